From an optimization exercise on the open Yosys and OpenROAD flow, aimed at small area and a short achievable clock period; shortcuts taken in it are not production practice.
Function was checked by simulation only, so behaviour that the tests miss may differ from the original.
Runs are listed by start time; runs that overlapped did not see each other's results, and the first one shown may already differ from the original design.
The series may have gaps, and a smaller design here may also do less where the tests do not look.

<file path="flow/run.sh">
#!/bin/bash
# synth_recipe.tcl (not shown) runs the flow's synth.tcl, then flattens the netlist and writes it again
# the make line also repeats each setting of config.mk as NAME=value (left out here)
make -C /OpenROAD-flow-scripts/flow DESIGN_CONFIG=/design/flow/config.mk WORK_HOME=/design/flow/orfs CLKGATE_MAP_FILE= SYNTH_SCRIPT=/design/flow/synth_recipe.tcl finish
</file>
<file path="flow/config.mk">
export PLATFORM = sky130hd
export DESIGN_NAME = KSK
export DESIGN_NICKNAME = KSK
export VERILOG_FILES = /design/flow/design.v
export SDC_FILE = /design/flow/constraint.sdc
export NUM_CORES = 4
export LEC_CHECK = 0
export CAP_MARGIN = 20
export CORE_MARGIN = 2
export CORE_UTILIZATION = 40
export PLACE_DENSITY = 0.6
export SLEW_MARGIN = 20
</file>
<file path="flow/constraint.sdc">
create_clock -name core_clock -period 150.0 [get_ports {clock}]
set_input_delay 30.0000 -clock core_clock [delete_from_list [all_inputs] [get_ports {clock}]]
set_output_delay 30.0000 -clock core_clock [all_outputs]
set_load 0.01 [all_outputs]
</file>
<file path="flow/design.v">
module ALU (flag_ALUOp, data_1, data_2, ALU_Result, shamt, zero, error_of, error_uf, error_div);
	input [5:0] flag_ALUOp;
	input [31:0] data_1, data_2;
	input [4:0] shamt;
	output zero;
	output reg error_of, error_uf, error_div;
	output reg [31:0] ALU_Result;
	parameter S0 = 6'b000000,	 
				 S1 = 6'b000001,	 
				 S2 = 6'b000010,	 
				 S3 = 6'b000011,	 
				 S4 = 6'b000100,	 
				 S5 = 6'b000101,	 
				 S6 = 6'b000110,	 
				 S7 = 6'b000111,	 
				 S8 = 6'b001000,	 
				 S9 = 6'b001001,	 
				 S10 = 6'b001010,	 
				 S11 = 6'b001011,	 
				 S12 = 6'b001100,	 
				 S13 = 6'b001101,	 
				 S14 = 6'b001110,	 
				 S15 = 6'b001111,	 
				 S16 = 6'b010000,	 
				 S17 = 6'b010001,	 
				 S18 = 6'b010010,	 
				 S19 = 6'b010011,	 
				 S20 = 6'b010100;	 
	always@(*)
	begin
		error_of = 0;
		error_uf = 0;
		error_div = 0;
		case(flag_ALUOp[5:0])
			S0: 
			begin
				ALU_Result = data_1 + data_2;
				if (data_1[31] == data_2[31] && data_1[31] != ALU_Result[31])
					error_of = 1;
			end
			S1: 
			begin
				ALU_Result = data_1 - data_2;
				if (data_1[31] != data_2[31] && data_1[31] != ALU_Result[31])
					error_uf = 1;
			end
			S2: ALU_Result = data_1[15:0] * data_2[15:0];
			S3: 
			begin
				ALU_Result = (data_2 == 32'd0) ? 32'd0 : data_1 / data_2;
				error_div = data_2 == 32'd0 ? 1 : 0;
			end
			S4: 
			begin
				ALU_Result = (data_2 == 32'd0) ? 32'd0 : data_1 % data_2;
				error_div = data_2 == 32'd0 ? 1 : 0;
			end
			S5: ALU_Result = data_1 & data_2;
			S6: ALU_Result = data_1 | data_2;
			S7: ALU_Result = data_1 ^ data_2;
			S8: ALU_Result = ~data_1;
			S9: ALU_Result = ($signed(data_1) < $signed(data_2)) ? 1 : 0;
			S10: ALU_Result = ($signed(data_1) <= $signed(data_2)) ? 1 : 0;
			S11: ALU_Result = ($signed(data_1) > $signed(data_2)) ? 1 : 0;
			S12: ALU_Result = ($signed(data_1) >= $signed(data_2)) ? 1 : 0;
			S13: ALU_Result = data_1 == data_2 ? 1 : 0;
			S14: ALU_Result = data_1 != data_2 ? 1 : 0;
			S15: ALU_Result = ($signed(data_1) < 0) ? 1 : 0;
			S16: ALU_Result = ($signed(data_1) <= 0) ? 1 : 0;
			S17: ALU_Result = ($signed(data_1) > 0) ? 1 : 0;
			S18: ALU_Result = ($signed(data_1) >= 0) ? 1 : 0;
			S19: ALU_Result = data_1 >> shamt;
			S20: ALU_Result = data_1 << shamt;
			default: ALU_Result = 0;
		endcase	
	end
	assign zero = (ALU_Result == 1);
endmodule
module BinaryToBCD_Converter (binary, negative, first, second, third, fourth, fifth, sixth, seventh);
	input [31:0] binary;
	reg [31:0] binary_out;
	output reg [3:0] first, second, third, fourth, fifth, sixth, seventh;
	reg [3:0] eighth;
	output reg negative;
	integer i;
	always@(binary)
	begin
		if(binary[31])
		begin
			binary_out = ~binary + 1;
			negative = 0;
		end
		else
		begin
			binary_out = binary;
			negative = 1;
		end
		first = 4'd0;
		second = 4'd0;
		third = 4'd0;
		fourth = 4'd0;
		fifth = 4'd0;
		sixth = 4'd0;
		seventh = 4'd0;
		eighth = 4'd0;
		for(i=31; i>=0; i=i-1)
		begin
			if(eighth >= 5)
				eighth = eighth + 4'd3;
			if(seventh >= 5)
				seventh = seventh + 4'd3;
			if(sixth >= 5)
				sixth = sixth + 4'd3;
			if(fifth >= 5)
				fifth = fifth + 4'd3;
			if(fourth >= 5)
				fourth = fourth + 4'd3;
			if(third >= 5)
				third = third + 4'd3;
			if(second >= 5)
				second = second + 4'd3;
			if(first >= 5)
				first = first + 4'd3;
			eighth = eighth << 1;
			eighth[0] = seventh[3];	
			seventh = seventh << 1;
			seventh[0] = sixth[3];	
			sixth = sixth << 1;
			sixth[0] = fifth[3];	
			fifth = fifth << 1;
			fifth[0] = fourth[3];
			fourth = fourth << 1;
			fourth[0] = third[3];
			third = third << 1;
			third[0] = second[3];
			second = second << 1;
			second[0] = first[3];
			first = first << 1;
			first[0] = binary_out[i];
		end
	end
endmodule 
module ControlUnit (OPCode, flag_Halt, PC_Halt, RB_Jal, RB_RegWrite, ALU_ALUOp, DM_MemWrite, DM_MemRead, MuxB_OrigPC, MuxIM_RegDst, MuxDM_MemtoReg, MuxRB_ALUSrc, MuxJ_Jump, MuxJr_Jr, MuxIn_SelectIn, Out);
	input [5:0] OPCode;
	input flag_Halt;
	output reg [5:0] ALU_ALUOp;
	output reg 	PC_Halt,
					MuxIM_RegDst,
					RB_Jal,
					RB_RegWrite,
					MuxRB_ALUSrc,
					DM_MemWrite,
					DM_MemRead,
					MuxDM_MemtoReg,
					MuxB_OrigPC,
					MuxJ_Jump,
					MuxJr_Jr,
					MuxIn_SelectIn,
					Out;
	parameter S0 = 6'b000000,	 
				 S1 = 6'b000001,	 
				 S2 = 6'b000010,	 
				 S3 = 6'b000011,	 
				 S4 = 6'b000100,	 
				 S5 = 6'b000101,	 
				 S6 = 6'b000110,	 
				 S7 = 6'b000111,	 
				 S8 = 6'b001000,	 
				 S9 = 6'b001001,	 
				 S10 = 6'b001010,	 
				 S11 = 6'b001011,	 
				 S12 = 6'b001100,	 
				 S13 = 6'b001101,	 
				 S14 = 6'b001110,	 
				 S15 = 6'b001111,	 
				 S16 = 6'b010000,	 
				 S17 = 6'b010001,	 
				 S18 = 6'b010010,	 
				 S19 = 6'b010011,	 
				 S20 = 6'b010100,	 
				 S21 = 6'b010101,	 
				 S22 = 6'b010110,	 
				 S23 = 6'b010111,	 
				 S24 = 6'b011000,	 
				 S25 = 6'b011001,	 
				 S26 = 6'b011010,	 
				 S27 = 6'b011011,	 
				 S28 = 6'b011100,	 
				 S29 = 6'b011101,	 
				 S30 = 6'b011110,	 
				 S31 = 6'b011111,	 
				 S32 = 6'b100000,	 
				 S33 = 6'b100001,	 
				 S34 = 6'b100010,	 
				 S35 = 6'b100011,	 
				 S36 = 6'b100101,	 
				 S37 = 6'b100110,	 
				 S38 = 6'b100111;  
	always@(*)
	begin
		case (OPCode)
			S0:	 
			begin
				PC_Halt = 0;
				MuxIM_RegDst = 0;
				RB_Jal = 0;
				RB_RegWrite = 1;
				MuxRB_ALUSrc = 0;
				ALU_ALUOp = 6'b000000;
				DM_MemWrite = 0;
				DM_MemRead = 0;
				MuxDM_MemtoReg = 0;
				MuxB_OrigPC = 0;
				MuxJ_Jump = 0;
				MuxJr_Jr = 0;
				MuxIn_SelectIn = 0;
				Out = 0;
			end
			S1:	 
			begin
				PC_Halt = 0;
				MuxIM_RegDst = 1;
				RB_Jal = 0;
				RB_RegWrite = 1;
				MuxRB_ALUSrc = 1;
				ALU_ALUOp = 6'b000000;
				DM_MemWrite = 0;
				DM_MemRead = 0;
				MuxDM_MemtoReg = 0;
				MuxB_OrigPC = 0;
				MuxJ_Jump = 0;
				MuxJr_Jr = 0;
				MuxIn_SelectIn = 0;
				Out = 0;
			end
			S2:	 
			begin
				PC_Halt = 0;
				MuxIM_RegDst = 0;
				RB_Jal = 0;
				RB_RegWrite = 1;
				MuxRB_ALUSrc = 0;
				ALU_ALUOp = 6'b000001;
				DM_MemWrite = 0;
				DM_MemRead = 0;
				MuxDM_MemtoReg = 0;
				MuxB_OrigPC = 0;
				MuxJ_Jump = 0;
				MuxJr_Jr = 0;
				MuxIn_SelectIn = 0;
				Out = 0;
			end
			S3:	 
			begin
				PC_Halt = 0;
				MuxIM_RegDst = 1;
				RB_Jal = 0;
				RB_RegWrite = 1;
				MuxRB_ALUSrc = 1;
				ALU_ALUOp = 6'b000001;
				DM_MemWrite = 0;
				DM_MemRead = 0;
				MuxDM_MemtoReg = 0;
				MuxB_OrigPC = 0;
				MuxJ_Jump = 0;
				MuxJr_Jr = 0;
				MuxIn_SelectIn = 0;
				Out = 0;
			end
			S4:	 
			begin
				PC_Halt = 0;
				MuxIM_RegDst = 0;
				RB_Jal = 0;
				RB_RegWrite = 1;
				MuxRB_ALUSrc = 0;
				ALU_ALUOp = 6'b000010;
				DM_MemWrite = 0;
				DM_MemRead = 0;
				MuxDM_MemtoReg = 0;
				MuxB_OrigPC = 0;
				MuxJ_Jump = 0;
				MuxJr_Jr = 0;
				MuxIn_SelectIn = 0;
				Out = 0;
			end
			S5:	 
			begin
				PC_Halt = 0;
				MuxIM_RegDst = 0;
				RB_Jal = 0;
				RB_RegWrite = 1;
				MuxRB_ALUSrc = 0;
				ALU_ALUOp = 6'b000011;
				DM_MemWrite = 0;
				DM_MemRead = 0;
				MuxDM_MemtoReg = 0;
				MuxB_OrigPC = 0;
				MuxJ_Jump = 0;
				MuxJr_Jr = 0;
				MuxIn_SelectIn = 0;
				Out = 0;
			end
			S6:	 
			begin
				PC_Halt = 0;
				MuxIM_RegDst = 0;
				RB_Jal = 0;
				RB_RegWrite = 1;
				MuxRB_ALUSrc = 0;
				ALU_ALUOp = 6'b000101;
				DM_MemWrite = 0;
				DM_MemRead = 0;
				MuxDM_MemtoReg = 0;
				MuxB_OrigPC = 0;
				MuxJ_Jump = 0;
				MuxJr_Jr = 0;
				MuxIn_SelectIn = 0;
				Out = 0;
			end
			S7:	 
			begin
				PC_Halt = 0;
				MuxIM_RegDst = 1;
				RB_Jal = 0;
				RB_RegWrite = 1;
				MuxRB_ALUSrc = 1;
				ALU_ALUOp = 6'b000101;
				DM_MemWrite = 0;
				DM_MemRead = 0;
				MuxDM_MemtoReg = 0;
				MuxB_OrigPC = 0;
				MuxJ_Jump = 0;
				MuxJr_Jr = 0;
				MuxIn_SelectIn = 0;
				Out = 0;
			end
			S8:	 
			begin
				PC_Halt = 0;
				MuxIM_RegDst = 0;
				RB_Jal = 0;
				RB_RegWrite = 1;
				MuxRB_ALUSrc = 0;
				ALU_ALUOp = 6'b000110;
				DM_MemWrite = 0;
				DM_MemRead = 0;
				MuxDM_MemtoReg = 0;
				MuxB_OrigPC = 0;
				MuxJ_Jump = 0;
				MuxJr_Jr = 0;
				MuxIn_SelectIn = 0;
				Out = 0;
			end
			S9:	 
			begin
				PC_Halt = 0;
				MuxIM_RegDst = 1;
				RB_Jal = 0;
				RB_RegWrite = 1;
				MuxRB_ALUSrc = 1;
				ALU_ALUOp = 6'b000110;
				DM_MemWrite = 0;
				DM_MemRead = 0;
				MuxDM_MemtoReg = 0;
				MuxB_OrigPC = 0;
				MuxJ_Jump = 0;
				MuxJr_Jr = 0;
				MuxIn_SelectIn = 0;
				Out = 0;
			end
			S10:	 
			begin
				PC_Halt = 0;
				MuxIM_RegDst = 0;
				RB_Jal = 0;
				RB_RegWrite = 1;
				MuxRB_ALUSrc = 0;
				ALU_ALUOp = 6'b000111;
				DM_MemWrite = 0;
				DM_MemRead = 0;
				MuxDM_MemtoReg = 0;
				MuxB_OrigPC = 0;
				MuxJ_Jump = 0;
				MuxJr_Jr = 0;
				MuxIn_SelectIn = 0;
				Out = 0;
			end
			S11:	 
			begin
				PC_Halt = 0;
				MuxIM_RegDst = 1;
				RB_Jal = 0;
				RB_RegWrite = 1;
				MuxRB_ALUSrc = 1;
				ALU_ALUOp = 6'b000111;
				DM_MemWrite = 0;
				DM_MemRead = 0;
				MuxDM_MemtoReg = 0;
				MuxB_OrigPC = 0;
				MuxJ_Jump = 0;
				MuxJr_Jr = 0;
				MuxIn_SelectIn = 0;
				Out = 0;
			end
			S12:	 
			begin
				PC_Halt = 0;
				MuxIM_RegDst = 0;
				RB_Jal = 0;
				RB_RegWrite = 1;
				MuxRB_ALUSrc = 0;
				ALU_ALUOp = 6'b001001;
				DM_MemWrite = 0;
				DM_MemRead = 0;
				MuxDM_MemtoReg = 0;
				MuxB_OrigPC = 0;
				MuxJ_Jump = 0;
				MuxJr_Jr = 0;
				MuxIn_SelectIn = 0;
				Out = 0;
			end
			S13:	 
			begin
				PC_Halt = 0;
				MuxIM_RegDst = 0;
				RB_Jal = 0;
				RB_RegWrite = 1;
				MuxRB_ALUSrc = 0;
				ALU_ALUOp = 6'b001010;
				DM_MemWrite = 0;
				DM_MemRead = 0;
				MuxDM_MemtoReg = 0;
				MuxB_OrigPC = 0;
				MuxJ_Jump = 0;
				MuxJr_Jr = 0;
				MuxIn_SelectIn = 0;
				Out = 0;
			end
			S14:	 
			begin
				PC_Halt = 0;
				MuxIM_RegDst = 0;
				RB_Jal = 0;
				RB_RegWrite = 1;
				MuxRB_ALUSrc = 0;
				ALU_ALUOp = 6'b001011;
				DM_MemWrite = 0;
				DM_MemRead = 0;
				MuxDM_MemtoReg = 0;
				MuxB_OrigPC = 0;
				MuxJ_Jump = 0;
				MuxJr_Jr = 0;
				MuxIn_SelectIn = 0;
				Out = 0;
			end
			S15:	 
			begin
				PC_Halt = 0;
				MuxIM_RegDst = 0;
				RB_Jal = 0;
				RB_RegWrite = 1;
				MuxRB_ALUSrc = 0;
				ALU_ALUOp = 6'b001100;
				DM_MemWrite = 0;
				DM_MemRead = 0;
				MuxDM_MemtoReg = 0;
				MuxB_OrigPC = 0;
				MuxJ_Jump = 0;
				MuxJr_Jr = 0;
				MuxIn_SelectIn = 0;
				Out = 0;
			end
			S16:	 
			begin
				PC_Halt = 0;
				MuxIM_RegDst = 0;
				RB_Jal = 0;
				RB_RegWrite = 0;
				MuxRB_ALUSrc = 0;
				ALU_ALUOp = 6'b001101;
				DM_MemWrite = 0;
				DM_MemRead = 0;
				MuxDM_MemtoReg = 0;
				MuxB_OrigPC = 1;
				MuxJ_Jump = 0;
				MuxJr_Jr = 0;
				MuxIn_SelectIn = 0;
				Out = 0;
			end
			S17:	 
			begin
				PC_Halt = 0;
				MuxIM_RegDst = 0;
				RB_Jal = 0;
				RB_RegWrite = 0;
				MuxRB_ALUSrc = 0;
				ALU_ALUOp = 6'b001110;
				DM_MemWrite = 0;
				DM_MemRead = 0;
				MuxDM_MemtoReg = 0;
				MuxB_OrigPC = 1;
				MuxJ_Jump = 0;
				MuxJr_Jr = 0;
				MuxIn_SelectIn = 0;
				Out = 0;
			end
			S18:	 
			begin
				PC_Halt = 0;
				MuxIM_RegDst = 0;
				RB_Jal = 0;
				RB_RegWrite = 0;
				MuxRB_ALUSrc = 0;
				ALU_ALUOp = 6'b001001;
				DM_MemWrite = 0;
				DM_MemRead = 0;
				MuxDM_MemtoReg = 0;
				MuxB_OrigPC = 1;
				MuxJ_Jump = 0;
				MuxJr_Jr = 0;
				MuxIn_SelectIn = 0;
				Out = 0;
			end
			S19:	 
			begin
				PC_Halt = 0;
				MuxIM_RegDst = 0;
				RB_Jal = 0;
				RB_RegWrite = 0;
				MuxRB_ALUSrc = 0;
				ALU_ALUOp = 6'b001010;
				DM_MemWrite = 0;
				DM_MemRead = 0;
				MuxDM_MemtoReg = 0;
				MuxB_OrigPC = 1;
				MuxJ_Jump = 0;
				MuxJr_Jr = 0;
				MuxIn_SelectIn = 0;
				Out = 0;
			end
			S20:	 
			begin
				PC_Halt = 0;
				MuxIM_RegDst = 0;
				RB_Jal = 0;
				RB_RegWrite = 0;
				MuxRB_ALUSrc = 0;
				ALU_ALUOp = 6'b001011;
				DM_MemWrite = 0;
				DM_MemRead = 0;
				MuxDM_MemtoReg = 0;
				MuxB_OrigPC = 1;
				MuxJ_Jump = 0;
				MuxJr_Jr = 0;
				MuxIn_SelectIn = 0;
				Out = 0;
			end
			S21:	 
			begin
				PC_Halt = 0;
				MuxIM_RegDst = 0;
				RB_Jal = 0;
				RB_RegWrite = 0;
				MuxRB_ALUSrc = 0;
				ALU_ALUOp = 6'b001100;
				DM_MemWrite = 0;
				DM_MemRead = 0;
				MuxDM_MemtoReg = 0;
				MuxB_OrigPC = 1;
				MuxJ_Jump = 0;
				MuxJr_Jr = 0;
				MuxIn_SelectIn = 0;
				Out = 0;
			end
			S22:	 
			begin
				PC_Halt = 0;
				MuxIM_RegDst = 0;
				RB_Jal = 0;
				RB_RegWrite = 0;
				MuxRB_ALUSrc = 0;
				ALU_ALUOp = 6'b001111;
				DM_MemWrite = 0;
				DM_MemRead = 0;
				MuxDM_MemtoReg = 0;
				MuxB_OrigPC = 1;
				MuxJ_Jump = 0;
				MuxJr_Jr = 0;
				MuxIn_SelectIn = 0;
				Out = 0;
			end
			S23:	 
			begin
				PC_Halt = 0;
				MuxIM_RegDst = 0;
				RB_Jal = 0;
				RB_RegWrite = 0;
				MuxRB_ALUSrc = 0;
				ALU_ALUOp = 6'b010000;
				DM_MemWrite = 0;
				DM_MemRead = 0;
				MuxDM_MemtoReg = 0;
				MuxB_OrigPC = 1;
				MuxJ_Jump = 0;
				MuxJr_Jr = 0;
				MuxIn_SelectIn = 0;
				Out = 0;
			end
			S24:	 
			begin
				PC_Halt = 0;
				MuxIM_RegDst = 0;
				RB_Jal = 0;
				RB_RegWrite = 0;
				MuxRB_ALUSrc = 0;
				ALU_ALUOp = 6'b010001;
				DM_MemWrite = 0;
				DM_MemRead = 0;
				MuxDM_MemtoReg = 0;
				MuxB_OrigPC = 1;
				MuxJ_Jump = 0;
				MuxJr_Jr = 0;
				MuxIn_SelectIn = 0;
				Out = 0;
			end
			S25:	 
			begin
				PC_Halt = 0;
				MuxIM_RegDst = 0;
				RB_Jal = 0;
				RB_RegWrite = 0;
				MuxRB_ALUSrc = 0;
				ALU_ALUOp = 6'b010010;
				DM_MemWrite = 0;
				DM_MemRead = 0;
				MuxDM_MemtoReg = 0;
				MuxB_OrigPC = 1;
				MuxJ_Jump = 0;
				MuxJr_Jr = 0;
				MuxIn_SelectIn = 0;
				Out = 0;
			end
			S26:	 
			begin
				PC_Halt = 0;
				MuxIM_RegDst = 0;
				RB_Jal = 0;
				RB_RegWrite = 1;
				MuxRB_ALUSrc = 0;
				ALU_ALUOp = 6'b010011;
				DM_MemWrite = 0;
				DM_MemRead = 0;
				MuxDM_MemtoReg = 0;
				MuxB_OrigPC = 0;
				MuxJ_Jump = 0;
				MuxJr_Jr = 0;
				MuxIn_SelectIn = 0;
				Out = 0;
			end
			S27:	 
			begin
				PC_Halt = 0;
				MuxIM_RegDst = 0;
				RB_Jal = 0;
				RB_RegWrite = 1;
				MuxRB_ALUSrc = 0;
				ALU_ALUOp = 6'b010100;
				DM_MemWrite = 0;
				DM_MemRead = 0;
				MuxDM_MemtoReg = 0;
				MuxB_OrigPC = 0;
				MuxJ_Jump = 0;
				MuxJr_Jr = 0;
				MuxIn_SelectIn = 0;
				Out = 0;
			end
			S28:	 
			begin
				PC_Halt = 0;
				MuxIM_RegDst = 1;
				RB_Jal = 0;
				RB_RegWrite = 1;
				MuxRB_ALUSrc = 1;
				ALU_ALUOp = 6'b000000;
				DM_MemWrite = 0;
				DM_MemRead = 0;
				MuxDM_MemtoReg = 0;
				MuxB_OrigPC = 0;
				MuxJ_Jump = 0;
				MuxJr_Jr = 0;
				MuxIn_SelectIn = 0;
				Out = 0;
			end
			S29:	 
			begin
				PC_Halt = 0;
				MuxIM_RegDst = 1;
				RB_Jal = 0;
				RB_RegWrite = 1;
				MuxRB_ALUSrc = 1;
				ALU_ALUOp = 6'b000000;
				DM_MemWrite = 0;
				DM_MemRead = 1;
				MuxDM_MemtoReg = 1;
				MuxB_OrigPC = 0;
				MuxJ_Jump = 0;
				MuxJr_Jr = 0;
				MuxIn_SelectIn = 0;
				Out = 0;
			end
			S30:	 
			begin
				PC_Halt = 0;
				MuxIM_RegDst = 1;
				RB_Jal = 0;
				RB_RegWrite = 0;
				MuxRB_ALUSrc = 1;
				ALU_ALUOp = 6'b000000;
				DM_MemWrite = 1;
				DM_MemRead = 0;
				MuxDM_MemtoReg = 0;
				MuxB_OrigPC = 0;
				MuxJ_Jump = 0;
				MuxJr_Jr = 0;
				MuxIn_SelectIn = 0;
				Out = 0;
			end
			S31:	 
			begin
				PC_Halt = 0;
				MuxIM_RegDst = 1;
				RB_Jal = 0;
				RB_RegWrite = 1;
				MuxRB_ALUSrc = 0;
				ALU_ALUOp = 6'b001000;
				DM_MemWrite = 0;
				DM_MemRead = 0;
				MuxDM_MemtoReg = 0;
				MuxB_OrigPC = 0;
				MuxJ_Jump = 0;
				MuxJr_Jr = 0;
				MuxIn_SelectIn = 0;
				Out = 0;
			end
			S32:	 
			begin
				PC_Halt = 0;
				MuxIM_RegDst = 1;
				RB_Jal = 0;
				RB_RegWrite = 1;
				MuxRB_ALUSrc = 0;
				ALU_ALUOp = 6'b000000;
				DM_MemWrite = 0;
				DM_MemRead = 0;
				MuxDM_MemtoReg = 0;
				MuxB_OrigPC = 0;
				MuxJ_Jump = 0;
				MuxJr_Jr = 0;
				MuxIn_SelectIn = 0;
				Out = 0;
			end
			S33:	 
			begin
				PC_Halt = 0;
				MuxIM_RegDst = 0;
				RB_Jal = 0;
				RB_RegWrite = 0;
				MuxRB_ALUSrc = 0;
				ALU_ALUOp = 6'b111111;
				DM_MemWrite = 0;
				DM_MemRead = 0;
				MuxDM_MemtoReg = 0;
				MuxB_OrigPC = 0;
				MuxJ_Jump = 1;
				MuxJr_Jr = 0;
				MuxIn_SelectIn = 0;
				Out = 0;
			end
			S34:	 
			begin
				PC_Halt = 0;
				MuxIM_RegDst = 0;
				RB_Jal = 1;
				RB_RegWrite = 0;
				MuxRB_ALUSrc = 0;
				ALU_ALUOp = 6'b111111;
				DM_MemWrite = 0;
				DM_MemRead = 0;
				MuxDM_MemtoReg = 0;
				MuxB_OrigPC = 0;
				MuxJ_Jump = 1;
				MuxJr_Jr = 0;
				MuxIn_SelectIn = 0;
				Out = 0;
			end
			S35:	 
			begin
				PC_Halt = 0;
				MuxIM_RegDst = 0;
				RB_Jal = 0;
				RB_RegWrite = 0;
				MuxRB_ALUSrc = 0;
				ALU_ALUOp = 6'b111111;
				DM_MemWrite = 0;
				DM_MemRead = 0;
				MuxDM_MemtoReg = 0;
				MuxB_OrigPC = 0;
				MuxJ_Jump = 0;
				MuxJr_Jr = 1;
				MuxIn_SelectIn = 0;
				Out = 0;
			end
			S36:	 
			begin
				PC_Halt = 0;
				MuxIM_RegDst = 0;
				RB_Jal = 0;
				RB_RegWrite = 0;
				MuxRB_ALUSrc = 0;
				ALU_ALUOp = 6'b111111;
				DM_MemWrite = 0;
				DM_MemRead = 0;
				MuxDM_MemtoReg = 0;
				MuxB_OrigPC = 0;
				MuxJ_Jump = 0;
				MuxJr_Jr = 0;
				MuxIn_SelectIn = 0;
				Out = 0;
			end
			S37:	 
			begin
				if (flag_Halt)
					PC_Halt = 1;
				else
					PC_Halt = 0;
				MuxIM_RegDst = 1;
				RB_Jal = 0;
				RB_RegWrite = 1;
				MuxRB_ALUSrc = 1;
				ALU_ALUOp = 6'b000000;
				DM_MemWrite = 0;
				DM_MemRead = 0;
				MuxDM_MemtoReg = 0;
				MuxB_OrigPC = 0;
				MuxJ_Jump = 0;
				MuxJr_Jr = 0;
				MuxIn_SelectIn = 1;
				Out = 0;
			end
			S38:	 
			begin
				if (flag_Halt)
					PC_Halt = 1;
				else
					PC_Halt = 0;
				MuxIM_RegDst = 0;
				RB_Jal = 0;
				RB_RegWrite = 0;
				MuxRB_ALUSrc = 1;
				ALU_ALUOp = 6'b000000;
				DM_MemWrite = 0;
				DM_MemRead = 0;
				MuxDM_MemtoReg = 0;
				MuxB_OrigPC = 0;
				MuxJ_Jump = 0;
				MuxJr_Jr = 0;
				MuxIn_SelectIn = 0;
				Out = 1;
			end
			default:
			begin
				PC_Halt = 0;
				MuxIM_RegDst = 0;
				RB_Jal = 0;
				RB_RegWrite = 0;
				MuxRB_ALUSrc = 0;
				ALU_ALUOp = 6'b000000;
				DM_MemWrite = 0;
				DM_MemRead = 0;
				MuxDM_MemtoReg = 0;
				MuxB_OrigPC = 0;
				MuxJ_Jump = 0;
				MuxJr_Jr = 0;
				MuxIn_SelectIn = 0;
				Out = 0;
			end
		endcase
	end
endmodule
module DataMemory (address, write_Data, read_Data, flag_MemWrite, flag_MemRead, clock);
	input [31:0] address, write_Data;
	input flag_MemWrite, flag_MemRead, clock;
	output [31:0] read_Data;
	reg [31:0] Memory [31:0];
	always@(posedge clock)
	begin
		if (flag_MemWrite && address < 32)
			Memory[address[4:0]] <= write_Data;
	end
	assign read_Data = (address < 32) ? Memory[address[4:0]] : 32'd0;
endmodule
module Display (entrada, saida);
	input [3:0] entrada;
	output reg [6:0] saida;
	always@(*)
	begin
		case (entrada [3:0])
			4'd0: saida = 7'b0000001;
			4'd1: saida = 7'b1001111;
			4'd2: saida = 7'b0010010;
			4'd3: saida = 7'b0000110;
			4'd4: saida = 7'b1001100;
			4'd5: saida = 7'b0100100;
			4'd6: saida = 7'b0100000;
			4'd7: saida = 7'b0001111;
			4'd8: saida = 7'b0000000;
			4'd9: saida = 7'b0000100;
			default: saida = 7'b1111111;
		endcase
	end
endmodule
module Extender_16_to_32 (inst_In, inst_Out);
	input [15:0] inst_In;
	output reg [31:0] inst_Out;
	always@(*)
	begin
		inst_Out = {{16{inst_In[15]}}, inst_In};
	end
endmodule
module Extender_26_to_32 (inst_In, inst_Out);
	input [25:0] inst_In;
	output reg[31:0] inst_Out;
	always@(*)
	begin
		inst_Out = {{6{inst_In[25]}}, inst_In};
	end
endmodule
module Mux_Branch (pc_In, offset_Branch, flag_OrigPC, flag_Zero, mux_Out);
	input [31:0] pc_In, offset_Branch;
	input flag_OrigPC, flag_Zero;
	output reg [31:0] mux_Out;
	reg [31:0] pc_Incremented;
	always@(*)
	begin
		pc_Incremented = pc_In + 1;
		if(flag_OrigPC & flag_Zero)
			mux_Out = offset_Branch;
		else
			mux_Out = pc_Incremented;
	end
endmodule
module Mux_DataMemory (ALU_Result, read_Data, flag_MemtoReg, mux_Out);
	input [31:0] ALU_Result, read_Data;
	input flag_MemtoReg;
	output reg [31:0] mux_Out;
	always@(*)
	begin
		if (flag_MemtoReg)
			mux_Out = read_Data;
		else
			mux_Out = ALU_Result;
	end
endmodule
module Mux_In (immediate, switches, flag_SelectIn, mux_Out);
	input [15:0] immediate, switches;
	input flag_SelectIn;
	output reg [15:0] mux_Out;
	always@(*)
	begin
		if (flag_SelectIn)
			mux_Out = switches;
		else
			mux_Out = immediate;
	end
endmodule
module Mux_InstructionMemory (inst_rt, inst_rd, flag_RegDst, mux_Out);
	input [4:0] inst_rt, inst_rd;
	input flag_RegDst;
	output reg [4:0] mux_Out;
	always@(*)
	begin
		if (flag_RegDst)
			mux_Out = inst_rt;
		else 
			mux_Out = inst_rd;
	end
endmodule
module Mux_Jr (mux_Jump, register_Address, flag_Jr, mux_Out);
	input [31:0] mux_Jump, register_Address;
	input flag_Jr;
	output reg [31:0] mux_Out;
	always@(*)
	begin
		if (flag_Jr)
			mux_Out = register_Address;
		else
			mux_Out = mux_Jump;
	end
endmodule
module Mux_Jump (jump_Address, mux_Branch, flag_Jump, mux_Out);
	input [31:0] jump_Address, mux_Branch;
	input flag_Jump;
	output reg [31:0] mux_Out;
	always@(*)
	begin
		if (flag_Jump)
			mux_Out = jump_Address;
		else
			mux_Out = mux_Branch;
	end
endmodule
module Mux_RegisterBank (read_Data2, immediate, flag_ALUSrc, mux_Out);
	input [31:0] read_Data2, immediate;
	input flag_ALUSrc;
	output reg [31:0] mux_Out;
	always@(*)
	begin
		if (flag_ALUSrc)
			mux_Out = immediate;
		else
			mux_Out = read_Data2;
	end
endmodule
module Out (address, write_Data, flag_Write, flag_Out, flag_Reset, data_Out, clock);
	input [31:0] address, write_Data;
	input flag_Write, flag_Out, flag_Reset, clock;
	output reg [31:0] data_Out;
	reg [31:0] Dados [31:0];
	always@(posedge clock)
	begin
		if (flag_Write)
		begin
			if (address < 32)
				Dados[address[4:0]] <= write_Data;
		end
		else if (flag_Out)
			data_Out <= (address < 32) ? Dados[address[4:0]] : 32'd0;
		else if (flag_Reset)
			data_Out <= 32'd0;
	end
endmodule
module ProgramCounter (address_In, address_Out, flag_Halt, flag_Reset, clock);
	input [15:0] address_In;
	input flag_Halt, flag_Reset, clock;
	output reg [15:0] address_Out;
	always@(posedge clock)
	begin
		if (flag_Reset)
			address_Out <= 0;
		else if (flag_Halt) 
		begin
		end
		else 
			address_Out <= address_In;
	end
endmodule
module RegisterBank (read_Reg1, read_Reg2, write_Reg, write_Data, data_Reg1, data_Reg2, address_PC, flag_Jal, flag_RegWrite, clock);
	input [4:0] read_Reg1, read_Reg2, write_Reg;
	input [31:0] write_Data, address_PC;
	input flag_Jal, flag_RegWrite, clock;
	output [31:0] data_Reg1, data_Reg2;
	reg [31:0] Registers [31:0];					 
	always@(posedge clock)
	begin
		Registers[0] <= 32'd0;
		if (flag_Jal)
			Registers[31] <= address_PC + 1;
		if (flag_RegWrite)
			Registers[write_Reg] <= write_Data;	 
	end
	assign data_Reg1 = Registers[read_Reg1];	 
	assign data_Reg2 = Registers[read_Reg2];	 
endmodule 
module botaoEstados(clock, reset, dbOut, saida);
	input clock, reset, dbOut;
	output reg saida;
	reg estado;
	always@(posedge clock)
	begin
		if(reset)
		begin
			estado <= 0;
			saida <= 1;
		end
		else if(estado == 0)
		begin
			saida <= dbOut;
			if(dbOut == 0)
				estado <= 1;
		end
		else
		begin
			saida <= 1;
			if(dbOut == 1)
				estado <= 0;
		end
	end
endmodule
module KSK (switches, 
	    negative, unidade, dezena, centena, milhar, dmilhar, cmilhar, bilhao,
	    errorAdd, errorSub, errorDiv,
	    Reset, haltButton, Halt, 
	    clock, imem_addr, imem_data);
	input [15:0] switches;
	input clock, haltButton, Reset;
	input [31:0] imem_data;
	output [15:0] imem_addr;
	output [6:0] unidade, dezena, centena, milhar, dmilhar, cmilhar, bilhao;
	output negative, errorAdd, errorSub, errorDiv;
	output wire Halt;
	wire haltIn;
	wire Jal, RegWrite, MemWrite, MemRead, OrigPC, Zero, RegDst, MemtoReg, ALUSrc, Jump, Jr, SelectIn, Out;
	wire [3:0] one, ten, hundred, thousand, tthousand, hthousand, billion;
	wire [5:0] ALUOp, OPCode;
	wire [4:0] mIM_Out;
	wire [15:0] inst16, instAddress;
	wire [31:0] pcAddress, inst16_32, inst26_32;
	wire [31:0] Instruction, data1, data2, ALU_Out, DM_Out, dataOut;
	wire [31:0] mRB_Out, mDM_Out, mB_Out, mJ_Out;
	assign imem_addr = instAddress;
	assign Instruction = imem_data;
	botaoEstados		BE (.clock(clock),
				    .reset(Reset),
				    .dbOut(haltButton),
				    .saida(haltIn));
	ProgramCounter 		PC (.address_In(pcAddress[15:0]), 
				    .address_Out(instAddress), 
				    .flag_Halt(Halt), 
				    .flag_Reset(Reset), 
				    .clock(clock));
	ControlUnit 	        CU (.OPCode(Instruction[31:26]), 
				    .flag_Halt(haltIn), 
				    .PC_Halt(Halt), 
				    .RB_Jal(Jal), 
				    .RB_RegWrite(RegWrite), 
				    .ALU_ALUOp(ALUOp), 
				    .DM_MemWrite(MemWrite), 
				    .DM_MemRead(MemRead), 
				    .MuxB_OrigPC(OrigPC), 
				    .MuxIM_RegDst(RegDst), 
				    .MuxDM_MemtoReg(MemtoReg), 
				    .MuxRB_ALUSrc(ALUSrc), 
				    .MuxJ_Jump(Jump), 
				    .MuxJr_Jr(Jr), 
				    .MuxIn_SelectIn(SelectIn), 
				    .Out(Out));
	Mux_InstructionMemory  mIM (.inst_rt(Instruction[20:16]), 
				    .inst_rd(Instruction[15:11]), 
				    .flag_RegDst(RegDst), 
				    .mux_Out(mIM_Out));
	RegisterBank 	       RB  (.read_Reg1(Instruction[25:21]), 
			 	    .read_Reg2(Instruction[20:16]), 
				    .write_Reg(mIM_Out), 
				    .write_Data(mDM_Out), 
				    .data_Reg1(data1), 
				    .data_Reg2(data2), 
				    .address_PC({16'd0, instAddress}), 
				    .flag_Jal(Jal), 
				    .flag_RegWrite(RegWrite), 
				    .clock(clock));
	Mux_In 		       mIn (.immediate(Instruction[15:0]), 
				    .switches(switches), 
				    .flag_SelectIn(SelectIn) , 
				    .mux_Out(inst16));
	Extender_16_to_32      E16 (.inst_In(inst16), 
				    .inst_Out(inst16_32));
	Mux_RegisterBank       mRB (.read_Data2(data2), 
				    .immediate(inst16_32), 
				    .flag_ALUSrc(ALUSrc), 
				    .mux_Out(mRB_Out));
	ALU 		       ULA (.flag_ALUOp(ALUOp), 
				    .data_1(data1), 
				    .data_2(mRB_Out), 
				    .ALU_Result(ALU_Out), 
				    .shamt(Instruction[10:6]), 
				    .zero(Zero), 
				    .error_of(errorAdd), 
				    .error_uf(errorSub), 
				    .error_div(errorDiv));
	DataMemory 		DM (.address(ALU_Out), 
				    .write_Data(data2), 
				    .read_Data(DM_Out), 
				    .flag_MemWrite(MemWrite), 
				    .flag_MemRead(MemRead), 
				    .clock(clock));
	Mux_DataMemory	       mDM (.ALU_Result(ALU_Out), 
				    .read_Data(DM_Out), 
				    .flag_MemtoReg(MemtoReg), 
				    .mux_Out(mDM_Out));
	Mux_Branch 		mB (.pc_In({16'd0, instAddress}), 
				    .offset_Branch(inst16_32), 
				    .flag_OrigPC(OrigPC), 
				    .flag_Zero(Zero), 
				    .mux_Out(mB_Out));
	Extender_26_to_32      E26 (.inst_In(Instruction[25:0]), 
				    .inst_Out(inst26_32));
	Mux_Jump 	        mJ (.jump_Address(inst26_32), 
				    .mux_Branch(mB_Out), 
				    .flag_Jump(Jump), 
				    .mux_Out(mJ_Out));
	Mux_Jr 		       mJr (.mux_Jump(mJ_Out), 
				    .register_Address(data1), 
				    .flag_Jr(Jr), 
				    .mux_Out(pcAddress));
	Out 		      POut (.address(ALU_Out), 
				    .write_Data(data2), 
				    .flag_Write(MemWrite), 
				    .flag_Out(Out), 
				    .flag_Reset(Reset), 
				    .data_Out(dataOut), 
				    .clock(clock));
	BinaryToBCD_Converter 	 C (.binary(dataOut), 
				    .negative(negative), 
				    .first(one), 
				    .second(ten), 
				    .third(hundred),
				    .fourth(thousand),
				    .fifth(tthousand),
				    .sixth(hthousand),
				    .seventh(billion));
	Display 		D1 (.entrada(one), 
				    .saida(unidade));
	Display 		D2 (.entrada(ten), 
				    .saida(dezena));
	Display		 	D3 (.entrada(hundred), 
				    .saida(centena));
	Display			D4 (.entrada(thousand), 
				    .saida(milhar));
	Display			D5 (.entrada(tthousand), 
				    .saida(dmilhar));
	Display			D6 (.entrada(hthousand), 
				    .saida(cmilhar));
	Display			D7(.entrada(billion), 
				   .saida(bilhao));
endmodule
</file>
==> impl_metrics.json, run 1 <==
{
  "timing.rr.start": "RB.Registers[18][30]",
  "dp_hpwl_um": 344000,
  "syn-cell-area_mm2": 0.150,
  "cp_num_cells": 634,
  "clk_pin_slew_ns": 0.06,
  "startpoint_type": "primary input",
  "dr.pass1.iters": 9,
  "ant_nets": 0,
  "dp.cells": 18253,
  "period_share_pct": 96.4,
  "avgRoutedWirePerCell_um": 27.6,
  "syn_avg_cell_area_um2": 11.4,
  "start_util_pct": 40.2,
  "hp-class": "register to register",
  "cts_max_level": 4,
  "worstPathMaxFanout": 25,
  "yosysMostFrequentCell": "edfxtp_1",
  "grt_first_pass_wirelength_um": 739000,
  "dieArea_mm2": 0.379,
  "nets": 15074,
  "grt_start_max_net_pins": 145,
  "reg2reg_to": "RB.Registers[14][28]",
  "layoutNonFillerInstCount": 18908,
  "maxCapViolCount": 0,
  "crit_start": "imem_data[19]",
  "crit_required_ns": 150.59,
  "finalWirelength_um": 521000,
  "drcViolationCount": 0,
  "die_h_um": 616,
  "placementRows": 224,
  "worstHoldPathCells": 1,
  "cp_num_buf_inv": 21,
  "cts_root_buf": "clkbuf_16",
  "ios": 121,
  "cts_tree": "yes",
  "hp-start": "BE.estado",
  "ys_top_cells_by_count": "edfxtp_1 (2,048), nand2_1 (1,141), ha_1 (1,061)",
  "relSlewSlack_pct": 7.03,
  "clock_latency_ns": 0.95,
  "final_area_mm2": 0.172,
  "holdPathEnd": "BE.saida",
  "synthDominantCellAreaShare_pct": 41.1,
  "rsz0062_at_grt": "true",
  "crit_end": "RB.Registers[14][28]",
  "synthArstFlopShare_pct": 0,
  "path_class": "primary input to register",
  "ys_top_cells_by_area": "edfxtp_1 (41%), mux4_2 (11%), ha_1 (8.9%), nand2_1 (2.9%), fa_1 (2.6%)",
  "endpoint_kind": "register",
  "finish.utilization_pct": 46.1,
  "synth_cell_types": 138,
  "slowest_delay_ns": 0.52,
  "syn_inst": 13173,
  "status": "no timing/DRC/antenna violations",
  "ys_seq_area_share_pct": 41.8,
  "period_minus_slack_ns": 144.58,
  "vias": 115827,
  "core_area_mm2": 0.372,
  "worstPathArrival_ns": 145.17,
  "overflow": 0,
  "layout-drive-gt1-share_pct": 20.3,
  "first_global_vias": 109259,
  "setup_viol": 0,
  "die_w_um": 616,
  "post_drt_via_cell_ratio": 6.13,
  "max_freq_ghz": 0.00692,
  "cts_buffers": 212,
  "hold_viol_final": 0,
  "io_buffers": 120,
  "crit_top_cell": "o21a_1",
  "area_delta_synth_final_pct": 14.7,
  "worstMarginPinSlew_ns": 1.38,
  "grt_use_total_pct": 26.1,
  "drtIter0Drc": 12850,
  "clock_sinks": 2098,
  "synth_top_area_cell": "edfxtp_1",
  "cp_slowest_cell": "o221ai_1",
  "worstRegToRegCells": 635,
  "setup_tns_ns": 0,
  "ys_ff_latch": 2098,
  "cts_hold_buf": 0,
  "r2r_setup_slack_ns": 34.41,
  "synthFlopType": "edfxtp_1",
  "placed_cell_area_mm2": 0.161,
  "cts_buffer_depth": 4,
  "cp_top_family": "compound AO/OA/AOI/OAI gates",
  "skew_ns": 0.138,
  "antenna_found_initial": 24,
  "ys_warn_count": 18,
  "slew_viol_final": 0,
  "synth_edf_count": 2048,
  "place.gp.congestion": 1.02
}
==> metal layers <==
metal	GRT usage, %	routed length, µm	vias up
met5	0	80	-
met4	15.1	35600	12
met3	4.19	48200	1178
met2	42.1	237000	5485
met1	33.4	200000	57373
li1	-	-	51779
==> metrics by stage <==
step           hold slack, ns  setup slack [ns]
2_1_floorplan           0.390           0.00291
3_3_place_gp            0.411              1.54
3_5_place_dp            0.406             0.122
4_1_cts                 0.418             0.564
5_1_grt                 0.438            -0.937
6_report                0.412              5.42
==> cells by family (layout without fill, tap and decap cells) <==
| kind of cell | after synthesis | count (layout) | synth area share, % |
|---|---|---|---|
| AOI/OAI and AO/OA | 2922 | 2922 | 13.8 |
| xor gates and xnor gates | 247 | 247 | 1.50 |
| adders and majority gates | 1258 | 1258 | 11.5 |
| buffers and inverters | 1409 | 2140 | 3.59 |
| DFF | 2098 | 2098 | 41.8 |
| muxes | 1424 | 1428 | 15.8 |
| other | 0 | 13 | 0 |
| and+or+nand+nor | 3815 | 3830 | 12.0 |
==> area by class of cell <==
type	count	area (µm²)
diodes	13	32.5
inverters	814	3060
well taps	4972	6220
repair buffers	954	8640
flip-flops and latches	2098	62500
clock buffers	260	5550
fillers	33882	201000
clock inverters	112	1310
multi-input cells	9685	84300
==> sequential cells by signal, indices dropped and copies added, names as in the netlist <==
| name | cells |
|---|---|
| DM.Memory | 992 |
| POut.data_Out | 32 |
| PC.address_Out | 16 |
| BE.estado | 1 |
| RB.Registers | 1024 |
| BE.saida | 1 |
| POut.Dados | 32 |
==> timing repair <==
item,in CTS,in global routing
setup buffers,0,221
setup endpoints to repair,0,2096
gates resized for setup,0,347
==> placed cells by master (no fill, tap or decap), types with 104 or more instances in the layout <==
master / synthesis / final
mux2i_1: 349 / 300
nand2_1: 1141 / 1136
clkbuf_16: 0 / 236
and2_1: 197 / 189
o21ai_0: 411 / 356
nand3_1: 226 / 224
fa_1: 197 / 196
ha_1: 1061 / 1059
o211ai_1: 151 / 151
edfxtp_1: 2048 / 2048
a211oi_1: 142 / 138
inv_1: 778 / 769
clkdlybuf4s50_1: 0 / 104
buf_4: 8 / 738
a31oi_1: 124 / 123
o21a_1: 446 / 442
mux4_2: 707 / 707
xnor2_1: 180 / 177
o31ai_1: 217 / 215
nor3_1: 508 / 500
a21oi_1: 470 / 414
nor2_1: 1005 / 906
mux2_2: 350 / 336
nand2b_1: 157 / 155
Power of run 1 is not shown: the default activity estimate is doubtful for this run.
==> run 2: changes to the inputs <==
==> flow/design.v (replaced) <==
module KSK (switches,
	    negative, unidade, dezena, centena, milhar, dmilhar, cmilhar, bilhao,
	    errorAdd, errorSub, errorDiv,
	    Reset, haltButton, Halt,
	    clock, imem_addr, imem_data);
	input [15:0] switches;
	input clock, haltButton, Reset;
	input [31:0] imem_data;
	output [15:0] imem_addr;
	output [6:0] unidade, dezena, centena, milhar, dmilhar, cmilhar, bilhao;
	output negative, errorAdd, errorSub, errorDiv;
	output Halt;
	wire [5:0]  op    = imem_data[31:26];
	wire [4:0]  rs    = imem_data[25:21];
	wire [4:0]  rt    = imem_data[20:16];
	wire [4:0]  rd    = imem_data[15:11];
	wire [4:0]  shamt = imem_data[10:6];
	wire [15:0] imm   = imem_data[15:0];
	wire op_in   = (op == 6'd38);
	wire op_out  = (op == 6'd39);
	wire op_lw   = (op == 6'd29);
	wire op_sw   = (op == 6'd30);
	wire op_jal  = (op == 6'd34);
	wire op_jr   = (op == 6'd35);
	wire op_j    = (op == 6'd33) | op_jal;
	wire op_br   = (op >= 6'd16) & (op <= 6'd25);
	reg we;
	always @* begin
		case (op)
			6'd0, 6'd1, 6'd2, 6'd3, 6'd4, 6'd5, 6'd6, 6'd7,
			6'd8, 6'd9, 6'd10, 6'd11, 6'd12, 6'd13, 6'd14, 6'd15,
			6'd26, 6'd27, 6'd28, 6'd29, 6'd31, 6'd32, 6'd38: we = 1'b1;
			default: we = 1'b0;
		endcase
	end
	wire dst_rt = (op[5:4] == 2'b00) ? (op[0] & (op[3] | op[2:1] != 2'b10) & (op[3:2] != 2'b11))
	                                 : ~(op == 6'd26 | op == 6'd27);
	wire [4:0] wa = dst_rt ? rt : rd;
	wire use_imm = (op == 6'd1) | (op == 6'd3) | (op == 6'd7) | (op == 6'd9) | (op == 6'd11) |
	               (op == 6'd28) | op_lw | op_sw | op_in | op_out;
	reg  [15:0] pc;
	reg  [31:0] rf [1:31];
	reg  [31:0] r0;
	reg  [31:0] mem [0:31];
	reg  [31:0] disp;
	reg         btn_state, btn_seen;
	assign imem_addr = pc;
	wire [31:0] a = (rs == 5'd0) ? r0 : rf[rs];
	wire [31:0] b = (rt == 5'd0) ? r0 : rf[rt];
	wire [15:0] ext16 = op_in ? switches : imm;
	wire [31:0] ext   = {{16{ext16[15]}}, ext16};
	wire [31:0] bs    = use_imm ? ext : b;
	wire [31:0] sum  = a + bs;
	wire [32:0] dif  = {1'b0, a} - {1'b0, bs};
	wire add_ovf = (a[31] == bs[31]) & (sum[31] != a[31]);
	wire sub_ovf = (a[31] != bs[31]) & (dif[31] != a[31]);
	wire lt  = (a[31] != b[31]) ? a[31] : dif[31];    
	wire eq  = (a == b);
	wire az  = (a == 32'd0);
	wire lez = a[31] | az;
	reg cmp;
	always @* begin
		case (op[3:0])
			4'd12: cmp = lt;           
			4'd13: cmp = lt | eq;      
			4'd14: cmp = ~(lt | eq);   
			4'd15: cmp = ~lt;          
			default: cmp = 1'b0;
		endcase
	end
	reg taken;
	always @* begin
		case (op)
			6'd16: taken = eq;
			6'd17: taken = ~eq;
			6'd18: taken = lt;
			6'd19: taken = lt | eq;
			6'd20: taken = ~(lt | eq);
			6'd21: taken = ~lt;
			6'd22: taken = a[31];
			6'd23: taken = lez;
			6'd24: taken = ~lez;
			6'd25: taken = ~a[31];
			default: taken = 1'b0;
		endcase
	end
	wire [31:0] prod = a[15:0] * b[15:0];
	wire [31:0] quo;
	Divider div (.n(a), .d(b), .q(quo));
	wire bz = (b == 32'd0);
	wire add_type = (op == 6'd0) | (op == 6'd1) | (op == 6'd28) | op_lw | op_sw | (op == 6'd32) |
	                (op == 6'd36) | (op >= 6'd38);
	assign errorAdd = add_type & add_ovf;
	assign errorSub = ((op == 6'd2) | (op == 6'd3)) & sub_ovf;
	assign errorDiv = (op == 6'd5) & bz;
	wire        addr_ok = (sum[31:5] == 27'd0);
	wire [31:0] mrd     = addr_ok ? mem[sum[4:0]] : 32'd0;
	reg [31:0] res;
	always @* begin
		case (op)
			6'd2, 6'd3:   res = dif[31:0];
			6'd4:         res = prod;
			6'd5:         res = bz ? 32'd0 : quo;
			6'd6, 6'd7:   res = a & bs;
			6'd8, 6'd9:   res = a | bs;
			6'd10, 6'd11: res = a ^ bs;
			6'd12, 6'd13, 6'd14, 6'd15: res = {31'd0, cmp};
			6'd26:        res = a >> shamt;
			6'd27:        res = a << shamt;
			6'd29:        res = mrd;
			6'd31:        res = ~a;
			default:      res = sum;
		endcase
	end
	wire [16:0] pc1 = {1'b0, pc} + 17'd1;
	integer k;
	always @(posedge clock) begin
		r0 <= (we && wa == 5'd0) ? res : 32'd0;
		for (k = 1; k < 32; k = k + 1)
			if (we && wa == k)
				rf[k] <= res;
			else if (op_jal && k == 31)
				rf[k] <= {15'd0, pc1};
		if (op_sw && addr_ok)
			mem[sum[4:0]] <= b;
	end
	assign Halt = (op_in | op_out) & btn_state;
	always @(posedge clock) begin
		if (Reset)
			pc <= 16'd0;
		else if (!Halt) begin
			if (op_jr)
				pc <= a[15:0];
			else if (op_j | (op_br & taken))
				pc <= imm;
			else
				pc <= pc1[15:0];
		end
	end
	always @(posedge clock) begin
		if (Reset) begin
			btn_seen  <= 1'b0;
			btn_state <= 1'b1;
		end else if (!btn_seen) begin
			btn_state <= haltButton;
			if (!haltButton) btn_seen <= 1'b1;
		end else begin
			btn_state <= 1'b1;
			if (haltButton) btn_seen <= 1'b0;
		end
	end
	always @(posedge clock) begin
		if (op_sw)
			;
		else if (op_out)
			disp <= mrd;
		else if (Reset)
			disp <= 32'd0;
	end
	wire [31:0] mag = disp[31] ? -disp : disp;
	assign negative = ~disp[31];
	wire [27:0] bcd;
	BinToBCD7 conv (.bin(mag), .bcd(bcd));
	SevenSeg s0 (.d(bcd[3:0]),   .seg(unidade));
	SevenSeg s1 (.d(bcd[7:4]),   .seg(dezena));
	SevenSeg s2 (.d(bcd[11:8]),  .seg(centena));
	SevenSeg s3 (.d(bcd[15:12]), .seg(milhar));
	SevenSeg s4 (.d(bcd[19:16]), .seg(dmilhar));
	SevenSeg s5 (.d(bcd[23:20]), .seg(cmilhar));
	SevenSeg s6 (.d(bcd[27:24]), .seg(bilhao));
endmodule
module Divider (n, d, q);
	input  [31:0] n, d;
	output [31:0] q;
	wire [33:0] d1 = {2'b00, d};
	wire [33:0] d2 = {1'b0, d, 1'b0};
	wire [33:0] d3 = d1 + d2;
	wire [31:0] rem [0:32];
	assign rem[32] = 32'd0;
	genvar i;
	generate
		for (i = 30; i >= 0; i = i - 2) begin : step
			localparam W = 32 - i;
			wire [W-1:0] y;
			if (W == 2) begin : first
				assign y = n[i+1:i];
			end else begin : next
				assign y = {rem[i+2][W-3:0], n[i+1:i]};
			end
			wire [W:0] s1 = {1'b0, y} - {1'b0, d1[W-1:0]};
			wire [W:0] s2 = {1'b0, y} - {1'b0, d2[W-1:0]};
			wire [W:0] s3 = {1'b0, y} - {1'b0, d3[W-1:0]};
			wire z1 = ~|d1[33:W];
			wire z2 = ~|d2[33:W];
			wire z3 = ~|d3[33:W];
			wire c1 = z1 & ~s1[W];
			wire c2 = z2 & ~s2[W];
			wire c3 = z3 & ~s3[W];
			assign q[i+1] = c2;
			assign q[i]   = c3 | (c1 & ~c2);
			wire [W-1:0] r = ({W{~c1}} & y) | ({W{c1 & ~c2}} & s1[W-1:0]) |
			                 ({W{c2 & ~c3}} & s2[W-1:0]) | ({W{c3}} & s3[W-1:0]);
			if (W == 32) begin : fullr
				assign rem[i] = r;
			end else begin : partr
				assign rem[i] = {{(32-W){1'b0}}, r};
			end
		end
	endgenerate
endmodule
module BinToBCD7 (bin, bcd);
	input  [31:0] bin;
	output [27:0] bcd;
	reg [31:0] s;
	integer i, j;
	always @* begin
		s = 32'd0;
		for (i = 31; i >= 0; i = i - 1) begin
			for (j = 0; j < 8; j = j + 1)
				if (s[4*j +: 4] >= 4'd5) s[4*j +: 4] = s[4*j +: 4] + 4'd3;
			s = {s[30:0], bin[i]};
		end
	end
	assign bcd = s[27:0];
endmodule
module SevenSeg (d, seg);
	input  [3:0] d;
	output reg [6:0] seg;
	always @* begin
		case (d)
			4'd0: seg = 7'b0000001;
			4'd1: seg = 7'b1001111;
			4'd2: seg = 7'b0010010;
			4'd3: seg = 7'b0000110;
			4'd4: seg = 7'b1001100;
			4'd5: seg = 7'b0100100;
			4'd6: seg = 7'b0100000;
			4'd7: seg = 7'b0001111;
			4'd8: seg = 7'b0000000;
			4'd9: seg = 7'b0000100;
			default: seg = 7'b1111111;
		endcase
	end
endmodule
--- a/flow/config.mk
+++ b/flow/config.mk
@@ -5,8 +5,10 @@
 export SDC_FILE = /design/flow/constraint.sdc
 export NUM_CORES = 4
 export LEC_CHECK = 0
+export ABC_AREA = 1
 export CAP_MARGIN = 20
 export CORE_MARGIN = 2
 export CORE_UTILIZATION = 40
 export PLACE_DENSITY = 0.6
 export SLEW_MARGIN = 20
+export SYNTH_HIERARCHICAL = 1
==> run 2 against run 1 <==
- utilization down 2.0 points
- area after synthesis up 10%
- clock skew decreased by 0.070 ns
- routed wire length is 44% higher
- critical path depth shrank 311
- setup slack better by 55 ns
- via count grew 35%
- non-clock buffer count is 404 lower
- maximum frequency is 61% higher
- first-iteration DRC count is 76% higher
- largest cell class unchanged
- die area rose by 9.9%
==> impl_metrics.json, run 2 <==
{
  "drcViolationCount": 0,
  "nets": 22319,
  "clock_latency_ns": 0.90,
  "rsz0062_at_grt": "false",
  "hp-start": "pc[3]",
  "start_util_pct": 40.2,
  "ios": 121,
  "core_area_mm2": 0.410,
  "syn-cell-area_mm2": 0.165,
  "hp-class": "register to register",
  "fillers": 40726,
  "muxShareOfSynthArea_pct": 0,
  "synthAdderAreaFrac_pct": 12.0,
  "hold_viol_final": 0,
  "relSlewSlack_pct": 12.8,
  "dp_hpwl_um": 525000,
  "r2r_setup_slack_ns": 91.43,
  "slowest_delay_ns": 0.88,
  "timing.rr.start": "rf[31][2]",
  "synth_top_area_cell": "edfxtp_1",
  "largest_reg_flops": 1024,
  "dieArea_mm2": 0.417,
  "die_w_um": 645,
  "max_freq_ghz": 0.0111,
  "worstPathArrival_ns": 90.49,
  "grt_first_pass_wirelength_um": 1050000,
  "ys_ff_latch": 2098,
  "period_share_pct": 60.0,
  "crit_required_ns": 150.54,
  "clk_pin_slew_ns": 0.07,
  "final_cell_mix": "nand2_1 (5,596), inv_1 (2,164), edfxtp_1 (2,048), nor2_1 (1,700), ha_1 (1,197)",
  "grt_start_max_net_pins": 112,
  "syn_inst": 20693,
  "cp_slowest_cell": "nand3_1",
  "setup_tns_ns": 0,
  "io_buffers": 120,
  "synthDominantCellAreaShare_pct": 37.4,
  "ys_top_cells_by_count": "nand2_1 (5,609), inv_1 (2,176), edfxtp_1 (2,048)",
  "startpoint_type": "primary input",
  "die_h_um": 645,
  "synth_cell_types": 100,
  "crit_start": "imem_data[17]",
  "worstPathMaxFanout": 52,
  "worstMarginPinSlew_ns": 1.29,
  "slew_viol_final": 0,
  "synth_edf_count": 2048,
  "synthFlopType": "edfxtp_1",
  "avgRoutedWirePerCell_um": 28.3,
  "final_common_cell": "nand2_1",
  "reg2reg_to": "rf[29][0]",
  "place.gp.congestion": 1.05,
  "synth_compound_area_share_pct": 12.2,
  "cts_max_level": 4,
  "clock_sinks": 2098,
  "yosysMostFrequentCell": "nand2_1",
  "layout-drive-gt1-share_pct": 10.0,
  "finalWirelength_um": 750000,
  "ant_nets": 0,
  "period_minus_slack_ns": 89.95,
  "drtIter0Drc": 22654,
  "grt_use_total_pct": 34.7,
  "synthSimpleGateAreaFrac_pct": 27.8,
  "ys_seq_area_share_pct": 38.0,
  "syn_avg_cell_area_um2": 7.95,
  "crit_top_cell": "nand2_1",
  "skew_ns": 0.0686,
  "overflow": 0,
  "area_delta_synth_final_pct": 9.62,
  "synthXorXnorAreaFrac_pct": 2.89,
  "synth_top_family_by_area": "simple AND/OR/NAND/NOR gates",
  "cts_tree": "yes",
  "ys_top_cells_by_area": "edfxtp_1 (37%), nand2_1 (13%), ha_1 (9.1%), inv_1 (5.0%), nor2_1 (4.1%)",
  "cts_setup_buffers": 0,
  "post_drt_via_cell_ratio": 5.92,
  "cts_resized": 0,
  "path_class": "primary input to register",
  "synthArstFlopShare_pct": 0,
  "worstRegToRegCells": 316,
  "vias": 156793,
  "placementRows": 235,
  "first_global_vias": 144110,
  "status": "no timing/DRC/antenna violations",
  "dr.pass1.iters": 12,
  "endpoint_kind": "register",
  "setup_viol": 0,
  "cts_hold_buf": 0,
  "crit_end": "rf[29][0]",
  "cts_buffers": 198,
  "cts_root_buf": "clkbuf_16",
  "antenna_found_initial": 68,
  "maxCapViolCount": 0,
  "cts_buffer_depth": 4,
  "ys_warn_count": 43
}
run 2: cell count changes in the layout (fill, tap and decap cells not counted), sizes merged, moves of 387 or more:
cell,before,now
a21oi,474,1042
buf,822,435
inv,812,2331
mux4,707,0
nand2,1141,6208
nand3,226,1302
nand4,77,474
nor2,1017,1851
o21a,447,33
o21ai,458,1054
o22ai,44,612
run 2: area by class of cell:
type                       instances  area (µm²)  area share [%]
tap                             5451        6820            3.78
clock buffer                     244        5220            2.90
timing repair buffer             550        4530            2.51
antenna                           41         103          0.0569
clock inverter                   109         891           0.494
multi-input combinational      15597       91300            50.6
sequential                      2098       62500            34.6
inverter                        2385        9020            5.00
run 2: modules after synthesis, one instance, submodules excluded:
module,cells inside,area (µm²)
BinToBCD7,2603,15200
Divider,6523,39400
KSK,11322,109000
SevenSeg,35,188
run 2: how the worst min path moves through the flow:
stage | to | slack [ns] | depth (start not counted)
finish | pc[3] | 0.65 | 2
global route | pc[3] | 0.69 | 2
CTS | pc[1] | 0.64 | 2
detailed placement | pc[1] | 0.62 | 2
global placement | pc[3] | 0.62 | 2
floorplan | btn_state | 0.39 | 2
run 2: metal layers:
metal  part of all wire (%)  wire [µm]  GRT usage (%)
met1                     39     291000           44.8
met4                    7.0      52400           20.0
met5                  0.041        310          0.173
met3                     12      92000           9.88
met2                     42     315000           52.0
run 2: cells by family (layout without fill, tap and decap cells):
group / after synthesis / after routing
simple gates: 10274 / 10274
compound gates: 3368 / 3368
buf+inv: 2998 / 3288
flops: 2098 / 2098
fa+ha+maj: 1438 / 1438
xor+xnor: 517 / 517
other cells: 0 / 41
run 2: worst max-delay path, delay by kind of cell:
kind            cells  cell delay (ns)
fa+ha+maj          16             6.13
simple gates      154            23.87
compound gates    110            21.27
buf+inv            43             8.89
run 2: through the flow:
step	std cells	util [%]	hold slack, ns	instance area [µm²]	setup WS (ns)
floorplan	20693	-	0.386	165000	77.36
global placement	26078	42.5	0.618	174000	62.23
detailed placement	26078	42.5	0.622	174000	60.83
CTS	26431	44.0	0.636	180000	61.58
global route	26443	44.0	0.690	180000	54.94
finish	26475	44.0	0.649	180000	60.05
Power of run 2 is not shown: default switching activity piles up to over one toggle a cycle in this logic, so the estimate is an artifact.
==> run 3: changes to the inputs <==
--- a/flow/design.v
+++ b/flow/design.v
@@ -84,7 +84,18 @@
 			default: taken = 1'b0;
 		endcase
 	end
-	wire [31:0] prod = a[15:0] * b[15:0];
+	wire        shr = ~op[0];
+	wire [31:0] shin, shout, shres;
+	genvar gi;
+	generate
+		for (gi = 0; gi < 32; gi = gi + 1) begin : rev
+			assign shin[gi]  = shr ? a[gi] : a[31-gi];
+			assign shres[gi] = shr ? shout[gi] : shout[31-gi];
+		end
+	endgenerate
+	assign shout = shin >> shamt;
+	wire [31:0] prod;
+	Mul16 mul (.x(a[15:0]), .y(b[15:0]), .p(prod));
 	wire [31:0] quo;
 	Divider div (.n(a), .d(b), .q(quo));
 	wire bz = (b == 32'd0);
@@ -105,8 +116,7 @@
 			6'd8, 6'd9:   res = a | bs;
 			6'd10, 6'd11: res = a ^ bs;
 			6'd12, 6'd13, 6'd14, 6'd15: res = {31'd0, cmp};
-			6'd26:        res = a >> shamt;
-			6'd27:        res = a << shamt;
+			6'd26, 6'd27: res = shres;
 			6'd29:        res = mrd;
 			6'd31:        res = ~a;
 			default:      res = sum;
@@ -169,6 +179,27 @@
 	SevenSeg s5 (.d(bcd[23:20]), .seg(cmilhar));
 	SevenSeg s6 (.d(bcd[27:24]), .seg(bilhao));
 endmodule
+module Mul16 (x, y, p);
+	input  [15:0] x, y;
+	output [31:0] p;
+	wire [15:0] s [0:16];
+	wire [15:0] c [0:16];
+	assign s[0] = 16'd0;
+	assign c[0] = 16'd0;
+	genvar i, j;
+	generate
+		for (j = 0; j < 16; j = j + 1) begin : row
+			wire [15:0] pp = x & {16{y[j]}};
+			wire [15:0] a = {1'b0, s[j][15:1]};
+			for (i = 0; i < 16; i = i + 1) begin : col
+				assign s[j+1][i] = a[i] ^ c[j][i] ^ pp[i];
+				assign c[j+1][i] = (a[i] & c[j][i]) | (a[i] & pp[i]) | (c[j][i] & pp[i]);
+			end
+			assign p[j] = s[j+1][0];
+		end
+	endgenerate
+	assign p[31:16] = {1'b0, s[16][15:1]} + c[16];
+endmodule
 module Divider (n, d, q);
 	input  [31:0] n, d;
 	output [31:0] q;
@@ -190,9 +221,9 @@
 			wire [W:0] s1 = {1'b0, y} - {1'b0, d1[W-1:0]};
 			wire [W:0] s2 = {1'b0, y} - {1'b0, d2[W-1:0]};
 			wire [W:0] s3 = {1'b0, y} - {1'b0, d3[W-1:0]};
-			wire z1 = ~|d1[33:W];
-			wire z2 = ~|d2[33:W];
-			wire z3 = ~|d3[33:W];
+			wire z1 = (W >= 32) ? 1'b1 : (d <= (33'h1_0000_0000 >> (32 - W)) - 33'd1);
+			wire z2 = (d <= (33'h1_0000_0000 >> (33 - W)) - 33'd1);
+			wire z3 = (d <= ((33'h1_0000_0000 >> (32 - W)) - 33'd1) / 3);
 			wire c1 = z1 & ~s1[W];
 			wire c2 = z2 & ~s2[W];
 			wire c3 = z3 & ~s3[W];
@@ -211,17 +242,31 @@
 module BinToBCD7 (bin, bcd);
 	input  [31:0] bin;
 	output [27:0] bcd;
-	reg [31:0] s;
-	integer i, j;
-	always @* begin
-		s = 32'd0;
-		for (i = 31; i >= 0; i = i - 1) begin
-			for (j = 0; j < 8; j = j + 1)
-				if (s[4*j +: 4] >= 4'd5) s[4*j +: 4] = s[4*j +: 4] + 4'd3;
-			s = {s[30:0], bin[i]};
-		end
-	end
-	assign bcd = s[27:0];
+	wire [27:0] st [0:32];
+	assign st[0] = 28'd0;
+	genvar t, k;
+	generate
+		for (t = 0; t < 32; t = t + 1) begin : sh
+			wire [27:0] adj;
+			for (k = 0; k < 7; k = k + 1) begin : dg
+				if ((64'd1 << t) > 64'd5 * (64'd10 ** k)) begin : a3
+					Add3 u (.x(st[t][4*k +: 4]), .y(adj[4*k +: 4]));
+				end else begin : pass
+					assign adj[4*k +: 4] = st[t][4*k +: 4];
+				end
+			end
+			assign st[t+1] = {adj[26:0], bin[31-t]};
+		end
+	endgenerate
+	assign bcd = st[32];
+endmodule
+module Add3 (x, y);
+	input  [3:0] x;
+	output [3:0] y;
+	assign y[3] = x[3] | (x[2] & (x[1] | x[0]));
+	assign y[2] = (x[2] & ~x[1] & ~x[0]) | (x[3] & x[0]);
+	assign y[1] = (~x[2] & x[1]) | (x[2] & x[1] & x[0]) | (x[3] & ~x[0]);
+	assign y[0] = (~x[3] & ~x[2] & x[0]) | (x[2] & x[1] & ~x[0]) | (x[3] & ~x[0]);
 endmodule
 module SevenSeg (d, seg);
 	input  [3:0] d;
==> flow/flow/run.sh (new file) <==
#!/bin/bash
set -euo pipefail
bash standard.sh SETUP_SLACK_MARGIN=84 TNS_END_PERCENT=5 "BUFFER_PORTS_ARGS=-buffer_cell sky130_fd_sc_hd__buf_4" finish > standard_flow.log 2>&1
==> flow/standard.sh (new file) <==
#!/bin/bash
# synth_recipe.tcl (not shown) runs the flow's synth.tcl, then flattens the netlist and writes it again
# the make line also repeats each setting of config.mk as NAME=value (left out here)
make -C /OpenROAD-flow-scripts/flow DESIGN_CONFIG=/design/flow/config.mk WORK_HOME=/design/flow/orfs CLKGATE_MAP_FILE= SYNTH_SCRIPT=/design/flow/synth_recipe.tcl "${@:-finish}"
--- a/flow/config.mk
+++ b/flow/config.mk
@@ -8,7 +8,7 @@
 export ABC_AREA = 1
 export CAP_MARGIN = 20
 export CORE_MARGIN = 2
-export CORE_UTILIZATION = 40
+export CORE_UTILIZATION = 42
 export PLACE_DENSITY = 0.6
 export SLEW_MARGIN = 20
 export SYNTH_HIERARCHICAL = 1
removed: flow/run.sh
==> run 3 against run 2 <==
- now fails the layout checks on capacitance limit, slew limit
- maximum frequency up 34%
- utilization up 7.3 points
- sequential share of layout area down 1.6 points
- global-route usage up 3.5 points
- critical endpoint is now errorAdd
- highest routed layer unchanged
==> impl_metrics.json, run 3 <==
{
  "status": "complete, but fails checks",
  "violations": "capacitance limit, slew limit",
  "hold_viol_final": 0,
  "die_w_um": 613,
  "endpoint_kind": "output port",
  "post_drt_via_cell_ratio": 6.07,
  "slew_viol_final": 4,
  "drtIter0Drc": 24223,
  "ant_nets": 0,
  "grt_first_pass_wirelength_um": 1030000,
  "skew_ns": 0.0905,
  "startpoint_type": "primary input",
  "cp_slowest_cell": "ha_1",
  "crit_required_ns": 120.00,
  "placementRows": 223,
  "worstHoldPathCells": 2,
  "cts_root_buf": "clkbuf_16",
  "crit_top_cell": "buf_4",
  "grt_use_total_pct": 38.3,
  "worstPathMaxFanout": 14,
  "cts_buffers": 222,
  "worstPathArrival_ns": 37.03,
  "crit_start": "imem_data[21]",
  "cts_max_level": 4,
  "syn_inst": 19781,
  "place.gp.congestion": 1.08,
  "area_delta_synth_final_pct": 21.7,
  "finalWirelength_um": 755000,
  "overflow": 0,
  "timing.rr.start": "rf[2][27]",
  "syn-cell-area_mm2": 0.156,
  "nets": 22226,
  "dieArea_mm2": 0.375,
  "clock_latency_ns": 0.95,
  "first_global_vias": 142316,
  "ys_warn_count": 44,
  "period_minus_slack_ns": 67.03,
  "dr.pass1.iters": 10,
  "drcViolationCount": 0,
  "largest_reg_flops": 1024,
  "die_h_um": 613,
  "setup_tns_ns": 0,
  "core_area_mm2": 0.369,
  "path_class": "primary input to output port",
  "clk_pin_slew_ns": 0.06,
  "hp-class": "register to register",
  "cts_tree": "yes",
  "cts_buffer_depth": 4,
  "syn_avg_cell_area_um2": 7.86,
  "vias": 158486,
  "grt_start_max_net_pins": 127,
  "dp_hpwl_um": 492000,
  "ios": 121,
  "final_common_cell": "nand2_1",
  "slowest_delay_ns": 0.66,
  "period_share_pct": 44.7,
  "avgRoutedWirePerCell_um": 28.9,
  "maxCapViolCount": 1,
  "r2r_setup_slack_ns": 113.05,
  "final_cell_mix": "nand2_1 (5,477), edfxtp_1 (2,048), nor2_1 (1,962), inv_1 (1,504), buf_4 (1,196)",
  "worstMarginPinSlew_ns": 1.53,
  "relSlewSlack_pct": -2.98,
  "crit_chain": "buf_4, inv_1, buf_4, nor2_4, nand3_4, buf_4, buf_4, nor2_1, nor2_1, nand2_1, nor2_1, nand3_1, nand2_1, nand2_1, ha_1, a21oi_1, nand2_1, a21oi_1, o21ai_0, xor2_2, xor2_1, nor3_4, buf_4",
  "crit_end": "errorAdd",
  "max_freq_ghz": 0.0149,
  "antenna_found_initial": 72,
  "clock_sinks": 2098,
  "reg2reg_to": "rf[30][0]",
  "worstRegToRegCells": 268,
  "rsz0062_at_grt": "true",
  "setup_viol": 0,
  "io_buffers": 120,
  "start_util_pct": 42.2,
  "layout-drive-gt1-share_pct": 16.9
}
==> run 3: layout make-up <==
cell class	instances	area (µm²)
tap	4950	6190
timing repair buffer	1518	15200
multi-input combinational	15265	90900
inverter	1792	7060
antenna	51	128
clock inverter	146	1440
timing repair inverter	7	47.5
clock buffer	265	5800
fill	34784	180000
sequential	2098	62500
==> run 3: critical path, delay by kind of cell <==
family	cells	cell delay (ns)
AOI/OAI and AO/OA	3	1.11
xor gates and xnor gates	2	0.56
adders and majority gates	1	0.66
buffers and inverters	6	1.75
and+or+nand+nor	11	2.88
==> run 3: worst min path at each step <==
stage / startpoint / end / slack [ns]
after floorplan: btn_seen / btn_state / 0.39
after global placement: btn_seen / btn_state / 0.42
after detailed placement: btn_seen / btn_state / 0.43
after CTS: btn_seen / btn_state / 0.45
after global routing: btn_seen / btn_state / 0.45
final: btn_seen / btn_state / 0.44
==> run 3: per-stage QoR <==
stage / setup slack (ns) / hold slack (ns) / std cells / cell area, µm² / util [%]
final: 82.97 / 0.441 / 26092 / 189000 / 51.3
after global routing: 82.04 / 0.455 / 26058 / 189000 / 51.3
after CTS: 83.52 / 0.446 / 25722 / 183000 / 49.7
after detailed placement: 68.85 / 0.432 / 24626 / 164000 / 44.5
after global placement: 69.70 / 0.417 / 24625 / 164000 / 44.5
after floorplan: 84.02 / 0.386 / 19795 / 156000 / -
==> run 3: repair_timing <==
action / in CTS / in global routing
resized for setup: 1160 / 645
endpoints found under the setup margin: 258 / 130
setup buffers: 632 / 299
pin swaps: 400 / 535
cloned: 53 / 20
hold buffers: 0 / 0
endpoints found under the hold margin: 0 / 0
==> run 3: metal layers <==
metal	wire, µm	global-route usage, %	vias up	part of all wire (%)
met4	61700	24.9	44	8.2
met5	666	0	-	0.088
met2	304000	54.8	11307	40
met1	279000	49.4	74937	37
met3	109000	12.3	2558	15
li1	-	-	69640	-
Power of run 3 is left out for the same reason.

-- what the ideal ports hide --
How much do the figures lean on ideal ports? The routed layouts below were timed once more, with nothing changed but the port constraints.
Step 1: set_driving_cell puts a clkbuf_16 on clock and a buf_2 on each other input, an assumption about the parent block.
Step 2 moves the port delays by t, midway between the first and last clock arrival at a register: inputs arrive t later, outputs are due t later. That takes back most of the time a late clock gives input paths.
Three values: ideal, step 1, step 2; two values: the first two.
run | t, ns | setup slack, ns | hold WS [ns] | worst register clock-pin slew, ns
run 1 | 0.971 | 5.423 / 5.245 / 4.274 | 0.412 / 0.412 / 0.412 | 0.07 / 0.07
run 2 | 0.976 | 60.050 / 60.135 / 59.159 | 0.649 / 0.649 / 0.649 | 0.09 / 0.09
run 3 | 1.023 | 82.969 / 82.879 / 82.712 | 0.441 / 0.441 / 0.441 | 0.07 / 0.07
For run 1, which loses most, drivers alone change the setup slack by -0.178 ns; drivers and shift together by -1.149 ns.
